This is an optimization exercise on Yosys and OpenROAD, whose aim is small area, a short achievable clock period and few clock cycles, not a production implementation.
In this exercise RTL edits were held to simulation tests only and were not proved equivalent to the original.
Order is by start time. A run may have started before the one above it ended, and the first run may already hold edits.
Some runs may be left out. An edit can pass the tests and still lose a function that they never use.

==> design/flow/design.v <==
module hash_r1 (
  input CLK
, input RST
, input emit
, input onloop
, input [31:0] ia
, input [31:0] ib
, input [31:0] ic
, input [31:0] k0
, input [31:0] k1
, input [31:0] k2
, output reg[31:0] oa
, output reg[31:0] ob
, output reg[31:0] oc
);
wire[31:0] a0 = ia + k0;
wire[31:0] b0 = ib + k1;
wire[31:0] c0 = ic + k2;
wire[31:0] a1 = (a0 - c0) ^ {c0[27:0], c0[31:28]};
wire[31:0] c1 = c0 + b0;
wire[31:0] b1 = (b0 - a1) ^ {a1[25:0], a1[31:26]};
wire[31:0] a2 = a1 + c1;
wire[31:0] c2 = (c1 - b1) ^ {b1[23:0], b1[31:24]};
wire[31:0] b2 = b1 + a2;
wire[31:0] a3 = (a2 - c2) ^ {c2[15:0], c2[31:16]};
wire[31:0] c3 = c2 + b2;
wire[31:0] b3 = (b2 - a3) ^ {a3[12:0], a3[31:13]};
wire[31:0] a4 = a3 + c3;
wire[31:0] c4 = (c3 - b3) ^ {b3[27:0], b3[31:28]};
wire[31:0] b4 = b3 + a4;
always @(posedge CLK) begin
  if (RST) begin
    oa <= 32'b0;
    ob <= 32'b0;
    oc <= 32'b0;
  end else begin
    if (emit) begin
      if (onloop) begin
        oa <= a4;
        oc <= c4;
        ob <= b4;
      end else begin
        oa <= ia;
        ob <= ib;
        oc <= ic;
      end
    end
  end
end
endmodule
module hash_r2 (
  input CLK
, input RST
, input emit
, input onloop
, input [7:0] wcount
, input [31:0] ia
, input [31:0] ib
, input [31:0] ic
, input [31:0] k0
, input [31:0] k1
, input [31:0] k2
, output reg[31:0] o
);
reg[31:0] a0, b0, c0;
wire[31:0] c1 = (c0 ^ b0) - {b0[17:0], b0[31:18]};
wire[31:0] a1 = (a0 ^ c1) - {c1[20:0], c1[31:21]};
wire[31:0] b1 = (b0 ^ a1) - {a1[6:0], a1[31:7]};
wire[31:0] c2 = (c1 ^ b1) - {b1[15:0], b1[31:16]};
wire[31:0] a2 = (a1 ^ c2) - {c2[27:0], c2[31:28]};
wire[31:0] b2 = (b1 ^ a2) - {a2[17:0], a2[31:18]};
wire[31:0] c3 = (c2 ^ b2) - {b2[7:0], b2[31:8]};
always @(posedge CLK) begin
  if (RST)
    o <= 32'b0;
  else begin
    if (emit) begin
      if (onloop)
        o <= c3;
      else
        o <= ic;
    end
  end
end
always @* begin
  case (wcount)
    8'd12: begin
      c0 = ic + k2;
      b0 = ib + k1;
      a0 = ia + k0;
    end
    8'd11: begin
      c0 = ic + (k2 & 32'h00FFFFFF);
      b0 = ib + k1;
      a0 = ia + k0;
    end
    8'd10: begin
      c0 = ic + (k2 & 32'h0000FFFF);
      b0 = ib + k1;
      a0 = ia + k0;
    end
    8'd9: begin
      c0 = ic + (k2 & 32'h000000FF);
      b0 = ib + k1;
      a0 = ia + k0;
    end
    8'd8: begin
      c0 = ic;
      b0 = ib + k1;
      a0 = ia + k0;
    end
    8'd7: begin
      c0 = ic;
      b0 = ib + (k1 & 32'h00FFFFFF);
      a0 = ia + k0;
    end
    8'd6: begin
      c0 = ic;
      b0 = ib + (k1 & 32'h0000FFFF);
      a0 = ia + k0;
    end
    8'd5: begin
      c0 = ic;
      b0 = ib + (k1 & 32'h000000FF);
      a0 = ia + k0;
    end
    8'd4: begin
      c0 = ic;
      b0 = ib;
      a0 = ia + k0;
    end
    8'd3: begin
      c0 = ic;
      b0 = ib;
      a0 = ia + (k0 & 32'h00FFFFFF);
    end
    8'd2: begin
      c0 = ic;
      b0 = ib;
      a0 = ia + (k0 & 32'h0000FFFF);
    end
    8'd1: begin
      c0 = ic;
      b0 = ib;
      a0 = ia + (k0 & 32'h000000FF);
    end
    default: begin
      c0 = ic;
      b0 = ib;
      a0 = ia;
    end
  endcase
end
endmodule
module hash (
  input CLK
, input RST
, input enable
, input onloop
, input [7:0] wcount       
, input [7:0] word         
, input [7:0] key_length   
, input [7:0] interval
, output reg valid
, output reg[31:0] hashkey
);
reg[31:0] k0, k1, k2;      
reg[3:0]  count12;         
reg       fresh;           
wire[31:0] sa, sb, sc;     
wire[31:0] lc;             
wire last  = enable & (wcount == 8'd1);
wire emit  = enable & (count12 == 4'd11) & ~last;
wire[31:0] init = 32'hDEADBEEF + key_length + interval;
wire[31:0] a    = fresh ? init : sa;
wire[31:0] b    = fresh ? init : sb;
wire[31:0] c    = fresh ? init : sc;
wire[95:0] kw = {k2, k1, k0} | ({88'b0, word} << {count12, 3'b0});
hash_r1 round ( .CLK(CLK)
              , .RST(RST)
              , .emit(emit)
              , .onloop(1'b1)
              , .ia(a)
              , .ib(b)
              , .ic(c)
              , .k0(kw[31:0])
              , .k1(kw[63:32])
              , .k2(kw[95:64])
              , .oa(sa)
              , .ob(sb)
              , .oc(sc) );
hash_r2 lastround ( .CLK(CLK)
                  , .RST(RST)
                  , .emit(last)
                  , .onloop(1'b1)
                  , .wcount({4'b0, count12} + 8'd1)
                  , .ia(a)
                  , .ib(b)
                  , .ic(c)
                  , .k0(kw[31:0])
                  , .k1(kw[63:32])
                  , .k2(kw[95:64])
                  , .o(lc) );
reg done;
always @(posedge CLK) begin
  if (RST) begin
    count12 <= 4'd0;
    fresh   <= 1'b1;
    k0      <= 32'b0;
    k1      <= 32'b0;
    k2      <= 32'b0;
  end else begin
    if (enable) begin
      if (last || count12 == 4'd11) begin
        count12 <= 4'd0;
        fresh   <= last;
        k0      <= 32'b0;
        k1      <= 32'b0;
        k2      <= 32'b0;
      end else begin
        count12 <= count12 + 4'd1;
        {k2, k1, k0} <= kw;
      end
    end
  end
end
always @(posedge CLK) begin
  if (RST) begin
    done    <= 1'b0;
    valid   <= 1'b0;
    hashkey <= 32'b0;
  end else begin
    done    <= last;
    valid   <= done;
    hashkey <= lc;
  end
end
endmodule
==> design/flow/run.sh <==
#!/bin/bash
# synth_recipe.tcl (not shown) runs the flow's synth.tcl, then flattens the netlist and writes it again
# the make line also repeats each setting of config.mk as NAME=value (left out here)
make -C /OpenROAD-flow-scripts/flow DESIGN_CONFIG=/design/flow/config.mk WORK_HOME=/design/flow/orfs CLKGATE_MAP_FILE= SYNTH_SCRIPT=/design/flow/synth_recipe.tcl finish
==> design/flow/config.mk <==
export PLATFORM = sky130hd
export DESIGN_NAME = hash
export DESIGN_NICKNAME = hash
export VERILOG_FILES = /design/flow/design.v
export SDC_FILE = /design/flow/constraint.sdc
export NUM_CORES = 8
export LEC_CHECK = 0
export CAP_MARGIN = 20
export CORE_MARGIN = 2
export CORE_UTILIZATION = 40
export SLEW_MARGIN = 20
==> design/flow/constraint.sdc <==
create_clock -name core_clock -period 40.0 [get_ports {CLK}]
set_input_delay 8.0000 -clock core_clock [delete_from_list [all_inputs] [get_ports {CLK}]]
set_output_delay 8.0000 -clock core_clock [all_outputs]
set_load 0.01 [all_outputs]
==> summary.txt, run 1 <==
- Ys Warns: 3
- Syn nets: 7704
- Final Cell Area: 0.0574 mm²
- DIE AREA: 0.129 mm²
- Synth area leader: ha_1
- Antenna fix cells: 0
- H-tree levels: 2
- Clock transition at the registers of the reported paths: 0.07 ns
- Via density: 5.78
- Fin crit share: 95.1%
- Critical-path top delay cell: fa_1
- Vias in the first global route: 49304
- Post-synthesis xor/xnor area fraction: a little under a fifth
- Multi-input logic area: 0.0419 mm²
- Fin crit period: between 30 and 40 ns
- Crit Path Max Fanout: 5
- Max-Cap Viols: 0
- FF-to-FF path depth: 159
- Register area: 0.00527 mm²
- Final setup viols: 0
- CP Class: in -> reg
- Final hold viol count: 0
- Hold path depth: 1
- DRC Markers: 0
- Row cnt: 130
- Worst setup SP type: primary input
- Synthesized area: 0.0504 mm²
- Synth Instances: 6906
- Synth Area in Compound Gates: 26.8%
- First-pass GRT wire length: 315000 µm
- Largest net degree at the start of global routing: approximately 100
- Final net count: 8107
- Critical path endpoint category: register
- All-layer global routing usage: roughly 32%
- Skew final: between 0.03 and 0.04 ns
- Initial antenna violation count: 2
- Clock Path Buffers: 3
- Clk latency of the worst-skew pair: 0.59 ns
- Slew margin rel.: 14.2%
- Fmax: 26.3 MHz
- Slowest Stage Delay on Critical Path: 0.48 ns
- Hold/Removal Path Class: reg -> reg
- Fillers: 12881
- Yosys top cell area share: 18.4%
- GR Overflow Total: 0
- Async S/R FF share, synth: 0%
- Commonest cells in the netlist: xnor2_1, inv_1, ha_1
- Initial DRC Count: 4081
- Mux cell area share after synthesis: less than 1%
- Clock sink count: 263
- Final Slew Violations: 0
- Post-CTS Setup Inserts: 0
- Number of flops mapped to enable cells by yosys: 0
- Post-DP HPWL: around 190000 µm
- Data required, critical path: 40.49 ns
- Register area share after synthesis: 10.4%
- Status: complete, no violations
- I/O pins: 69
- Die span in y: 359 µm
- Post-DRT Antenna Nets: 0
- Port Buf Inserts: 67
- Tightest Pin Transition: 1.29 ns
- 1st-pass router iterations: 9
- Final WL: roughly 220000 µm
- Placer Congestion: ~1.1
- #FFs+latches synth: 263
- Cts bufs inserted: 34
- Average cell area after synthesis: 7.30 µm²
- Post-Synth Simple-Gate Area: 17.0%
- Post-synth top flop: dfxtp_1
- WL/cell: 24.3 µm
- Layout cell share with drive strength beyond 1: 9.63%
- Core area: 0.125 mm²
- Post-CTS Resized: 0
- DP Area: roughly 0.056 mm²
- Hold buffers post-CTS: 0
- Die Wd: roughly 360 µm
- Synth unique cells: 124
- CTS tree: done
- WP data arrival: 38.53 ns
- Largest family of logic cells by synthesized area: compound AO/OA/AOI/OAI gates
- Synthesized-area fraction occupied by adder cells: 19.4%
- Worst reg2reg setup slack: 9.59 ns
- Area grow syn2layout: 13.8%
- Most common cell in the netlist: xnor2_1
- Top cells by area, synth: ha_1, xnor2_1, dfxtp_1, a21oi_1, inv_1
- CTS root buf: clkbuf_16
- Initial Util: 40.2%
- Via count of the routed design: 51904
## final timing paths
check / from / to
worst max-delay path: key_length[1] / lastround.o[28]
worst min-delay path: done / valid
worst max register to register: count12[2] / lastround.o[28]
worst min register to register: done / valid
## worst max-delay path: cells and delay by family
family / cells / cell delay (ns)
AOI/OAI and AO/OA: 107 / 20.29
xor gates and xnor gates: 7 / 1.19
adders and majority gates: 12 / 3.77
buffers and inverters: 18 / 2.61
muxes: 2 / 0.21
and+or+nand+nor: 17 / 2.38
## metal layers
metal | share of wire, % | routed length (µm) | track usage [%] | vias up
met5 | 0.012 | 27 | 0 | -
met4 | 8.7 | 19000 | 23.7 | 4
met3 | 5.7 | 12400 | 3.56 | 554
met2 | 45 | 98400 | 54.0 | 1828
met1 | 40 | 88200 | 38.6 | 24554
li1 | - | - | - | 24964
## registers in the layout, indices dropped and copies added (netlist names)
| register | count |
|---|---|
| k2 | 32 |
| hashkey | 32 |
| round.oc | 32 |
| valid | 1 |
| round.ob | 32 |
| count12 | 4 |
| k0 | 32 |
| k1 | 32 |
| lastround.o | 32 |
| fresh | 1 |
| round.oa | 32 |
| done | 1 |
## cell usage in the layout, fill, tap and decap left out, drive strengths merged, types with 52 or more instances in the layout
cell / count
nand2: 486
o21ai: 404
dfxtp: 263
nor2: 543
a21oi: 663
o21a: 110
a211oi: 52
nand3: 101
buf: 459
inv: 751
xnor2: 791
clkdlybuf4s50: 65
and3: 52
nand2b: 77
o21bai: 129
xor2: 262
ha: 740
a21o: 227
or2: 66
nor3: 154
nor2b: 117
a21boi: 96
## per-stage QoR
| stage | std cells | TNS [ns] | util [%] | setup slack (ns) | hold WS, ns |
|---|---|---|---|---|---|
| floorplan | 6906 | 0 | - | 4.72 | 0.414 |
| global placement | 8923 | 0 | 44.7 | 0.617 | 0.428 |
| detailed placement | 8923 | 0 | 44.7 | 0.586 | 0.433 |
| CTS | 8984 | 0 | 45.7 | 0.896 | 0.449 |
| global route | 8984 | -0.434 | 45.7 | -0.127 | 0.470 |
| finish | 8984 | 0 | 45.7 | 1.96 | 0.448 |
## cells by family (layout without fill, tap and decap cells)
kind of cell	count (synthesis)	after routing
AO/OA/AOI/OAI	2069	2069
XOR/XNOR	1065	1065
adder cells (fa/ha/maj)	768	768
buffers and inverters	905	1333
flip-flops	263	263
multiplexers	34	34
AND/OR/NAND/NOR	1802	1802
## layout make-up
type / count / share of cell area (%)
Tap cell: 1650 / 3.60
Clock inverter: 20 / 0.478
Sequential cell: 263 / 9.18
Timing Repair Buffer: 524 / 7.14
Multi-Input combinational cell: 5738 / 73.1
Inverter: 748 / 4.89
Clock buffer: 41 / 1.60
Testbench counts, summed over its fixed seeds: cycles 83,872.
Power of run 1 is left out: the tool's default activity adds up to more than one toggle a clock period on the data nets, which glitch-free logic cannot reach.
==> inputs of run 2 (changes only) <==
==> design/flow/design.v (replaced) <==
module hash_add32 (
  input  [31:0] x
, input  [31:0] y
, input         ci
, output [31:0] s
);
  wire [31:0] g0 = x & y;
  wire [31:0] p0 = x ^ y;
  wire [31:0] G [0:5];
  wire [31:0] P [0:5];
  assign G[0] = {g0[31:1], g0[0] | (p0[0] & ci)};
  assign P[0] = p0;
  genvar l, i;
  generate
    for (l = 0; l < 5; l = l + 1) begin : lv
      for (i = 0; i < 32; i = i + 1) begin : bt
        if ((i >> l) & 1) begin : op
          assign G[l+1][i] = G[l][i] | (P[l][i] & G[l][((i >> l) << l) - 1]);
          assign P[l+1][i] = P[l][i] & P[l][((i >> l) << l) - 1];
        end else begin : pass
          assign G[l+1][i] = G[l][i];
          assign P[l+1][i] = P[l][i];
        end
      end
    end
  endgenerate
  assign s = p0 ^ {G[5][30:0], ci};
endmodule
module hash_fstep #(parameter R = 0) (
  input  [31:0] x
, input  [31:0] y
, output [31:0] o
);
  wire [31:0] ry = (y << R) | (y >> (32 - R));
  hash_add32 u (.x(x ^ y), .y(~ry), .ci(1'b1), .s(o));
endmodule
module hash_mline (
  input  [31:0] x
, input  [31:0] y
, input  [31:0] z
, input  [31:0] ry       
, output [31:0] xo
, output [31:0] yo
);
  wire [31:0] d;
  hash_add32 us (.x(x), .y(~y), .ci(1'b1), .s(d));
  hash_add32 ua (.x(y), .y(z), .ci(1'b0), .s(yo));
  assign xo = d ^ ry;
endmodule
module hash (
  input CLK
, input RST
, input enable
, input onloop
, input [7:0] wcount       
, input [7:0] word         
, input [7:0] key_length   
, input [7:0] interval
, output reg valid
, output reg[31:0] hashkey
);
reg       i_v;             
reg       i_last;          
reg       i_rst;           
reg [7:0] i_b;
reg [7:0] i_len, i_iv;
always @(posedge CLK) begin
  i_v    <= enable & ~RST;
  i_last <= (wcount == 8'd1);
  i_rst  <= RST;
  i_b    <= word;
  i_len  <= key_length;
  i_iv   <= interval;
end
reg [8:0] s9;
always @(posedge CLK) s9 <= {1'b0, i_len} + {1'b0, i_iv};
wire [31:0] init = 32'hDEADBEEF + {23'b0, s9};
reg [3:0] pos;             
reg       fresh;           
reg       op_last;         
reg [1:0] op_lane;         
reg       op_fresh;        
reg       mb;              
reg       f1v, f2v;        
wire lane_a = (pos[3:2] == 2'd0);
wire lane_b = (pos[3:2] == 2'd1);
wire p3     = (pos[1:0] == 2'd3);
wire p10    = (pos == 4'd10);
wire p11    = (pos == 4'd11);
wire nl     = i_v & ~i_last;
wire ev_wa  = nl & p3 & lane_a;               
wire ev_wb  = nl & p3 & lane_b;               
wire ev_wc  = nl & p10;                       
wire ev_ma  = nl & p11;                       
always @(posedge CLK) begin
  if (i_rst) begin
    pos     <= 4'd0;
    fresh   <= 1'b1;
    op_last <= 1'b0;
    mb      <= 1'b0;
    f1v     <= 1'b0;
    f2v     <= 1'b0;
  end else begin
    if (i_v) begin
      pos   <= (i_last | p11) ? 4'd0 : pos + 4'd1;
      if (i_last)     fresh <= 1'b1;
      else if (ev_wa) fresh <= 1'b0;
    end
    op_last  <= i_v & i_last;
    op_lane  <= pos[3:2];
    op_fresh <= fresh;
    mb       <= ev_ma;
    f1v      <= op_last;
    f2v      <= f1v;
  end
end
reg [31:0] w;
always @(posedge CLK) begin
  if (i_v) begin
    case (pos[1:0])
      2'd0: w <= {24'b0, i_b};
      2'd1: w[15:8]  <= i_b;
      2'd2: w[23:16] <= i_b;
      2'd3: w <= p11 ? {i_b, 24'b0} : {i_b, w[23:0]};
    endcase
  end
end
reg [31:0] sa, sb, sc;
wire [31:0] w_eff = ev_wc ? {8'b0, i_b, w[15:0]} : {i_b, w[23:0]};
wire        bt_add = ev_wa | ev_wb | ev_wc;
wire [31:0] add_x = op_last ? (op_fresh ? init :
                               op_lane == 2'd0 ? sa :
                               op_lane == 2'd1 ? sb : sc)
                            : (fresh ? init : ev_wa ? sa : ev_wb ? sb : sc);
wire [31:0] add_y = op_last ? w : w_eff;
wire [31:0] add_s;
hash_add32 wadd (.x(add_x), .y(add_y), .ci(1'b0), .s(add_s));
wire [31:0] la = (op_lane == 2'd0) ? add_s : sa;
wire [31:0] lb = (op_lane == 2'd1) ? add_s : (op_fresh ? init : sb);
wire [31:0] lc = (op_lane == 2'd2) ? add_s : (op_fresh ? init : sc);
wire [31:0] fc1;
hash_fstep #(14) f1 (.x(lc), .y(lb), .o(fc1));
wire [7:0]  ctop = sc[31:24] + (mb ? 8'd0 : i_b);
wire [31:0] mc0  = {ctop, sc[23:0]};
wire [31:0] ma1, mc1, mb1, ma2, mc2, mb2;
hash_mline l1 (.x(sa),  .y(mc0), .z(sb),
               .ry(mb ? {mc0[15:0], mc0[31:16]} : {mc0[27:0], mc0[31:28]}),
               .xo(ma1), .yo(mc1));
hash_mline l2 (.x(sb),  .y(ma1), .z(mc1),
               .ry(mb ? {ma1[12:0], ma1[31:13]} : {ma1[25:0], ma1[31:26]}),
               .xo(mb1), .yo(ma2));
hash_mline l3 (.x(mc1), .y(mb1), .z(ma2),
               .ry(mb ? {mb1[27:0], mb1[31:28]} : {mb1[23:0], mb1[31:24]}),
               .xo(mc2), .yo(mb2));
always @(posedge CLK) begin
  if (op_last) begin
    sa <= la;
    sb <= lb;
    sc <= fc1;
  end else if (ev_ma | mb) begin
    sa <= ma2;
    sb <= mb2;
    sc <= mc2;
  end else if (bt_add) begin
    if (ev_wa) sa <= add_s;
    if (ev_wb) sb <= add_s;
    if (ev_wc) sc <= add_s;
    if (fresh) begin
      sb <= init;
      sc <= init;
    end
  end
end
reg [31:0] ta, tb, tc;
wire [31:0] fa1, fb1, fc2, fa2, fb2, fc3;
hash_fstep #(11) f2 (.x(sa),  .y(sc),  .o(fa1));
hash_fstep #(25) f3 (.x(sb),  .y(fa1), .o(fb1));
hash_fstep #(16) f4 (.x(sc),  .y(fb1), .o(fc2));
always @(posedge CLK) begin
  ta <= fa1;
  tb <= fb1;
  tc <= fc2;
end
hash_fstep #(4)  f5 (.x(ta),  .y(tc),  .o(fa2));
hash_fstep #(14) f6 (.x(tb),  .y(fa2), .o(fb2));
hash_fstep #(24) f7 (.x(tc),  .y(fb2), .o(fc3));
always @(posedge CLK) begin
  hashkey <= fc3;
  valid   <= f2v & ~i_rst & ~RST;
end
endmodule
==> summary.txt, run 2 <==
- Most common cell in the netlist: ha_1
- Hold/Removal Path Class: reg -> reg
- Cts bufs inserted: 36
- 1st-pass router iterations: 6
- Status: complete, no violations
- Largest family of logic cells by synthesized area: adder cells
- Worst reg2reg setup slack: 28.96 ns
- Post-DP HPWL: ~110000 µm
- Fmax: 90.5 MHz
- Critical path endpoint category: register
- Post-CTS Resized: 0
- WL/cell: 26.8 µm
- Tightest Pin Transition: around 1.2 ns
- Via density: 5.82
- Row cnt: approximately 110
- H-tree levels: 2
- Post-Synth Simple-Gate Area: around an eighth
- Synth area leader: ha_1
- Final setup TNS: 0 ns
- Final Slew Violations: 0
- Via count of the routed design: between 30000 and 40000
- Post-synthesis xor/xnor area fraction: ~18%
- Synth unique cells: 85
- Top cells by area, synth: ha_1, edfxtp_1, xnor2_1, dfxtp_1, xor2_1
- Critical path's most frequent cell: a21oi_1
- Delay-heaviest family, CP: compound AO/OA/AOI/OAI gates
- Synthesized area: 0.0344 mm²
- #FFs+latches synth: 305
- Data required, critical path: between 40 and 50 ns
- Critical R2R Launch: sc[2]
- DRC Markers: 0
- Slew margin rel.: 20.8%
- Async S/R FF share, synth: 0%
- GR Overflow Total: 0
- Average cell area after synthesis: 8.55 µm²
- FF-to-FF path depth: 37
- Fin crit share: 27.6%
- Worst setup SP type: register
- Post-CTS Setup Inserts: 0
- Clock sink count: 305
- Placer Congestion: 1.07
- WP data arrival: 11.52 ns
- Largest net degree at the start of global routing: 76
- Most frequent cells in the layout: ha_1, xnor2_1, inv_1
- Port Buf Inserts: 67
- Core area: approximately 0.085 mm²
- Synth Area in Compound Gates: 19.3%
- CP Class: reg -> reg
- Die span in y: 297 µm
- Syn nets: 4567
- First-pass GRT wire length: 198000 µm
- Crit path buffers/inverters: 4
- Commonest cells in the netlist: ha_1, xnor2_1, inv_1
- Post-DRT Antenna Nets: 0
- Clock transition at the registers of the reported paths: 0.06 ns
- Skew final: 0.0248 ns
- Reg-to-reg endpoint: tc[31]
- All-layer global routing usage: between 30% and 40%
- Hold path depth: 1
- Crit Path Max Fanout: 6
- I/O pins: 69
- Slowest Stage Delay on Critical Path: between 0.8 and 0.9 ns
- Most common cell after layout, fill and taps aside: ha_1
- Final hold viol count: 0
- Layout cell share with drive strength beyond 1: 4.98%
- Ys Warns: 2
- Clock Path Buffers: 3
- Register area share after synthesis: 21.6%
- Number of flops mapped to enable cells by yosys: around 130
- Area grow syn2layout: 10.1%
- Setup repair after global routing missed its margin: false
- Crit path from: sc[2]
- Mux cell area share after synthesis: 3.85%
- Post-synth top flop: dfxtp_1
- Final setup viols: 0
- Fin crit period: 11.04 ns
- Die Wd: approximately 300 µm
- Vias in the first global route: around 29000
- DIE AREA: between 0.08 and 0.09 mm²
- Initial antenna violation count: 3
- Final net count: approximately 4600
- Hold buffers post-CTS: 0
- Max-Cap Viols: 0
- Initial Util: 40.3%
- Worst hold endpoint: f2v
- Clk latency of the worst-skew pair: ~0.58 ns
- Final WL: 141000 µm
- Critical-path top delay cell: o31ai_1
- Hold Startpoint: f1v
- CTS root buf: clkbuf_16
- Synth Instances: 4019
- Initial DRC Count: 3472
- CTS tree: done
- Synthesized-area fraction occupied by adder cells: 20.3%
- Yosys top cell area share: 16.0%
==> run 2: changes by cell type after synthesis, sizes merged, moves of 151 or more <==
cell   change
a21oi    -328
ha       -300
inv      -400
nand2    -264
nor2     -282
o21ai    -151
xnor2    -375
==> run 2: metrics by stage <==
| stage | hold slack [ns] | setup slack (ns) | cell area (µm²) | utilization, % | std cells |
|---|---|---|---|---|---|
| 2_1_floorplan | 0.414 | 29.99 | 34400 | - | 4019 |
| 3_3_place_gp | 0.433 | 29.01 | 36600 | 43.0 | 5193 |
| 3_5_place_dp | 0.428 | 29.03 | 36700 | 43.0 | 5193 |
| 4_1_cts | 0.457 | 29.01 | 37800 | 44.4 | 5258 |
| 5_1_grt | 0.483 | 28.37 | 37800 | 44.4 | 5258 |
| 6_report | 0.447 | 28.96 | 37800 | 44.4 | 5259 |
==> run 2: area by class of cell <==
| type | count | area, µm² |
|---|---|---|
| inverters | 348 | 1310 |
| well taps | 1144 | 1430 |
| clock buffers | 47 | 982 |
| clock inverters | 18 | 185 |
| diodes | 1 | 2.50 |
| fillers | 8596 | 47300 |
| flip-flops and latches | 305 | 7430 |
| repair buffers | 144 | 1250 |
| multi-input cells | 3252 | 25200 |
==> run 2: metal layers <==
layer,routed length (µm),vias to the layer above,global-route usage [%]
li1,-,14242,-
met1,54100,14234,37.9
met2,60600,1618,48.1
met3,12600,487,5.49
met4,13700,2,24.9
met5,9,-,0
==> run 2: worst max-delay path by stage <==
stage              to  slack (ns)  depth (start not counted)
6_report       tc[31]       28.96                         37
5_1_grt        tc[31]       28.37                         37
3_5_place_dp   tc[31]       29.03                         37
2_1_floorplan  sc[31]       29.99                         43
4_1_cts        tc[31]       29.01                         37
3_3_place_gp   tc[31]       29.01                         37
==> run 2: cell families after synthesis <==
family                   Yosys count
AO/OA/AOI/OAI                   1049
AND/OR/NAND/NOR                  878
XOR/XNOR                         682
adder cells (fa/ha/maj)          514
buffers and inverters            462
flip-flops                       305
multiplexers                     129
Testbench counts for the RTL of run 2, summed over its fixed seeds: cycles 83,896.
Power of run 2 is not shown: the default activity estimate is doubtful for this run.
==> inputs of run 3 (changes only) <==
--- a/design/flow/config.mk
+++ b/design/flow/config.mk
@@ -5,6 +5,7 @@
 export SDC_FILE = /design/flow/constraint.sdc
 export NUM_CORES = 8
 export LEC_CHECK = 0
+export ABC_AREA = 1
 export CAP_MARGIN = 20
 export CORE_MARGIN = 2
 export CORE_UTILIZATION = 40
==> summary.txt, run 3 <==
- Synth Area in Compound Gates: 14.9%
- Tightest Pin Transition: 1.08 ns
- Top cells by area, synth: ha_1, nand2_1, edfxtp_1, dfxtp_1, inv_1
- 1st-pass router iterations: 8
- Syn nets: 5500
- DIE AREA: between 0.09 and 0.1 mm²
- Skew final: approximately 0.046 ns
- Slew margin rel.: 27.0%
- Final hold viol count: 0
- Clock sink count: 305
- Hold buffers post-CTS: 0
- GR Overflow Total: 0
- Clock transition at the registers of the reported paths: ~0.060 ns
- Post-Synth Simple-Gate Area: 20.5%
- Placer Congestion: 1.05
- Ys Warns: 2
- Async S/R FF share, synth: 0%
- Cts bufs inserted: 37
- Layout cell share with drive strength beyond 1: under 10%
- Area grow syn2layout: 9.83%
- Initial Util: 40.4%
- Setup repair after global routing missed its margin: false
- Via density: 5.52
- WP data arrival: 10.20 ns
- Final setup viols: 0
- Clock Path Buffers: 3
- Status: complete, no violations
- Initial antenna violation count: 9
- Clk latency of the worst-skew pair: 0.60 ns
- Number of flops mapped to enable cells by yosys: 131
- Final net count: 5565
- Fin crit period: 9.77 ns
- Metal2 WL: about 62000 µm
- Post-CTS Setup Inserts: 0
- Commonest cells in the netlist: nand2_1, inv_1, ha_1
- Most common cell after layout, fill and taps aside: nand2_1
- Port Buf Inserts: 67
- Fillers: 8969
- Register area share after synthesis: between 20% and 30%
- Critical path endpoint category: register
- Final WL: 149000 µm
- Fin crit share: 24.4%
- Yosys top cell area share: 15.6%
- Final setup TNS: 0 ns
- Synth unique cells: 70
- Synthesized-area fraction occupied by adder cells: 19.7%
- Data required, critical path: 40.43 ns
- Via count of the routed design: 34247
- Max-Cap Viols: 0
- Wire length on met1: 60200 µm
- Core area: 0.0870 mm²
- First-pass GRT wire length: 212000 µm
- H-tree levels: 2
- Routed met3 length: 14000 µm
- Largest family of logic cells by synthesized area: simple AND/OR/NAND/NOR gates
- Final Slew Violations: 0
- Top Metal Used: met5
- Die span in y: between 300 and 400 µm
- Most frequent cells in the layout: nand2_1, inv_1, ha_1
- Vias in the first global route: 31338
- CTS root buf: clkbuf_16
- Crit Path Max Fanout: 56
- Average cell area after synthesis: 7.11 µm²
- Slowest Stage Delay on Critical Path: 0.67 ns
- DRC Markers: 0
- Post-CTS Resized: 0
- Largest net degree at the start of global routing: 78
- Critical path's most frequent cell: nand2_1
- CP Class: reg -> reg
- Post-DP HPWL: 123000 µm
- CTS tree: done
- #FFs+latches synth: 305
- Mux cell area share after synthesis: 0.0284%
- Post-synth top flop: dfxtp_1
- Most common cell in the netlist: nand2_1
- Synth area leader: ha_1
- Synth Instances: a little under 5000
- Fmax: slightly above 100 MHz
- Post-DRT Antenna Nets: 0
- Critical-path top delay cell: ha_1
- Hold/Removal Path Class: reg -> reg
- Row cnt: 108
- All-layer global routing usage: 32.4%
- Worst setup SP type: register
- Initial DRC Count: 3818
- Post-synthesis xor/xnor area fraction: 13.0%
- I/O pins: 69
- Synthesized area: about 0.035 mm²
- WL/cell: 24.0 µm
- Die Wd: 301 µm
## run 3: cells by family (layout without fill, tap and decap cells)
family                     Yosys count  after routing
muxes                                1              1
and+or+nand+nor                   1727           1727
other                                0              5
AOI/OAI and AO/OA                  897            897
xor gates and xnor gates           519            519
DFF                                305            305
buffers and inverters              991           1083
adders and majority gates          512            512
## run 3: layout make-up
class	count	area, µm²	area share [%]
multi-input cells	3656	24100	62.3
flip-flops and latches	305	7420	19.2
inverters	890	3340	8.64
well taps	1155	1450	3.74
repair buffers	127	1120	2.90
clock buffers	51	1100	2.85
clock inverters	15	133	0.343
diodes	5	12.5	0.0324
## run 3: critical path: cells and delay by family (launching register included)
family                   cells  cell delay, ns
flip-flops                   1            0.40
buffers and inverters        5            1.23
AND/OR/NAND/NOR             24            3.12
adder cells (fa/ha/maj)      5            2.14
AO/OA/AOI/OAI               13            2.64
## run 3: final timing paths
check        startpoint  slack (ns)  cells past startpoint     end
max              pos[0]       30.23                     47  sc[16]
min                 f1v        0.41                      2     f2v
max reg2reg      pos[0]       30.23                     47  sc[16]
min reg2reg         f1v        0.41                      2     f2v
## run 3: stage by stage
step	hold slack (ns)	std cells	util, %	area, µm²	setup WS (ns)
floorplan	0.388	4952	-	35200	31.27
global placement	0.394	6133	43.0	37400	30.59
detailed placement	0.400	6133	43.0	37400	30.56
CTS	0.408	6199	44.4	38600	30.54
global route	0.445	6199	44.4	38600	29.57
finish	0.409	6204	44.4	38700	30.23
## run 3: routing by layer
layer	track usage (%)	vias to the layer above
li1	-	16222
met1	41.5	15770
met2	49.4	1777
met3	5.79	470
met4	22.7	8
met5	0	-
Power of run 3 is not shown: the default activity estimate is doubtful for this run.
==> inputs of run 4 (changes only) <==
==> design/flow/flow/run.sh (new file) <==
#!/bin/bash
# Layout flow: the standard ORFS flow with a custom synthesis mapping
# (flow/synth.tcl, flow/abc.script) and timing repair aimed at a tighter
# setup target than the clock period. Each tool's output goes to a log here.
set -euo pipefail
W=$(pwd)
export FLOW_DIR=$W/flow
MARGIN=${FLOW_SETUP_MARGIN:-31}
VARS=(DESIGN_CONFIG=$W/config.mk WORK_HOME=$W/orfs CLKGATE_MAP_FILE=
      SYNTH_SCRIPT=$W/flow/synth.tcl)
make -C "$FLOW_HOME" "${VARS[@]}" synth > "$W/synth.log" 2>&1
make -C "$FLOW_HOME" "${VARS[@]}" SETUP_SLACK_MARGIN=$MARGIN \
  "BUFFER_PORTS_ARGS=-buffer_cell sky130_fd_sc_hd__buf_2" finish > "$W/layout.log" 2>&1
R=$W/orfs/results/$FLOW_PLATFORM/hash/base
: # left out here: write the final layout as DEF
==> design/flow/flow/abc.script (new file) <==
strash
dch
amap
topo
stime -c
buffer -c
upsize -c
dnsize -c
==> design/flow/flow/synth.tcl (new file) <==
proc synth {args} { yosys synth -nofsm -noshare {*}$args }
proc abc {args} {
  set i [lsearch -exact $args -script]
  if {$i >= 0} { set args [lreplace $args $i [expr {$i+1}] -script $::env(FLOW_DIR)/abc.script] }
  set i [lsearch -exact $args -D]
  if {$i >= 0} { set args [lreplace $args $i [expr {$i+1}]] }
  puts "flow: abc $args"
  yosys abc {*}$args
}
proc extract_fa {args} { puts "flow: extract_fa skipped" }
source $::env(SCRIPTS_DIR)/synth.tcl
# left out here: clear keep_hierarchy, flatten, clean up, hide names made inside functions, write 1_2_yosys.v
==> design/flow/standard.sh (new file) <==
#!/bin/bash
# synth_recipe.tcl (not shown) runs the flow's synth.tcl, then flattens the netlist and writes it again
# the make line also repeats each setting of config.mk as NAME=value (left out here)
make -C /OpenROAD-flow-scripts/flow DESIGN_CONFIG=/design/flow/config.mk WORK_HOME=/design/flow/orfs CLKGATE_MAP_FILE= SYNTH_SCRIPT=/design/flow/synth_recipe.tcl "${@:-finish}"
--- a/design/flow/config.mk
+++ b/design/flow/config.mk
@@ -5,7 +5,6 @@
 export SDC_FILE = /design/flow/constraint.sdc
 export NUM_CORES = 8
 export LEC_CHECK = 0
-export ABC_AREA = 1
 export CAP_MARGIN = 20
 export CORE_MARGIN = 2
 export CORE_UTILIZATION = 40
removed: design/flow/run.sh
==> summary.txt, run 4 <==
- Post-DRT Antenna Nets: 0
- Tightest Pin Transition: 1.31 ns
- Placer Congestion: ~1.1
- Clk latency of the worst-skew pair: 0.60 ns
- DRC Markers: 0
- Final net count: 5212
- Most common cell after layout, fill and taps aside: nor2_1
- Data required, critical path: 32.00 ns
- Die span in y: 284 µm
- 1st-pass router iterations: 9
- H-tree levels: 2
- CTS root buf: clkbuf_16
- Initial Util: 40.5%
- Via density: 6.14
- Hold/Removal Path Class: reg -> reg
- #FFs+latches synth: 305
- Skew final: a little over 0.04 ns
- Fin crit share: approximately 23%
- Number of flops mapped to enable cells by yosys: 131
- Register area share after synthesis: 23.6%
- Post-DP HPWL: around 130000 µm
- Most common cell in the netlist: nor2_1
- Initial DRC Count: between 5000 and 6000
- Fillers: 8267
- CP Class: reg -> out
- Synth unique cells: 95
- Status: complete, no violations
- Commonest cells in the netlist: nor2_1, a21oi_1, nand2_1
- Clock Path Buffers: 3
- Yosys top cell area share: about an eighth
- Async S/R FF share, synth: 0%
- Fmax: 111 MHz
- Clock transition at the registers of the reported paths: 0.06 ns
- Average cell area after synthesis: slightly above 6 µm²
- Hold buffers post-CTS: 0
- Final setup viols: 0
- Setup repair after global routing missed its margin: true
- First-pass GRT wire length: 225000 µm
- All-layer global routing usage: between 30 and 40%
- Fin crit period: 9.01 ns
- Layout cell share with drive strength beyond 1: 11.1%
- Synth Instances: 5054
- Most frequent cells in the layout: nor2_1, a21oi_1, nand2_1
- Port Buf Inserts: 67
- I/O pins: 69
- Max-Cap Viols: 0
- Area grow syn2layout: 13.4%
- Vias in the first global route: 33100
- Cts bufs inserted: 41
- WL/cell: 25.6 µm
- CTS tree: done
- Syn nets: 5090
- Via count of the routed design: 38355
- Largest net degree at the start of global routing: 70
- GR Overflow Total: 0
- Final hold viol count: 0
- Final setup TNS: 0 ns
- Row cnt: about 100
- DIE AREA: 0.0808 mm²
- Die Wd: 284 µm
- Slew margin rel.: around 13%
- Critical-path top delay cell: dfxtp_1
- Delay-heaviest family, CP: flip-flops
- WP data arrival: 1.01 ns
- Crit Path Max Fanout: 1
- Synth area leader: edfxtp_1
- Ys Warns: 2
- Initial antenna violation count: 4
- Final Slew Violations: 0
- Clock sink count: between 300 and 400
- Top cells by area, synth: edfxtp_1, nor2_1, dfxtp_1, a21oi_1, o21ai_0
- Synthesized area: around 0.031 mm²
- Worst setup SP type: register
- Finished Core Util: 45.9%
- Crit path buffers/inverters: 1
- Slowest Stage Delay on Critical Path: 0.29 ns
- Post-synth top flop: dfxtp_1
- Critical path endpoint category: output port
- Final WL: 160000 µm
- Worst path cell trace: buf_2
- Core area: 0.0776 mm²
## run 4: cell count changes in the layout (fill, tap and decap cells not counted), moves of 67 or more
cell | previous run | this run
o22ai_1 | 45 | 314
inv_1 | 871 | 506
nand3_1 | 206 | 28
a21oi_1 | 274 | 638
o21ai_0 | 296 | 544
nor2_1 | 289 | 1015
xnor2_1 | 166 | 6
xor2_1 | 347 | 16
fa_1 | 72 | 0
clkdlybuf4s50_1 | 67 | 0
ha_1 | 440 | 0
nand2_1 | 1052 | 567
## run 4: layout make-up
cell class / instances / area (µm²) / share of cell area [%]
Sequential cell: 305 / 7430 / 20.9
Inverter: 580 / 2200 / 6.19
Clock buffer: 55 / 1160 / 3.26
Clock inverter: 18 / 200 / 0.562
Antenna cell: 5 / 12.5 / 0.0351
Tap cell: 1040 / 1300 / 3.66
Timing Repair Buffer: 193 / 1390 / 3.90
Multi-Input combinational cell: 4055 / 21900 / 61.5
## run 4: repair_timing
action,in CTS,in global routing
buffers inserted,2,36
resized for setup,27,106
setup endpoints to repair,67,95
pin swaps,0,15
hold endpoints to repair,0,0
## run 4: metrics by stage
step	cell area [µm²]	worst slack, ns	std cells	hold slack [ns]
after floorplan	31400	31.21	5054	0.395
after global placement	33200	30.10	6135	0.401
after detailed placement	33200	30.10	6135	0.406
after CTS	34700	30.97	6210	0.415
after global routing	35600	30.88	6247	0.436
final	35600	30.99	6251	0.411
## run 4: final timing paths
check	slack [ns]	from	endpoint	depth (start not counted)
min	0.41	f2v	valid	2
min reg2reg	0.41	f2v	valid	2
max	30.99	valid	valid	1
max reg2reg	31.31	op_lane[1]	sc[25]	39
## run 4: metal layers
| layer | wire length [µm] | up-vias | GRT usage, % | share of wire (%) |
|---|---|---|---|---|
| met5 | 0 | - | 0 | 0 |
| met4 | 16400 | 0 | 31.6 | 10 |
| met3 | 18300 | 651 | 9.29 | 11 |
| met2 | 65500 | 2364 | 56.6 | 41 |
| met1 | 60000 | 16817 | 46.1 | 37 |
| li1 | - | 18523 | - | - |
## run 4: worst min-delay path, delay by kind of cell (launching register included)
| kind | cells | cell delay [ns] |
|---|---|---|
| flops | 1 | 0.29 |
| simple gates | 2 | 0.07 |
## run 4: cells by family after synthesis
family | count (synthesis) | synth area share [%]
xor gates and xnor gates | 23 | 0.641
buffers and inverters | 694 | 8.47
and+or+nand+nor | 1883 | 25.2
DFF | 305 | 23.6
AOI/OAI and AO/OA | 2149 | 42.1
Power of run 4 is not shown: the default activity estimate is doubtful for this run.
==> inputs of run 5 (changes only) <==
--- a/design/flow/design.v
+++ b/design/flow/design.v
@@ -80,7 +80,7 @@
 reg       op_last;         
 reg [1:0] op_lane;         
 reg       op_fresh;        
-reg       mb;              
+reg       m2, m3;          
 reg       f1v, f2v;        
 wire lane_a = (pos[3:2] == 2'd0);
 wire lane_b = (pos[3:2] == 2'd1);
@@ -97,7 +97,8 @@
     pos     <= 4'd0;
     fresh   <= 1'b1;
     op_last <= 1'b0;
-    mb      <= 1'b0;
+    m2      <= 1'b0;
+    m3      <= 1'b0;
     f1v     <= 1'b0;
     f2v     <= 1'b0;
   end else begin
@@ -109,7 +110,8 @@
     op_last  <= i_v & i_last;
     op_lane  <= pos[3:2];
     op_fresh <= fresh;
-    mb       <= ev_ma;
+    m2       <= ev_ma;
+    m3       <= m2;
     f1v      <= op_last;
     f2v      <= f1v;
   end
@@ -126,41 +128,43 @@
   end
 end
 reg [31:0] sa, sb, sc;
-wire [31:0] w_eff = ev_wc ? {8'b0, i_b, w[15:0]} : {i_b, w[23:0]};
+wire        m1   = ev_ma;
+wire [7:0]  ctop = sc[31:24] + (m1 ? i_b : 8'd0);
+wire [31:0] mx   = sa;
+wire [31:0] my   = {ctop, sc[23:0]};
+wire [31:0] mz   = sb;
+wire [31:0] mx1, my1, mz1, mx2;
+hash_mline la_ (.x(mx),  .y(my),  .z(mz),
+                .ry(m1 ? {my[27:0], my[31:28]} : m2 ? {my[23:0], my[31:24]} : {my[12:0], my[31:13]}),
+                .xo(mx1), .yo(my1));
+hash_mline lb_ (.x(mz),  .y(mx1), .z(my1),
+                .ry(m1 ? {mx1[25:0], mx1[31:26]} : m2 ? {mx1[15:0], mx1[31:16]} : {mx1[27:0], mx1[31:28]}),
+                .xo(mz1), .yo(mx2));
+wire        mg     = m3 & op_last;
+wire [31:0] w_eff  = ev_wc ? {8'b0, i_b, w[15:0]} : {i_b, w[23:0]};
 wire        bt_add = ev_wa | ev_wb | ev_wc;
-wire [31:0] add_x = op_last ? (op_fresh ? init :
-                               op_lane == 2'd0 ? sa :
-                               op_lane == 2'd1 ? sb : sc)
-                            : (fresh ? init : ev_wa ? sa : ev_wb ? sb : sc);
+wire [31:0] add_x  = mg ? my1 :
+                     op_last ? (op_fresh ? init :
+                                op_lane == 2'd0 ? sa :
+                                op_lane == 2'd1 ? sb : sc)
+                             : (fresh ? init : ev_wa ? sa : ev_wb ? sb : sc);
 wire [31:0] add_y = op_last ? w : w_eff;
 wire [31:0] add_s;
 hash_add32 wadd (.x(add_x), .y(add_y), .ci(1'b0), .s(add_s));
-wire [31:0] la = (op_lane == 2'd0) ? add_s : sa;
-wire [31:0] lb = (op_lane == 2'd1) ? add_s : (op_fresh ? init : sb);
-wire [31:0] lc = (op_lane == 2'd2) ? add_s : (op_fresh ? init : sc);
+wire [31:0] la = (mg | op_lane == 2'd0) ? add_s : sa;
+wire [31:0] lb = mg ? mx2 : (op_lane == 2'd1) ? add_s : (op_fresh ? init : sb);
+wire [31:0] lc = mg ? mz1 : (op_lane == 2'd2) ? add_s : (op_fresh ? init : sc);
 wire [31:0] fc1;
 hash_fstep #(14) f1 (.x(lc), .y(lb), .o(fc1));
-wire [7:0]  ctop = sc[31:24] + (mb ? 8'd0 : i_b);
-wire [31:0] mc0  = {ctop, sc[23:0]};
-wire [31:0] ma1, mc1, mb1, ma2, mc2, mb2;
-hash_mline l1 (.x(sa),  .y(mc0), .z(sb),
-               .ry(mb ? {mc0[15:0], mc0[31:16]} : {mc0[27:0], mc0[31:28]}),
-               .xo(ma1), .yo(mc1));
-hash_mline l2 (.x(sb),  .y(ma1), .z(mc1),
-               .ry(mb ? {ma1[12:0], ma1[31:13]} : {ma1[25:0], ma1[31:26]}),
-               .xo(mb1), .yo(ma2));
-hash_mline l3 (.x(mc1), .y(mb1), .z(ma2),
-               .ry(mb ? {mb1[27:0], mb1[31:28]} : {mb1[23:0], mb1[31:24]}),
-               .xo(mc2), .yo(mb2));
 always @(posedge CLK) begin
   if (op_last) begin
     sa <= la;
     sb <= lb;
     sc <= fc1;
-  end else if (ev_ma | mb) begin
-    sa <= ma2;
-    sb <= mb2;
-    sc <= mc2;
+  end else if (m1 | m2 | m3) begin
+    sa <= my1;
+    sc <= mz1;
+    sb <= mx2;
   end else if (bt_add) begin
     if (ev_wa) sa <= add_s;
     if (ev_wb) sb <= add_s;
--- a/design/flow/flow/run.sh
+++ b/design/flow/flow/run.sh
@@ -10,6 +10,7 @@
       SYNTH_SCRIPT=$W/flow/synth.tcl)
 make -C "$FLOW_HOME" "${VARS[@]}" synth > "$W/synth.log" 2>&1
 make -C "$FLOW_HOME" "${VARS[@]}" SETUP_SLACK_MARGIN=$MARGIN \
-  "BUFFER_PORTS_ARGS=-buffer_cell sky130_fd_sc_hd__buf_2" finish > "$W/layout.log" 2>&1
+  "BUFFER_PORTS_ARGS=-buffer_cell sky130_fd_sc_hd__buf_2" ${FLOW_TARGET:-finish} > "$W/layout.log" 2>&1
+[ "${FLOW_TARGET:-finish}" = finish ] || exit 0
 R=$W/orfs/results/$FLOW_PLATFORM/hash/base
 : # left out here: write the final layout as DEF
--- a/design/flow/config.mk
+++ b/design/flow/config.mk
@@ -8,4 +8,6 @@
 export CAP_MARGIN = 20
 export CORE_MARGIN = 2
 export CORE_UTILIZATION = 40
+export CTS_CLUSTER_DIAMETER = 80
+export CTS_CLUSTER_SIZE = 20
 export SLEW_MARGIN = 20
==> summary.txt, run 5 <==
- CTS tree: done
- H-tree levels: 1
- Clock transition at the registers of the reported paths: 0.09 ns
- Initial DRC Count: ~4800
- DIE AREA: 0.0782 mm²
- Synthesized area: 0.0304 mm²
- Placer Congestion: 1.03
- Status: complete, no violations
- Area grow syn2layout: 14.9%
- Most frequent cells in the layout: nor2_1, a21oi_1, nand2_1
- Register area share after synthesis: 24.5%
- Cts bufs inserted: 30
- Final net count: 4905
- Final WL: 154000 µm
- Ys Warns: 2
- Worst slack, placed: 29.49 ns
- Largest net degree at the start of global routing: 58
- WL/cell: 26.1 µm
- Syn nets: 4792
- DRC Markers: 0
- Async S/R FF share, synth: 0%
- Hold Startpoint: f1v
- CP Class: reg -> out
- Initial antenna violation count: 3
- Yosys top cell area share: 12.9%
- Hold path depth: 1
- Post-synth top flop: dfxtp_1
- Final Slew Violations: 0
- Final Cell Area: 0.0349 mm²
- All-layer global routing usage: 37.7%
- Fin crit period: 9.08 ns
- Crit Path Max Fanout: 1
- Hold buffers post-CTS: 0
- Crit path from: valid
- Synth area leader: edfxtp_1
- PnR worst setup slack: ~30 ns
- Vias in the first global route: 31360
- Clk latency of the worst-skew pair: 0.67 ns
- CP Depth: 1
- Skew final: between 0.06 and 0.07 ns
- Via density: 6.16
- Post-DRT Antenna Nets: 0
- Critical-path top delay cell: dfxtp_2
- Number of flops mapped to enable cells by yosys: 131
- Fin crit share: 22.7%
- Slew margin rel.: 18.1%
- Setup repair after global routing missed its margin: true
- Final setup viols: 0
- Port Buf Inserts: 67
- Average cell area after synthesis: 6.39 µm²
- Placed Cells: 5744
- #FFs+latches synth: 306
- Row cnt: 101
- Delay-heaviest family, CP: flip-flops
- Final hold viol count: 0
- Fin cells: between 5000 and 6000
- GR Overflow Total: 0
- Synth Instances: 4756
- Clock Path Buffers: 3
- Fmax: 110 MHz
- Post-DP HPWL: 120000 µm
- Commonest cells in the netlist: nor2_1, a21oi_1, nand2_1
- Initial Util: 40.2%
- Worst path cell trace: buf_6
- Most common cell in the netlist: nor2_1
- WP data arrival: 1.08 ns
- Clock sink count: 306
- Via count of the routed design: 36158
- Critical R2R Launch: pos[3]
- Die span in y: 280 µm
- Die Wd: roughly 280 µm
- Core area: 0.0756 mm²
- Hold/Removal Path Class: reg -> reg
- Crit path buffers/inverters: 1
- Synth unique cells: ~110
- Tightest Pin Transition: between 1 and 1.5 ns
- Worst setup SP type: register
- Slowest Stage Delay on Critical Path: 0.32 ns
- I/O pins: 69
- CTS root buf: clkbuf_16
- Data required, critical path: between 30 and 40 ns
- Top cells by area, synth: edfxtp_1, nor2_1, dfxtp_1, a21oi_1, o21ai_0
- Final setup TNS: 0 ns
- DP Area: 0.0321 mm²
- 1st-pass router iterations: 9
- Layout cell share with drive strength beyond 1: approximately 15%
- FF-to-FF path depth: approximately 50
- Most common cell after layout, fill and taps aside: nor2_1
- Max-Cap Viols: 0
- First-pass GRT wire length: 215000 µm
- Critical path endpoint category: output port
## run 5: changes by cell type after synthesis, sizes merged, moves of 8 or more
cell    previous run  this run
a21oi            698       622
a22oi             63        94
clkbuf            84       115
inv              568       499
nand2            569       508
nor2            1037      1013
nor3             102        69
o21ai            664       575
o22ai            333       313
or3               20        12
## run 5: logic make-up after synthesis
kind of cell,share of synthesized area [%]
xor+xnor,0.749
buf+inv,8.42
flops,24.5
simple gates,24.1
compound gates,42.2
## run 5: stage by stage
stage	utilization, %	hold WS, ns
finish	46.2	0.455
global route	46.2	0.475
CTS	44.4	0.455
detailed placement	42.4	0.428
global placement	42.4	0.421
floorplan	-	0.395
## run 5: final timing paths
path / end / slack, ns
worst max-delay path: valid / 30.92
worst min-delay path: f2v / 0.46
worst max register to register: sc[20] / 31.27
worst min register to register: f2v / 0.46
## run 5: layout make-up
type / instances / area (µm²)
multi-input combinational: 3788 / 21400
tap: 978 / 1220
clock inverter: 21 / 289
antenna: 2 / 5.00
sequential: 306 / 7460
inverter: 513 / 1990
timing repair buffer: 230 / 1750
clock buffer: 34 / 786
fill: 7879 / 40600
## run 5: timing repair
action / CTS / global route
endpoints found under the setup margin: 62 / 87
resized for setup: 59 / 214
pin swaps: 6 / 25
endpoints found under the hold margin: 0 / 0
setup buffers: 18 / 52
## run 5: metal layers
metal,track usage (%),part of all wire (%),vias to the layer above
li1,-,-,17461
met1,46.3,37,16078
met2,57.1,41,2109
met3,8.17,11,508
met4,30.4,10,2
met5,0,0.0072,-
Testbench counts for the RTL of run 5, summed over its fixed seeds: cycles 83,896.
Power of run 5 is not shown: the default activity estimate is doubtful for this run.
==> inputs of run 6 (changes only) <==
--- a/design/flow/design.v
+++ b/design/flow/design.v
@@ -82,16 +82,16 @@
 reg       op_fresh;        
 reg       m2, m3;          
 reg       f1v, f2v;        
-wire lane_a = (pos[3:2] == 2'd0);
-wire lane_b = (pos[3:2] == 2'd1);
-wire p3     = (pos[1:0] == 2'd3);
-wire p10    = (pos == 4'd10);
-wire p11    = (pos == 4'd11);
-wire nl     = i_v & ~i_last;
-wire ev_wa  = nl & p3 & lane_a;               
-wire ev_wb  = nl & p3 & lane_b;               
-wire ev_wc  = nl & p10;                       
-wire ev_ma  = nl & p11;                       
+wire p11 = (pos == 4'd11);
+wire [3:0] pnext = i_rst ? 4'd0 : ~i_v ? pos : (i_last | p11) ? 4'd0 : pos + 4'd1;
+wire       pnl   = enable & ~RST & (wcount != 8'd1);
+reg        ev_wa, ev_wb, ev_wc, ev_ma;
+always @(posedge CLK) begin
+  ev_wa <= pnl & (pnext == 4'd3);             
+  ev_wb <= pnl & (pnext == 4'd7);             
+  ev_wc <= pnl & (pnext == 4'd10);            
+  ev_ma <= pnl & (pnext == 4'd11);            
+end
 always @(posedge CLK) begin
   if (i_rst) begin
     pos     <= 4'd0;
@@ -102,8 +102,8 @@
     f1v     <= 1'b0;
     f2v     <= 1'b0;
   end else begin
+    pos <= pnext;
     if (i_v) begin
-      pos   <= (i_last | p11) ? 4'd0 : pos + 4'd1;
       if (i_last)     fresh <= 1'b1;
       else if (ev_wa) fresh <= 1'b0;
     end
--- a/design/flow/config.mk
+++ b/design/flow/config.mk
@@ -10,4 +10,6 @@
 export CORE_UTILIZATION = 40
 export CTS_CLUSTER_DIAMETER = 80
 export CTS_CLUSTER_SIZE = 20
+export PLACE_DENSITY = 0.75
 export SLEW_MARGIN = 20
+export TNS_END_PERCENT = 20
==> summary.txt, run 6 <==
- Status: complete, no violations
- Most common cell after layout, fill and taps aside: nor2_1
- Cts bufs inserted: 27
- Post-DRT Antenna Nets: 0
- I/O pins: 69
- Slew margin rel.: between 20% and 30%
- WP data arrival: 1.06 ns
- Yosys top cell area share: 13.1%
- Commonest cells in the netlist: nor2_1, a21oi_1, nand2_1
- GR Overflow Total: 0
- #FFs+latches synth: 310
- Register area share after synthesis: 25.0%
- Final setup viols: 0
- Port Buf Inserts: 67
- Core area: ~0.074 mm²
- Ys Warns: 2
- All-layer global routing usage: 35.1%
- Worst reg2reg setup slack: 31.10 ns
- Via density: 6.26
- DIE AREA: 0.0774 mm²
- Die span in y: around 280 µm
- Tightest Pin Transition: 1.19 ns
- Post-synth top flop: dfxtp_1
- Synth Instances: 4819
- Synth unique cells: 94
- Crit Path Max Fanout: 1
- Average cell area after synthesis: 6.24 µm²
- Most common cell in the netlist: nor2_1
- Hold Startpoint: i_last
- Fillers: 7826
- Antenna fix cells: 0
- Initial Util: 40.4%
- Critical-path top delay cell: dfxtp_1
- CP Class: reg -> out
- Vias in the first global route: 31045
- Post-DP HPWL: 112000 µm
- Setup repair after global routing missed its margin: true
- Initial antenna violation count: 1
- Data required, critical path: 32.00 ns
- Skew final: roughly 0.043 ns
- Async S/R FF share, synth: 0%
- Top cells by area, synth: edfxtp_1, nor2_1, dfxtp_1, a21oi_1, o21ai_0
- Fmax: 110 MHz
- Clock transition at the registers of the reported paths: 0.07 ns
- Final net count: 4919
- Die Wd: 278 µm
- DRC Markers: 0
- Number of flops mapped to enable cells by yosys: roughly 130
- Row cnt: 100
- Area grow syn2layout: 12.4%
- Largest net degree at the start of global routing: 68
- Most frequent cells in the layout: nor2_1, a21oi_1, nand2_1
- Hold buffers post-CTS: 0
- H-tree levels: 1
- First-pass GRT wire length: 202000 µm
- Placer Congestion: 1.07
- Final Slew Violations: 0
- Delay-heaviest family, CP: flip-flops
- CTS root buf: clkbuf_16
- Fin crit period: 9.06 ns
- Max-Cap Viols: 0
- Clock Path Buffers: 3
- Final setup TNS: 0 ns
- Slowest Stage Delay on Critical Path: 0.31 ns
- Clock sink count: 310
- Hold path depth: 2
- Worst setup SP type: register
- Synthesized area: 0.0301 mm²
- Final hold viol count: 0
- Critical path endpoint category: output port
- Clk latency of the worst-skew pair: 0.64 ns
- Syn nets: between 4000 and 5000
- Worst path cell trace: buf_2
- Worst hold endpoint: op_last
- Layout cell share with drive strength beyond 1: roughly a tenth
- FF-to-FF path depth: 42
- Critical R2R Launch: sb[1]
- Crit path buffers/inverters: 1
- CTS tree: done
- Fin crit share: between 20% and 30%
- Hold/Removal Path Class: reg -> reg
- 1st-pass router iterations: 10
- Reg-to-reg endpoint: sc[25]
- WL/cell: 24.6 µm
- Via count of the routed design: between 30000 and 40000
- Synth area leader: edfxtp_1
- Initial DRC Count: 5295
- Final WL: 144000 µm
==> run 6: cell type report <==
class                           instances  area, µm²  area share, %
Sequential cell                       310       7530           22.3
Timing Repair Buffer                  186       1300           3.84
Inverter                              520       1980           5.86
Tap cell                              969       1210           3.59
Multi-Input combinational cell       3838      20800           61.5
Clock buffer                           31        701           2.07
Clock inverter                         19        299          0.885
==> run 6: cell families after synthesis <==
kind of cell | synth area share [%]
buf+inv | 8.48
simple gates | 23.9
flops | 25.0
xor+xnor | 0.495
compound gates | 42.1
==> run 6: worst register-to-register path, delay by kind of cell (launching register included) <==
| family | cells | cell delay [ns] |
|---|---|---|
| flip-flops | 1 | 0.51 |
| AND/OR/NAND/NOR | 12 | 1.51 |
| AO/OA/AOI/OAI | 23 | 5.50 |
| buffers and inverters | 7 | 1.10 |
==> run 6: what timing repair did <==
action	CTS	global route
pin swaps	3	9
setup buffers	8	33
setup endpoints to repair	66	76
cloned	0	1
gates resized for setup	29	145
==> run 6: worst max path at each step <==
stage | endpoint | cells after the start | start
after floorplan | ev_wc | 4 | wcount[5]
after global placement | sc[29] | 30 | sc[14]
after detailed placement | sc[29] | 39 | op_lane[1]
after CTS | valid | 1 | valid
after global routing | sc[29] | 42 | sb[1]
final | valid | 1 | valid
==> run 6: per-stage QoR <==
step	hold slack [ns]	util [%]	cell area, µm²	worst slack, ns	cells
floorplan	0.404	-	30100	31.01	4819
global placement	0.417	42.5	31600	30.18	5781
CTS	0.437	44.1	32800	30.92	5839
finish	0.434	45.4	33800	30.94	5873
global route	0.445	45.4	33800	30.86	5873
detailed placement	0.426	42.5	31600	30.16	5781
==> run 6: layer usage <==
metal / GRT usage [%] / part of all wire, % / up-vias
li1: - / - / 17556
met1: 42.4 / 36 / 15982
met2: 51.0 / 40 / 2600
met3: 11.3 / 14 / 598
met4: 28.5 / 10 / 2
met5: 0 / 0.0090 / -
Testbench counts for the RTL of run 6, summed over its fixed seeds: cycles 83,896.
Power of run 6 is not shown: the default activity estimate is doubtful for this run.
==> inputs of run 7 (changes only) <==
--- a/design/flow/design.v
+++ b/design/flow/design.v
@@ -78,19 +78,38 @@
 reg [3:0] pos;             
 reg       fresh;           
 reg       op_last;         
-reg [1:0] op_lane;         
-reg       op_fresh;        
 reg       m2, m3;          
 reg       f1v, f2v;        
 wire p11 = (pos == 4'd11);
 wire [3:0] pnext = i_rst ? 4'd0 : ~i_v ? pos : (i_last | p11) ? 4'd0 : pos + 4'd1;
 wire       pnl   = enable & ~RST & (wcount != 8'd1);
 reg        ev_wa, ev_wb, ev_wc, ev_ma;
-always @(posedge CLK) begin
+reg  [7:0] i_top;          
+always @(posedge CLK) begin
+  i_top <= (pnl & pnext == 4'd11) ? word : 8'd0;
   ev_wa <= pnl & (pnext == 4'd3);             
   ev_wb <= pnl & (pnext == 4'd7);             
   ev_wc <= pnl & (pnext == 4'd10);            
   ev_ma <= pnl & (pnext == 4'd11);            
+end
+wire fresh_n = i_rst | (i_v ? (i_last | (fresh & ~ev_wa)) : fresh);
+wire last_n  = ~i_rst & i_v & i_last;
+wire mg_n    = last_n & m2;
+reg  xs_my1, xs_init, xs_sa, xs_sb, xs_sc;
+reg  la_add, lb_mx2, lb_add, lb_init, lc_mz1, lc_add, lc_init;
+always @(posedge CLK) begin
+  xs_my1  <= mg_n;
+  xs_init <= last_n ? fresh : fresh_n;
+  xs_sa   <= last_n ? (~fresh & ~m2 & pos[3:2] == 2'd0) : (~fresh_n & pnl & pnext == 4'd3);
+  xs_sb   <= last_n ? (~fresh & pos[3:2] == 2'd1)       : (~fresh_n & pnl & pnext == 4'd7);
+  xs_sc   <= last_n ? (~fresh & pos[3:2] == 2'd2)       : (~fresh_n & pnl & pnext == 4'd10);
+  la_add  <= m2 | pos[3:2] == 2'd0;
+  lb_mx2  <= m2;
+  lb_add  <= ~m2 & pos[3:2] == 2'd1;
+  lb_init <= ~m2 & pos[3:2] != 2'd1 & fresh;
+  lc_mz1  <= m2;
+  lc_add  <= ~m2 & pos[3:2] == 2'd2;
+  lc_init <= ~m2 & pos[3:2] != 2'd2 & fresh;
 end
 always @(posedge CLK) begin
   if (i_rst) begin
@@ -108,8 +127,6 @@
       else if (ev_wa) fresh <= 1'b0;
     end
     op_last  <= i_v & i_last;
-    op_lane  <= pos[3:2];
-    op_fresh <= fresh;
     m2       <= ev_ma;
     m3       <= m2;
     f1v      <= op_last;
@@ -129,7 +146,7 @@
 end
 reg [31:0] sa, sb, sc;
 wire        m1   = ev_ma;
-wire [7:0]  ctop = sc[31:24] + (m1 ? i_b : 8'd0);
+wire [7:0]  ctop = sc[31:24] + i_top;
 wire [31:0] mx   = sa;
 wire [31:0] my   = {ctop, sc[23:0]};
 wire [31:0] mz   = sb;
@@ -140,20 +157,18 @@
 hash_mline lb_ (.x(mz),  .y(mx1), .z(my1),
                 .ry(m1 ? {mx1[25:0], mx1[31:26]} : m2 ? {mx1[15:0], mx1[31:16]} : {mx1[27:0], mx1[31:28]}),
                 .xo(mz1), .yo(mx2));
-wire        mg     = m3 & op_last;
 wire [31:0] w_eff  = ev_wc ? {8'b0, i_b, w[15:0]} : {i_b, w[23:0]};
 wire        bt_add = ev_wa | ev_wb | ev_wc;
-wire [31:0] add_x  = mg ? my1 :
-                     op_last ? (op_fresh ? init :
-                                op_lane == 2'd0 ? sa :
-                                op_lane == 2'd1 ? sb : sc)
-                             : (fresh ? init : ev_wa ? sa : ev_wb ? sb : sc);
+wire [31:0] add_x  = ({32{xs_my1}}  & my1) | ({32{xs_init}} & init) |
+                     ({32{xs_sa}}   & sa)  | ({32{xs_sb}}   & sb)   | ({32{xs_sc}} & sc);
 wire [31:0] add_y = op_last ? w : w_eff;
 wire [31:0] add_s;
 hash_add32 wadd (.x(add_x), .y(add_y), .ci(1'b0), .s(add_s));
-wire [31:0] la = (mg | op_lane == 2'd0) ? add_s : sa;
-wire [31:0] lb = mg ? mx2 : (op_lane == 2'd1) ? add_s : (op_fresh ? init : sb);
-wire [31:0] lc = mg ? mz1 : (op_lane == 2'd2) ? add_s : (op_fresh ? init : sc);
+wire [31:0] la = la_add ? add_s : sa;
+wire [31:0] lb = ({32{lb_mx2}} & mx2) | ({32{lb_add}} & add_s) | ({32{lb_init}} & init) |
+                 ({32{~(lb_mx2 | lb_add | lb_init)}} & sb);
+wire [31:0] lc = ({32{lc_mz1}} & mz1) | ({32{lc_add}} & add_s) | ({32{lc_init}} & init) |
+                 ({32{~(lc_mz1 | lc_add | lc_init)}} & sc);
 wire [31:0] fc1;
 hash_fstep #(14) f1 (.x(lc), .y(lb), .o(fc1));
 always @(posedge CLK) begin
==> summary.txt, run 7 <==
- Row cnt: just under 100
- Clock sink count: 326
- CP Class: reg -> out
- Top cells by area, synth: dfxtp_1, edfxtp_1, nor2_1, a21oi_1, o21ai_0
- Die span in y: 274 µm
- Crit path from: valid
- Final WL: between 100000 and 150000 µm
- Yosys top cell area share: 13.6%
- Most common cell after layout, fill and taps aside: nor2_1
- Fmax: 110 MHz
- Initial DRC Count: 5573
- Data required, critical path: 32.00 ns
- H-tree levels: 1
- Setup repair after global routing missed its margin: true
- Register area share after synthesis: between 20% and 30%
- Placer Congestion: 1.09
- WL/cell: 24.2 µm
- Delay-heaviest family, CP: flip-flops
- Async S/R FF share, synth: 0%
- 1st-pass router iterations: 14
- Port Buf Inserts: 67
- Status: complete, no violations
- Initial antenna violation count: 2
- Ys Warns: 2
- Post-synth top flop: dfxtp_1
- #FFs+latches synth: between 300 and 400
- Number of flops mapped to enable cells by yosys: between 100 and 150
- Final net count: 4651
- Average cell area after synthesis: 6.48 µm²
- Final setup viols: 0
- Synth Instances: between 4000 and 5000
- Critical path endpoint category: output port
- Hold/Removal Path Class: reg -> reg
- First-pass GRT wire length: 191000 µm
- Synth area leader: dfxtp_1
- DRC Markers: 0
- Initial Util: 40.2%
- Fillers: 7427
- Area grow syn2layout: 13.0%
- Clock transition at the registers of the reported paths: about 0.09 ns
- Largest net degree at the start of global routing: 81
- Clk latency of the worst-skew pair: 0.65 ns
- Hold Startpoint: f2v
- All-layer global routing usage: 34.5%
- Die Wd: 274 µm
- Crit path buffers/inverters: 1
- CTS tree: done
- Tightest Pin Transition: 1.16 ns
- Core area: a little over 0.07 mm²
- Via density: roughly 6.3
- Post-DRT Antenna Nets: 0
- Slew margin rel.: 21.9%
- Layout cell share with drive strength beyond 1: between 10% and 20%
- Worst setup SP type: register
- Clock Path Buffers: 3
- Worst path cell trace: buf_6
- Synth unique cells: between 100 and 150
- WP data arrival: 1.09 ns
- Final hold viol count: 0
- I/O pins: 69
- Vias in the first global route: 29943
- Final setup TNS: 0 ns
- Skew final: 0.0521 ns
- Synthesized area: 0.0292 mm²
- Fin cells: roughly 5600
- Critical-path top delay cell: dfxtp_2
- Most frequent cells in the layout: nor2_1, nand2_1, a21oi_1
- CTS root buf: clkbuf_16
- Most common cell in the netlist: nor2_1
- GR Overflow Total: 0
- Max-Cap Viols: 0
- Fin crit period: 9.09 ns
- Via count of the routed design: 34999
- Placed Cells: 5488
- Hold buffers post-CTS: 0
- Crit Path Max Fanout: 1
- Final Slew Violations: 0
- DIE AREA: 0.0753 mm²
- Post-DP HPWL: roughly 110000 µm
- Commonest cells in the netlist: nor2_1, a21oi_1, nand2_1
- Critical R2R Launch: sb[1]
- Syn nets: 4544
- Cts bufs inserted: 29
- Slowest Stage Delay on Critical Path: 0.33 ns
- Fin crit share: 22.7%
run 7: cell types whose count changed in the layout (fill, tap and decap cells not counted), moves of 18 or more:
cell      change
a222oi_1     +54
o221ai_1     +30
nand3_1      +21
inv_1        -24
nand2_1      +18
dfxtp_1      +21
a221oi_1     -21
nor2_1      -143
o32ai_1      -35
a21oi_1      -89
o22ai_1     -116
run 7: cells by family after synthesis:
kind of cell,after synthesis,synth area share [%]
compound gates,1867,40.4
simple gates,1684,24.3
buf+inv,612,8.09
flops,326,26.7
xor+xnor,19,0.569
run 7: tightest hold or removal path, cell delays in order (launching register included):
cell and delay, ns:
dfxtp_1 0.31, nand2_1 0.07, nor2_1 0.04
run 7: final cells by class:
class | count | area, µm² | share of cell area, %
diodes | 2 | 5.00 | 0.0152
clock buffers | 33 | 762 | 2.31
clock inverters | 19 | 259 | 0.784
inverters | 512 | 1980 | 5.99
multi-input cells | 3570 | 19800 | 60.0
flip-flops and latches | 326 | 7810 | 23.6
well taps | 959 | 1200 | 3.63
repair buffers | 176 | 1210 | 3.66
run 7: per-layer routing:
metal	GRT usage, %	wire length (µm)	vias up
li1	-	-	16633
met1	41.7	49000	15349
met2	50.6	54300	2412
met3	9.49	17700	605
met4	29.7	14700	0
met5	0	0	-
run 7: path summary, 6_finish.rpt:
| kind | depth (start not counted) | end | slack [ns] |
|---|---|---|---|
| worst max-delay path | 1 | valid | 30.91 |
| worst min-delay path | 2 | valid | 0.45 |
| worst max register to register | 45 | sc[29] | 31.10 |
| worst min register to register | 2 | valid | 0.45 |
run 7: per-stage QoR:
step | setup WS (ns) | hold WS, ns | utilization [%] | area (µm²)
floorplan | 30.87 | 0.367 | - | 29300
global placement | 29.85 | 0.420 | 42.4 | 30800
detailed placement | 29.83 | 0.434 | 42.4 | 30800
CTS | 30.90 | 0.447 | 44.2 | 32100
global route | 30.84 | 0.457 | 45.4 | 33000
finish | 30.91 | 0.446 | 45.4 | 33000
run 7: repair_timing:
| action | 4_1_cts | 5_1_grt |
|---|---|---|
| resized for setup | 36 | 133 |
| pin swaps | 6 | 16 |
| setup buffers | 17 | 37 |
| hold endpoints to repair | 0 | 0 |
| endpoints found under the setup margin | 75 | 78 |
Testbench counts for the RTL of run 7, summed over its fixed seeds: cycles 83,896.
Power of run 7 is not shown: the default activity estimate is doubtful for this run.
==> inputs of run 8 (changes only) <==
--- a/design/flow/flow/run.sh
+++ b/design/flow/flow/run.sh
@@ -9,6 +9,10 @@
 VARS=(DESIGN_CONFIG=$W/config.mk WORK_HOME=$W/orfs CLKGATE_MAP_FILE=
       SYNTH_SCRIPT=$W/flow/synth.tcl)
 make -C "$FLOW_HOME" "${VARS[@]}" synth > "$W/synth.log" 2>&1
+if [ -n "${FLOW_FP_MARGIN:-}" ]; then
+  make -C "$FLOW_HOME" "${VARS[@]}" SETUP_SLACK_MARGIN=$FLOW_FP_MARGIN \
+    "BUFFER_PORTS_ARGS=-buffer_cell sky130_fd_sc_hd__buf_2" floorplan > "$W/floorplan.log" 2>&1
+fi
 make -C "$FLOW_HOME" "${VARS[@]}" SETUP_SLACK_MARGIN=$MARGIN \
   "BUFFER_PORTS_ARGS=-buffer_cell sky130_fd_sc_hd__buf_2" ${FLOW_TARGET:-finish} > "$W/layout.log" 2>&1
 [ "${FLOW_TARGET:-finish}" = finish ] || exit 0
--- a/design/flow/config.mk
+++ b/design/flow/config.mk
@@ -8,8 +8,8 @@
 export CAP_MARGIN = 20
 export CORE_MARGIN = 2
 export CORE_UTILIZATION = 40
-export CTS_CLUSTER_DIAMETER = 80
-export CTS_CLUSTER_SIZE = 20
+export CTS_CLUSTER_DIAMETER = 90
+export CTS_CLUSTER_SIZE = 24
 export PLACE_DENSITY = 0.75
 export SLEW_MARGIN = 20
 export TNS_END_PERCENT = 20
==> summary.txt, run 8 <==
- Status: complete, no violations
- Hold buffers post-CTS: 0
- Fin crit period: 9.04 ns
- Row cnt: 99
- Worst path cell trace: buf_2
- Data required, critical path: 32.00 ns
- Core area: 0.0727 mm²
- First-pass GRT wire length: roughly 190000 µm
- All-layer global routing usage: 34.4%
- Tightest Pin Transition: 1.21 ns
- Final Cell Area: about 0.033 mm²
- Critical path endpoint category: output port
- Yosys top cell area share: 13.6%
- Post-DP HPWL: 106000 µm
- Antenna fix cells: 0
- Syn nets: 4544
- Register area share after synthesis: around a quarter
- Delay-heaviest family, CP: flip-flops
- Critical-path top delay cell: dfxtp_1
- Die span in y: ~270 µm
- Final Slew Violations: 0
- Number of flops mapped to enable cells by yosys: 128
- Initial Util: about 40%
- Cts bufs inserted: 24
- WP data arrival: 1.04 ns
- Synthesized area: slightly below 0.03 mm²
- Final hold viol count: 0
- Setup repair after global routing missed its margin: true
- Layout cell share with drive strength beyond 1: 11.5%
- DRC Markers: 0
- Port Buf Inserts: 67
- Clk latency of the worst-skew pair: 0.62 ns
- Slew margin rel.: 18.4%
- DIE AREA: between 0.07 and 0.08 mm²
- GR Overflow Total: 0
- Largest net degree at the start of global routing: 81
- Final setup TNS: 0 ns
- Initial DRC Count: 5102
- CP Class: reg -> out
- Top cells by area, synth: dfxtp_1, edfxtp_1, nor2_1, a21oi_1, o21ai_0
- Multi-input logic area: ~0.02 mm²
- I/O pins: 69
- Worst setup SP type: register
- Initial antenna violation count: 0
- CTS tree: done
- Ys Warns: 2
- Fin crit share: between 20% and 30%
- Fillers: 7438
- #FFs+latches synth: 326
- Most common cell in the netlist: nor2_1
- Via density: about 6.2
- Fmax: 111 MHz
- Area grow syn2layout: 12.4%
- Synth Instances: 4508
- Commonest cells in the netlist: nor2_1, a21oi_1, nand2_1
- Final setup viols: 0
- Average cell area after synthesis: roughly 6.5 µm²
- Skew final: 0.0380 ns
- CTS root buf: clkbuf_16
- Register area: 0.00781 mm²
- Most common cell after layout, fill and taps aside: nor2_1
- Via count of the routed design: 34680
- Most frequent cells in the layout: nor2_1, nand2_1, a21oi_1
- Hold/Removal Path Class: reg -> reg
- Clock Path Buffers: 3
- WL/cell: 24.2 µm
- Max-Cap Viols: 0
- Clock sink count: 326
- Slowest Stage Delay on Critical Path: 0.32 ns
- Final WL: 135000 µm
- Vias in the first global route: 29849
- Post-synth top flop: dfxtp_1
- Worst reg2reg setup slack: 31.10 ns
- Final net count: 4644
- Synth area leader: dfxtp_1
- Crit Path Max Fanout: 1
- Async S/R FF share, synth: 0%
- DP Area: 0.0308 mm²
- H-tree levels: 1
- Crit path buffers/inverters: 1
- 1st-pass router iterations: 15
- Synth unique cells: between 100 and 150
- Placer Congestion: 1.09
- Post-DRT Antenna Nets: 0
- Clock transition at the registers of the reported paths: 0.10 ns
- Die Wd: 274 µm
[run 8: cell counts after synthesis]
Identical to the previous run, type by type.
[run 8: final timing paths]
path,from,to,depth (start not counted)
hold / removal,f2v,valid,2
hold reg to reg,f2v,valid,2
setup reg to reg,sb[1],sc[21],43
setup / recovery,hashkey[27],hashkey[27],1
[run 8: kinds of logic after synthesis]
logic type / after synthesis / synth area share (%)
DFF: 326 / 26.7
AOI/OAI and AO/OA: 1867 / 40.4
xor gates and xnor gates: 19 / 0.569
buffers and inverters: 612 / 8.09
and+or+nand+nor: 1684 / 24.3
[run 8: metrics by stage]
step | instances | utilization [%] | hold WS, ns | setup slack [ns]
floorplan | 4508 | - | 0.367 | 30.87
global placement | 5488 | 42.4 | 0.420 | 29.85
detailed placement | 5488 | 42.4 | 0.434 | 29.83
CTS | 5546 | 44.0 | 0.440 | 30.95
global route | 5583 | 45.2 | 0.451 | 30.92
finish | 5583 | 45.2 | 0.442 | 30.96
[run 8: layout make-up]
| cell class | count | area share [%] |
|---|---|---|
| Clock buffer | 27 | 1.99 |
| Sequential cell | 326 | 23.8 |
| Multi-Input combinational cell | 3570 | 60.3 |
| Tap cell | 959 | 3.65 |
| Clock inverter | 15 | 0.644 |
| Inverter | 512 | 6.02 |
| Timing Repair Buffer | 174 | 3.60 |
[run 8: per-layer routing]
metal | global-route usage (%) | wire (µm) | vias to the layer above
met3 | 9.05 | 17700 | 610
li1 | - | - | 16582
met2 | 50.0 | 53500 | 2327
met1 | 41.5 | 48400 | 15161
met5 | 0 | 0 | -
met4 | 30.8 | 15400 | 0
[run 8: timing repair]
action                                 in CTS  in global routing
setup buffers                              16                 37
endpoints found under the hold margin       0                  0
resized for setup                          38                139
pin swaps                                   6                 19
setup endpoints to repair                  74                 81
Power of run 8 is not shown: the default activity estimate is doubtful for this run.

-- re-timing with driven ports --
How much do the figures lean on ideal ports? The routed layouts below were timed once more, with nothing changed but the port constraints.
Step 1 (the two cells are an assumption about what drives the block):
set clk [get_ports {CLK}]
set_driving_cell -lib_cell sky130_fd_sc_hd__clkbuf_16 $clk
set_driving_cell -lib_cell sky130_fd_sc_hd__buf_2 [delete_from_list [all_inputs] $clk]
Step 2 times the ports against the registers' clock, not the clock port: input delays grow and output delays shrink by t, the midpoint of the rising clock arrivals with the driver on.
Slacks: ideal ports / drivers / drivers and shift; pairs: ideal ports / drivers.
run | shift t [ns] | slack for setup (ns) | slew at the worst register clock pin (ns) | pins driven straight from the clock port
run 1 | 0.655 | 1.961 / 2.008 / 1.353 | 0.07 / 0.07 | 1
run 2 | 0.631 | 28.956 / 28.956 / 28.956 | 0.07 / 0.07 | 1
run 3 | 0.638 | 30.231 / 30.231 / 30.231 | 0.07 / 0.07 | 1
run 4 | 0.659 | 30.986 / 30.911 / 31.098 | 0.07 / 0.07 | 1
run 5 | 0.707 | 30.915 / 30.847 / 31.271 | 0.09 / 0.09 | 1
run 6 | 0.688 | 30.942 / 30.869 / 30.833 | 0.09 / 0.09 | 1
run 7 | 0.691 | 30.912 / 30.845 / 30.640 | 0.09 / 0.09 | 1
run 8 | 0.663 | 30.958 / 30.891 / 30.647 | 0.10 / 0.10 | 1
After both steps every run listed still meets setup and hold. The setup slack of run 1, which loses most, moves by +0.047 ns with the drivers and by -0.608 ns with both steps.
